Context: an optimization exercise on an open-source flow, tuned for small area. The choices shown serve that exercise and are no tape-out recipe. At most, simulation tests tie the RTL to the original design; equivalence was not proved. Runs are listed by start time; runs that overlapped did not see each other's results, and the first one shown may already differ from the original design. Some runs may be left out. An edit can pass the tests and still lose a function that they never use. No functional check of the RTL was part of run 11. Power and IR drop assume default switching activity.

$ cat design.v
`timescale 1ps / 1fs
module top_module(input logic [7:0] pixel_r,pixel_g,pixel_b, input logic clk,reset,data_in_en,output logic signed [12:0] Convo_final,output logic start_add_1);
parameter N=10;
logic [3:0] x, y;           
logic [9:0] a [1:11];       
logic [9:0] b [1:9];        
logic [9:0] s;
logic acc;
assign s = pixel_r + pixel_g + pixel_b;
assign acc = reset && data_in_en;
always_ff @(posedge clk)
begin
if (!reset)
begin
x<=0;
y<=0;
start_add_1<=1'b0;
end
else
begin
start_add_1 <= data_in_en && (y >= 2) && (x != 0) && (x != N-1);
if (data_in_en)
begin
if (x==N-1)
begin
x<=0;
y<= (y==N-1) ? 4'd0 : y+1;
end
else
x<=x+1;
end
end
end
always_ff @(posedge clk)
begin
if (acc)
begin
a[1] <= s;
for (int k=2;k<=11;k++) a[k] <= a[k-1];
if (x != 0)
begin
b[1] <= a[11];
for (int k=2;k<=9;k++) b[k] <= b[k-1];
end
end
end
assign Convo_final = {3'b0,a[1]} + {3'b0,a[10]} + {3'b0,b[1]} + {3'b0,b[9]} - {1'b0,a[11],2'b0};
endmodule
$ cat constraint.sdc
create_clock -name core_clock -period 10.0 [get_ports {clk}]
set_input_delay 2.0000 -clock core_clock [delete_from_list [all_inputs] [get_ports {clk}]]
set_output_delay 2.0000 -clock core_clock [all_outputs]
set_load 0.01 [all_outputs]
$ cat run.sh
#!/bin/bash
# synth_recipe.tcl (not shown) runs the flow's synth.tcl, then flattens the netlist and writes it again
# the make line also repeats each setting of config.mk as NAME=value (left out here)
make -C /OpenROAD-flow-scripts/flow DESIGN_CONFIG=/design/flow/config.mk WORK_HOME=/design/flow/orfs CLKGATE_MAP_FILE= SYNTH_SCRIPT=/design/flow/synth_recipe.tcl finish
$ cat config.mk
export PLATFORM = sky130hd
export DESIGN_NAME = top_module
export DESIGN_NICKNAME = top_module
export VERILOG_FILES = /design/flow/design.v
export SDC_FILE = /design/flow/constraint.sdc
export NUM_CORES = 4
export LEC_CHECK = 0
export CAP_MARGIN = 20
export CORE_MARGIN = 2
export CORE_UTILIZATION = 40
export SLEW_MARGIN = 20
==> results_dict.tcl, run 1 <==
set metrics [dict create \
    status "no timing/DRC/antenna violations" \
    yosysWarnings 3 \
    cts-buffers-inserted 22 \
    rsz0062_at_grt "false" \
    layout.nets 600 \
    fin_ws_ns 3.422 \
    setup_tns_ns 0 \
    clockBufferDepth 3 \
    core-area_sq_um 20170 \
    grt.total_usage_pct 10.81 \
    endpoint_kind "output pin" \
    crit_path_max_incr_delay_ns 0.57 \
    start_util_pct 40.52 \
    first_pass_iters 4 \
    fillCellCount 1699 \
    drtAntennaViolNets 0 \
    setup_violations 0 \
    ys_ff_latch 209 \
    crit_top_cell "fa_1" \
    p_leak_nw 3.457 \
    ys_top_cells_by_count "200 x edfxtp_1, 69 x inv_1, 36 x fa_1, 24 x ha_1, 14 x xnor2_1" \
    crit_chain "fa_1 > fa_1 > inv_1 > fa_1 > inv_1 > ha_1 > a21oi_1 > o2111ai_2 > a31oi_1 > o21ai_1 > xor2_1 > clkdlybuf4s50_1" \
    critPathBufInv 3 \
    cts.sinks 209 \
    die_w_microns 146.9 \
    max_freq_mhz 152.0 \
    grt_remaining_overflow 0 \
    place_hpwl_microns 7310 \
    synth_most_common_cell "edfxtp_1" \
    worst_slew_pin_slew_ns 0.8882 \
    ys_async_sr_fraction_pct 0 \
    worstSetupStartpointType "flop" \
    synthToLayoutAreaGrowth_pct 18.08 \
    slew_viol_final 0 \
    peakVddDrop_mv 0.09989 \
    num_rows 52 \
    synth_area_sq_um 8173 \
    reg2reg_slack_ns 7.68 \
    max-slew-margin-rel_pct 40.79 \
    synth.net_count 536 \
    synth-seq-area-share_pct 75.69 \
    hold_viol_final 0 \
    crit_family "adder cells" \
    grt_start_max_net_pins 92 \
    drt_iter0_drc 341 \
    drc 0 \
    synthFlopType "edfxtp_1" \
    diodes 0 \
    netlist_instances 449 \
    syn_area_per_cell_sq_um 18.20 \
    place.gp.congestion 0.8097 \
    synth_top_area_share_pct 73.48 \
    finClkSkew_ns 0.01108 \
    crit_arrival_ns 4.58 \
    die_y_microns 146.9 \
    setup.worst_path.class "reg -> out" \
    hold_path_class "reg -> reg" \
    synthTopCellsByArea "edfxtp_1 73%, fa_1 8.8%, ha_1 3.7%" \
    period_minus_slack_ns 6.578 \
    yosysTopAreaCell "edfxtp_1" \
    grt_pass1_vias 3793 \
    port_buffers 40 \
    wl_microns 11170 \
    report.power.total_w 0.002354 \
    post_drt_wl_per_cell_microns 13.99 \
    seqCellArea_sq_um 6186 \
    cts_resized 0 \
    cap_violations 0 \
    vias_per_cell 4.588 \
    crit_fanout 3 \
    clk_pin_slew_ns 0.06 \
    postCtsSetupBuffers 0 \
    vias 3661 \
    antenna_found_initial 0 \
    hold_buffers 0 \
    critPathSlowestCell "clkdlybuf4s50_1" \
    io_pins 41 \
    clock_latency_ns 0.50 \
    cts_tree "done" \
    crit_required_ns 8.00 \
    cts_root_buf "clkbuf_16" \
    power_density_nw_per_um2 243.9 \
    floorplan.die_area_sq_um 21590 \
    htreeDepth 1 \
    post-place-ws_ns 3.866 \
    grt_pass1_wl_microns 18640 \
    min_period_over_period_pct 65.78 \
    yosys.cell_types.count 35 \
    layout-drive-gt1-share_pct 7.197 \
    multi_input_area_sq_um 1728 \
    synth-edff-count 200 \
]
per-stage QoR:
stage	cell area (sq um)	hold WS, ns	cells	utilization (%)
final	9651	0.4092	798	47.85
after global routing	9651	0.4213	798	47.85
after CTS	9647	0.4112	798	47.83
after detailed placement	8929	0.4045	759	44.27
after global placement	8929	0.4003	759	44.27
after floorplan	8173	0.4003	449	-
kinds of logic (layout without fill, tap and decap cells):
family / count (synthesis) / in the layout / share of synthesized area [%]
simple gates: 50 / 50 / 3.154
mux: 1 / 1 / 0.1225
flops: 209 / 209 / 75.69
xor+xnor: 19 / 19 / 2.036
fa+ha+maj: 60 / 60 / 12.49
buf+inv: 71 / 150 / 3.307
compound gates: 39 / 39 / 3.200
layer usage:
metal,routed length (microns),global-route usage (%),vias up,part of all wire (%)
met1,5429,15.76,1817,49
met5,0,0,-,0
met2,4901,15.96,91,44
met4,227,3.894,0,2.0
li1,-,-,1733,-
met3,607,2.702,20,5.4
cells in the final DEF, fill, tap and decap left out, drive strengths merged:
| cell | n |
|---|---|
| a211oi | 4 |
| a21boi | 1 |
| a21o | 2 |
| a21oi | 8 |
| a221oi | 1 |
| a31oi | 2 |
| and2 | 4 |
| and4bb | 1 |
| buf | 2 |
| bufinv | 3 |
| clkbuf | 24 |
| clkdlybuf4s50 | 40 |
| clkinv | 10 |
| clkinvlp | 2 |
| dfxtp | 9 |
| edfxtp | 200 |
| fa | 36 |
| ha | 24 |
| inv | 69 |
| mux2i | 1 |
| nand2 | 9 |
| nand2b | 1 |
| nand3 | 8 |
| nand4 | 2 |
| nor2 | 12 |
| nor2b | 8 |
| nor3 | 2 |
| nor3b | 1 |
| o2111ai | 1 |
| o21a | 5 |
| o21ai | 11 |
| o21bai | 1 |
| o221ai | 2 |
| o31a | 1 |
| or4 | 2 |
| xnor2 | 14 |
| xor2 | 5 |
power by group:
group          total, W  internal [W]  switching (W)
Sequential      0.00102       0.00100      0.0000160
Clock          0.000796      0.000481       0.000315
Combinational  0.000540      0.000264       0.000276
flip-flops by register name, indices dropped and copies added, names as in the netlist:
name	cells
start_add_1	1
b	90
y	4
x	4
a	110
path summary, 6_finish.rpt:
check	startpoint	to	cells past startpoint
max	a[1][2]	Convo_final[10]	12
min	a[3][6]	a[4][6]	0
max reg2reg	x[1]	b[2][1]	3
min reg2reg	a[3][6]	a[4][6]	0
area by class of cell:
type                    count  share of cell area, %
repair buffers             42                  4.343
flip-flops and latches    209                  64.10
clock inverters            15                  1.660
inverters                  69                  2.710
multi-input cells         169                  17.90
clock buffers              24                  5.782
well taps                 270                  3.501
==> inputs of run 2 (changes only) <==
--- a/config.mk
+++ b/config.mk
@@ -8,4 +8,7 @@
 export CAP_MARGIN = 20
 export CORE_MARGIN = 2
 export CORE_UTILIZATION = 40
+export CTS_BUF_LIST = sky130_fd_sc_hd__clkbuf_8
+export CTS_CLUSTER_DIAMETER = 60
+export CTS_CLUSTER_SIZE = 18
 export SLEW_MARGIN = 20
==> results_dict.tcl, run 2 <==
set metrics [dict create \
    grt_start_max_net_pins 92 \
    grt_pass1_vias 3727 \
    core-area_sq_um 20170 \
    worstSetupStartpointType "flop" \
    crit_arrival_ns 4.61 \
    peakVddDrop_mv 0.07688 \
    port_buffers 40 \
    reg.largest.list "a x110, b x90" \
    ys_ff_latch 209 \
    hold_viol_final 0 \
    place.gp.congestion 0.8097 \
    fillCellCount 1726 \
    min_period_over_period_pct 66.08 \
    max-slew-margin-rel_pct 39.82 \
    hold_path_class "reg -> reg" \
    postCtsSetupBuffers 0 \
    yosysWarnings 3 \
    final_design_area_no_fill_sq_um 9239 \
    synthTopCellsByArea "edfxtp_1 73%, fa_1 8.8%, ha_1 3.7%" \
    layout.nets 595 \
    die_y_microns 146.9 \
    vias 3593 \
    endpoint_kind "output pin" \
    critPathBufInv 3 \
    setup_tns_ns 0 \
    status "no timing/DRC/antenna violations" \
    cts.sinks 209 \
    num_rows 52 \
    ys_top_cells_by_count "200 x edfxtp_1, 69 x inv_1, 36 x fa_1, 24 x ha_1, 14 x xnor2_1" \
    rsz0062_at_grt "false" \
    die_w_microns 146.9 \
    synth-edff-count 200 \
    p_leak_nw 3.274 \
    drt_iter0_drc 358 \
    critPathSlowestCell "clkdlybuf4s50_1" \
    ys_async_sr_fraction_pct 0 \
    synth.net_count 536 \
    cts_tree "done" \
    synth_area_sq_um 8173 \
    synth_top_area_share_pct 73.48 \
    yosys.cell_types.count 35 \
    synth-seq-area-share_pct 75.69 \
    setup.worst_path.class "reg -> out" \
    largest_reg_flops 110 \
    diodes 0 \
    grt_remaining_overflow 0 \
    drtAntennaViolNets 0 \
    first_pass_iters 4 \
    floorplan.die_area_sq_um 21590 \
    htreeDepth 1 \
    cts-buffers-inserted 17 \
    hold_buffers 0 \
    worst_slew_pin_slew_ns 0.9028 \
    slew_viol_final 0 \
    final_cell_mix "200 x edfxtp_1, 71 x inv_1, 40 x clkdlybuf4s50_1" \
    place_area_sq_um 8929 \
    period_minus_slack_ns 6.608 \
    finClkSkew_ns 0.01825 \
    netlist_instances 449 \
    post_drt_wl_per_cell_microns 13.91 \
    vias_per_cell 4.565 \
    clock_latency_ns 0.50 \
    synthFlopType "edfxtp_1" \
    largest_register "a" \
    cap_violations 0 \
    grt.total_usage_pct 10.52 \
    max_freq_mhz 151.3 \
    io_pins 41 \
    setup_violations 0 \
    synthToLayoutAreaGrowth_pct 13.04 \
    crit_top_cell "fa_1" \
    layout.cells.most_common "edfxtp_1" \
    start_util_pct 40.52 \
    crit_family "adder cells" \
    layout-drive-gt1-share_pct 5.803 \
    antenna_found_initial 0 \
    yosysTopAreaCell "edfxtp_1" \
    wl_microns 10950 \
    syn_area_per_cell_sq_um 18.20 \
    crit_fanout 3 \
    crit_path_max_incr_delay_ns 0.57 \
    crit_chain "fa_1 > fa_1 > inv_1 > fa_1 > inv_1 > ha_1 > a21oi_1 > o2111ai_2 > a31oi_1 > o21bai_1 > xnor2_1 > clkdlybuf4s50_1" \
    report.power.total_w 0.001995 \
    power_density_nw_per_um2 215.9 \
    clockBufferDepth 3 \
    grt_pass1_wl_microns 18330 \
    hold_ws_ns 0.4116 \
    cts_root_buf "clkbuf_8" \
    crit_required_ns 8.00 \
    place_hpwl_microns 7310 \
    clk_pin_slew_ns 0.10 \
    cts_resized 0 \
    synth_most_common_cell "edfxtp_1" \
    drc 0 \
]
[run 2: area by class of cell]
class                           instances  area (sq um)  share of cell area, %
Sequential cell                       209          6186                  66.96
Multi-Input combinational cell        169          1728                  18.70
Timing Repair Buffer                   42         419.2                  4.537
Tap cell                              270         337.8                  3.657
Inverter                               69         261.5                  2.830
Clock buffer                           17         234.0                  2.532
Clock inverter                         11         72.57                 0.7855
[run 2: stage by stage]
stage,worst slack [ns],utilization [%],std cells
after floorplan,2.989,-,449
after global placement,3.919,44.27,759
after detailed placement,3.866,44.27,759
after CTS,3.290,45.79,787
after global routing,3.141,45.81,787
final,3.392,45.81,787
[run 2: cell families after synthesis]
group	synth area share, %
AOI/OAI and AO/OA	3.200
adders and majority gates	12.49
DFF	75.69
xor gates and xnor gates	2.036
and+or+nand+nor	3.154
muxes	0.1225
buffers and inverters	3.307
[run 2: final timing paths]
path,from,end,slack (ns),depth (start not counted)
max reg2reg,x[1],b[8][6],7.66,3
min,a[3][6],a[4][6],0.41,0
min reg2reg,a[3][6],a[4][6],0.41,0
max,a[1][2],Convo_final[12],3.39,12
[run 2: report_power, final]
part / total, W / switching (W) / internal, W
sequential: 0.00102 / 0.0000162 / 0.00100
combinational: 0.000539 / 0.000275 / 0.000264
clock: 0.000440 / 0.000271 / 0.000169
[run 2: per-layer routing]
| metal | routed length, microns | share of wire (%) | global-route usage [%] | vias up |
|---|---|---|---|---|
| met5 | 0 | 0 | 0 | - |
| met4 | 208 | 1.9 | 3.173 | 0 |
| met3 | 493 | 4.5 | 2.391 | 21 |
| met2 | 4823 | 44 | 15.63 | 78 |
| met1 | 5424 | 50 | 15.64 | 1785 |
| li1 | - | - | - | 1709 |
[run 2: worst register-to-register path: cells and delay by family (launching register included)]
family	cells	cell delay (ns)
and+or+nand+nor	1	0.14
AOI/OAI and AO/OA	1	0.53
buffers and inverters	1	0.78
DFF	1	0.44
==> inputs of run 3 (changes only) <==
--- a/config.mk
+++ b/config.mk
@@ -8,7 +8,7 @@
 export CAP_MARGIN = 20
 export CORE_MARGIN = 2
 export CORE_UTILIZATION = 40
-export CTS_BUF_LIST = sky130_fd_sc_hd__clkbuf_8
-export CTS_CLUSTER_DIAMETER = 60
-export CTS_CLUSTER_SIZE = 18
+export CTS_BUF_LIST = sky130_fd_sc_hd__clkbuf_4
+export CTS_CLUSTER_DIAMETER = 50
+export CTS_CLUSTER_SIZE = 10
 export SLEW_MARGIN = 20
==> results_dict.tcl, run 3 <==
set metrics [dict create \
    hold_path_class "reg -> reg" \
    r2r-start "x[1]" \
    dp.cells 759 \
    synthToLayoutAreaGrowth_pct 13.15 \
    port_buffers 40 \
    status "no timing/DRC/antenna violations" \
    cts-buffers-inserted 26 \
    hold_buffers 0 \
    hold_depth 0 \
    worst_slew_pin_slew_ns 0.9111 \
    hold_viol_final 0 \
    io_pins 41 \
    ys_ff_latch 209 \
    cap_violations 0 \
    wl_microns 11180 \
    worstSetupStartpointType "flop" \
    start_util_pct 40.52 \
    die_w_microns 146.9 \
    grt.total_usage_pct 10.72 \
    grt_pass1_vias 3792 \
    grt_start_max_net_pins 92 \
    p_leak_nw 3.294 \
    grt_pass1_wl_microns 18600 \
    max_freq_mhz 148.8 \
    fin_util_pct 45.85 \
    floorplan.die_area_sq_um 21590 \
    clk_pin_slew_ns 0.10 \
    synth.net_count 536 \
    die_y_microns 146.9 \
    worstRegToRegCells 3 \
    setup_tns_ns 0 \
    crit_required_ns 8.00 \
    cts_root_buf "clkbuf_4" \
    crit_fanout 3 \
    htreeDepth 1 \
    clock_latency_ns 0.62 \
    setup_violations 0 \
    crit_arrival_ns 4.72 \
    place_hpwl_microns 7310 \
    layout-drive-gt1-share_pct 8.523 \
    crit_path_max_incr_delay_ns 0.57 \
    netlist_instances 449 \
    synthFlopType "edfxtp_1" \
    cts_tree "done" \
    vias_per_cell 4.611 \
    vias 3684 \
    first_pass_iters 4 \
    period_minus_slack_ns 6.719 \
    power_density_nw_per_um2 217.0 \
    drc 0 \
    startpoint "a[1][2]" \
    num_rows 52 \
    yosysTopAreaCell "edfxtp_1" \
    cts.sinks 209 \
    place.gp.congestion 0.8097 \
    syn_area_per_cell_sq_um 18.20 \
    yosys.cell_types.count 35 \
    fin_cells 799 \
    largest_register "a" \
    antenna_found_initial 1 \
    synth_area_sq_um 8173 \
    synth-seq-area-share_pct 75.69 \
    synth_most_common_cell "edfxtp_1" \
    post_drt_wl_per_cell_microns 13.99 \
    yosysWarnings 3 \
    setup.worst_path.class "reg -> out" \
    endpoint_kind "output pin" \
    reg.largest.list "a x110, b x90" \
    layout.cells.most_common "edfxtp_1" \
    drtAntennaViolNets 0 \
    max-slew-margin-rel_pct 39.26 \
    synth-edff-count 200 \
    min_period_over_period_pct 67.19 \
    cts_resized 0 \
    postCtsSetupBuffers 0 \
    crit_top_cell "fa_1" \
    hold_start "b[3][4]" \
    largest_reg_flops 110 \
    ys_async_sr_fraction_pct 0 \
    synthTopCellsByArea "edfxtp_1 73%, fa_1 8.8%, ha_1 3.7%" \
    ys_top_cells_by_count "200 x edfxtp_1, 69 x inv_1, 36 x fa_1, 24 x ha_1, 14 x xnor2_1" \
    grt_remaining_overflow 0 \
    clockBufferDepth 3 \
    crit_chain "fa_1 > fa_1 > inv_1 > fa_1 > inv_1 > ha_1 > a21oi_1 > o2111ai_2 > a31oi_1 > o21ai_1 > xor2_1 > clkdlybuf4s50_1" \
    critPathSlowestCell "clkdlybuf4s50_1" \
    drt_iter0_drc 340 \
    final_cell_mix "200 x edfxtp_1, 68 x inv_1, 40 x clkdlybuf4s50_1" \
    slew_viol_final 0 \
    rsz0062_at_grt "false" \
    finClkSkew_ns 0.01807 \
    core-area_sq_um 20170 \
    layout.nets 604 \
    peakVddDrop_mv 0.08880 \
    synth_top_area_share_pct 73.48 \
]
-- run 3: cell types whose count changed in the layout (fill, tap and decap cells not counted), moves of 2 or more --
cell and delta:
clkbuf_4 +34, clkbuf_8 -17, inv_1 -3, inv_6 -2
-- run 3: final timing paths --
kind	end	slack, ns
worst min-delay path	b[4][4]	0.41
worst min register to register	b[4][4]	0.41
worst max register to register	b[3][4]	7.64
worst max-delay path	Convo_final[10]	3.28
-- run 3: worst max-delay path, delay by kind of cell (launching register included) --
| kind | cells | cell delay (ns) |
|---|---|---|
| flops | 1 | 0.44 |
| buf+inv | 3 | 0.68 |
| xor+xnor | 1 | 0.19 |
| compound gates | 4 | 0.92 |
| fa+ha+maj | 4 | 1.87 |
-- run 3: where the power goes --
group | total (W) | internal, W | switching, W
sequential | 0.00102 | 0.00100 | 0.0000160
clock | 0.000449 | 0.000185 | 0.000264
combinational | 0.000541 | 0.000264 | 0.000277
total | 0.00201 | 0.00145 | 0.000557
-- run 3: logic make-up (layout without fill, tap and decap cells) --
logic type	count (synthesis)	count (layout)	share of synthesized area [%]
AO/OA/AOI/OAI	39	39	3.200
adder cells (fa/ha/maj)	60	60	12.49
buffers and inverters	71	150	3.307
multiplexers	1	1	0.1225
XOR/XNOR	19	19	2.036
AND/OR/NAND/NOR	50	50	3.154
other	0	1	0
flip-flops	209	209	75.69
-- run 3: stage by stage --
| step | hold WS, ns | setup slack, ns | total power, W | cell area, sq um |
|---|---|---|---|---|
| floorplan | 0.4003 | 2.989 | 0.001357 | 8173 |
| global placement | 0.4003 | 3.919 | 0.001570 | 8929 |
| detailed placement | 0.4045 | 3.866 | 0.001582 | 8929 |
| CTS | 0.4126 | 3.135 | 0.002042 | 9241 |
| global route | 0.4196 | 2.995 | 0.002140 | 9248 |
| finish | 0.4118 | 3.281 | 0.002007 | 9248 |
-- run 3: area by class of cell --
cell class                      instances  area, sq um
Inverter                               69        261.5
Multi-Input combinational cell        169         1728
Clock inverter                          5        57.56
Antenna cell                            1        2.502
Clock buffer                           34        255.2
Fill cell                            1746        10920
Tap cell                              270        337.8
Timing Repair Buffer                   42        419.2
Sequential cell                       209         6186
-- run 3: routing by layer --
metal | vias to the layer above | wire length, microns | share of wire [%] | GRT usage (%)
li1 | 1743 | - | - | -
met4 | 0 | 201 | 1.8 | 3.750
met5 | - | 0 | 0 | 0
met2 | 88 | 4961 | 44 | 15.70
met1 | 1836 | 5440 | 49 | 15.69
met3 | 17 | 575 | 5.1 | 2.795
==> inputs of run 4 (changes only) <==
==> design.v (replaced) <==
`timescale 1ps / 1fs
module fa(input logic a, b, c, output logic s, co);
assign s = a ^ b ^ c;
assign co = (a & b) | (a & c) | (b & c);
endmodule
module ha(input logic a, b, output logic s, co);
assign s = a ^ b;
assign co = a & b;
endmodule
`timescale 1ps / 1fs
module top_module(input logic [7:0] pixel_r,pixel_g,pixel_b, input logic clk,reset,data_in_en,output logic signed [12:0] Convo_final,output logic start_add_1);
parameter N=10;
logic [3:0] x, y;           
logic [9:0] a1,a2,a3,a4,a5,a6,a7,a8,a9,a10,a11;
logic [9:0] b1,b2,b3,b4,b5,b6,b7,b8,b9;
logic [9:0] s;
always_ff @(posedge clk)
begin
if (!reset)
begin
x<=0;
y<=0;
start_add_1<=1'b0;
end
else
begin
start_add_1 <= data_in_en && (y >= 2) && (x != 0) && (x != N-1);
if (data_in_en)
begin
if (x==N-1)
begin
x<=0;
y<= (y==N-1) ? 4'd0 : y+1;
end
else
x<=x+1;
end
end
end
always_ff @(posedge clk)
begin
if (reset && data_in_en)
begin
{a11,a10,a9,a8,a7,a6,a5,a4,a3,a2,a1} <= {a10,a9,a8,a7,a6,a5,a4,a3,a2,a1,s};
if (x != 0)
{b9,b8,b7,b6,b5,b4,b3,b2,b1} <= {b8,b7,b6,b5,b4,b3,b2,b1,a11};
end
end
logic sa1;
logic sa2;
logic sa3;
logic sa4;
logic sa5;
logic sa6;
logic sa7;
logic sa8;
logic sa9;
logic sa10;
logic sa11;
logic sa12;
logic sa13;
logic sa14;
logic sa15;
logic sa16;
logic sa17;
logic sa18;
logic sa19;
logic sa20;
logic sa21;
logic sa22;
logic sa23;
logic sa24;
logic sa25;
logic sa26;
logic sa27;
logic sa28;
logic sa29;
logic sa30;
logic sa31;
logic sa32;
logic sa33;
logic sa34;
ha u_sa1 (pixel_r[0], pixel_g[0], sa1, sa2);
fa u_sa3 (pixel_r[1], pixel_g[1], pixel_b[1], sa3, sa4);
fa u_sa5 (pixel_r[2], pixel_g[2], pixel_b[2], sa5, sa6);
fa u_sa7 (pixel_r[3], pixel_g[3], pixel_b[3], sa7, sa8);
fa u_sa9 (pixel_r[4], pixel_g[4], pixel_b[4], sa9, sa10);
fa u_sa11 (pixel_r[5], pixel_g[5], pixel_b[5], sa11, sa12);
fa u_sa13 (pixel_r[6], pixel_g[6], pixel_b[6], sa13, sa14);
fa u_sa15 (pixel_r[7], pixel_g[7], pixel_b[7], sa15, sa16);
ha u_sa17 (sa1, pixel_b[0], sa17, sa18);
fa u_sa19 (sa2, sa3, sa18, sa19, sa20);
fa u_sa21 (sa4, sa5, sa20, sa21, sa22);
fa u_sa23 (sa6, sa7, sa22, sa23, sa24);
fa u_sa25 (sa8, sa9, sa24, sa25, sa26);
fa u_sa27 (sa10, sa11, sa26, sa27, sa28);
fa u_sa29 (sa12, sa13, sa28, sa29, sa30);
fa u_sa31 (sa14, sa15, sa30, sa31, sa32);
ha u_sa33 (sa16, sa32, sa33, sa34);
assign s = {sa34, sa33, sa31, sa29, sa27, sa25, sa23, sa21, sa19, sa17};
logic la1;
logic la2;
logic la3;
logic la4;
logic la5;
logic la6;
logic la7;
logic la8;
logic la9;
logic la10;
logic la11;
logic la12;
logic la13;
logic la14;
logic la15;
logic la16;
logic la17;
logic la18;
logic la19;
logic la20;
logic la21;
logic la22;
logic la23;
logic la24;
logic la25;
logic la26;
logic la27;
logic la28;
logic la29;
logic la30;
logic la31;
logic la32;
logic la33;
logic la34;
logic la35;
logic la36;
logic la37;
logic la38;
logic la39;
logic la40;
logic la41;
logic la42;
logic la43;
logic la44;
logic la45;
logic la46;
logic la47;
logic la48;
logic la49;
logic la50;
logic la51;
logic la52;
logic la53;
logic la54;
logic la55;
logic la56;
logic la57;
logic la58;
logic la59;
logic la60;
logic la61;
logic la62;
logic la63;
logic la64;
logic la65;
logic la66;
logic la67;
logic la68;
logic la69;
logic la70;
logic la71;
logic la72;
logic la73;
logic la74;
logic la75;
logic la76;
logic la77;
logic la78;
logic la79;
logic la80;
logic la81;
logic la82;
logic la83;
logic la84;
assign la1 = ~(~a11[0] ^ a1[2]);
assign la2 = ~a11[0] | a1[2];
fa u_la3 (~a11[1], a1[3], a10[3], la3, la4);
fa u_la5 (~a11[2], a1[4], a10[4], la5, la6);
fa u_la7 (~a11[3], a1[5], a10[5], la7, la8);
fa u_la9 (~a11[4], a1[6], a10[6], la9, la10);
fa u_la11 (~a11[5], a1[7], a10[7], la11, la12);
fa u_la13 (~a11[6], a1[8], a10[8], la13, la14);
fa u_la15 (~a11[7], a1[9], a10[9], la15, la16);
ha u_la17 (a1[0], a10[0], la17, la18);
fa u_la19 (a1[1], a10[1], b1[1], la19, la20);
fa u_la21 (la1, a10[2], b1[2], la21, la22);
fa u_la23 (la2, la3, b1[3], la23, la24);
fa u_la25 (la4, la5, b1[4], la25, la26);
fa u_la27 (la6, la7, b1[5], la27, la28);
fa u_la29 (la8, la9, b1[6], la29, la30);
fa u_la31 (la10, la11, b1[7], la31, la32);
fa u_la33 (la12, la13, b1[8], la33, la34);
fa u_la35 (la14, la15, b1[9], la35, la36);
ha u_la37 (la17, b1[0], la37, la38);
fa u_la39 (la18, la19, b9[1], la39, la40);
fa u_la41 (la20, la21, b9[2], la41, la42);
fa u_la43 (la22, la23, b9[3], la43, la44);
fa u_la45 (la24, la25, b9[4], la45, la46);
fa u_la47 (la26, la27, b9[5], la47, la48);
fa u_la49 (la28, la29, b9[6], la49, la50);
fa u_la51 (la30, la31, b9[7], la51, la52);
fa u_la53 (la32, la33, b9[8], la53, la54);
fa u_la55 (la34, la35, b9[9], la55, la56);
fa u_la57 (la36, la16, ~a11[8], la57, la58);
ha u_la59 (la37, b9[0], la59, la60);
fa u_la61 (la38, la39, la60, la61, la62);
fa u_la63 (la40, la41, la62, la63, la64);
fa u_la65 (la42, la43, la64, la65, la66);
fa u_la67 (la44, la45, la66, la67, la68);
fa u_la69 (la46, la47, la68, la69, la70);
fa u_la71 (la48, la49, la70, la71, la72);
fa u_la73 (la50, la51, la72, la73, la74);
fa u_la75 (la52, la53, la74, la75, la76);
fa u_la77 (la54, la55, la76, la77, la78);
fa u_la79 (la56, la57, la78, la79, la80);
fa u_la81 (la58, ~a11[9], la80, la81, la82);
assign la83 = ~la82;
assign Convo_final = {la83, la81, la79, la77, la75, la73, la71, la69, la67, la65, la63, la61, la59};
endmodule
--- a/config.mk
+++ b/config.mk
@@ -8,7 +8,8 @@
 export CAP_MARGIN = 20
 export CORE_MARGIN = 2
 export CORE_UTILIZATION = 40
-export CTS_BUF_LIST = sky130_fd_sc_hd__clkbuf_4
-export CTS_CLUSTER_DIAMETER = 50
-export CTS_CLUSTER_SIZE = 10
+export CTS_BUF_LIST = sky130_fd_sc_hd__clkbuf_8
+export CTS_CLUSTER_DIAMETER = 60
+export CTS_CLUSTER_SIZE = 18
 export SLEW_MARGIN = 20
+export SYNTH_HIERARCHICAL = 1
==> results_dict.tcl, run 4 <==
set metrics [dict create \
    floorplan.die_area_sq_um 20330 \
    p_sw_share_pct 24.96 \
    fin_util_pct 45.91 \
    grt_pass1_wl_microns 15540 \
    layout-drive-gt1-share_pct 8.462 \
    reg2reg_slack_ns 7.91 \
    hold_viol_final 0 \
    p_int_w 0.001357 \
    place_hpwl_microns 6141 \
    synthTopCellsByArea "edfxtp_1 78%, fa_1 13%, dfxtp_1 2.3%" \
    yosys.cell_types.count 28 \
    cap_violations 0 \
    postCtsSetupBuffers 0 \
    port_buffers 40 \
    io_pins 41 \
    crit_path_max_incr_delay_ns 0.59 \
    endpoint_kind "output pin" \
    synthToLayoutAreaGrowth_pct 12.17 \
    crit_fanout 2 \
    hold_path_class "reg -> reg" \
    vias 2907 \
    cts_tree "done" \
    pwr-share-comb_pct 19.1 \
    critPathSlowestCell "fa_1" \
    ys_top_cells_by_count "200 x edfxtp_1, 51 x fa_1, 16 x inv_1, 13 x buf_4, 9 x dfxtp_1" \
    synthFlopType "edfxtp_1" \
    crit_required_ns 8.00 \
    ys_ff_latch 209 \
    core-area_sq_um 18770 \
    synth-edff-count 200 \
    slew_viol_final 0 \
    setup_tns_ns 0 \
    grt_start_max_net_pins 88 \
    post_drt_wl_per_cell_microns 15.73 \
    hold_buffers 0 \
    final_design_area_no_fill_sq_um 8616 \
    finClkSkew_ns 0.02208 \
    synth_most_common_cell "edfxtp_1" \
    synth.net_count 418 \
    crit_top_cell "fa_1" \
    cts_resized 0 \
    place_area_sq_um 8307 \
    worstSetupStartpointType "flop" \
    ys_async_sr_fraction_pct 0 \
    rsz0062_at_grt "false" \
    grt.total_usage_pct 10.01 \
    seqPwrFrac_pct 56.3 \
    crit_arrival_ns 6.94 \
    grt_remaining_overflow 0 \
    setup.worst_path.class "reg -> out" \
    clk_pin_slew_ns 0.11 \
    clockBufferDepth 3 \
    start_util_pct 40.93 \
    netlist_instances 333 \
    grt_pass1_vias 3000 \
    post-place-ws_ns 1.504 \
    worst_slew_pin_slew_ns 1.052 \
    synth_area_sq_um 7681 \
    drt_iter0_drc 255 \
    peakVddDrop_mv 0.06951 \
    drc 0 \
    synth-seq-area-share_pct 80.53 \
    fin_ws_ns 1.059 \
    num_rows 50 \
    wl_microns 9818 \
    crit_chain "fa_1 > fa_1 > fa_1 > fa_1 > fa_1 > fa_1 > fa_1 > fa_1 > fa_1 > fa_1 > fa_1 > fa_1 > fa_1 > clkdlybuf4s50_1" \
    max_freq_mhz 111.8 \
    yosysTopAreaCell "edfxtp_1" \
    min_period_over_period_pct 89.41 \
    yosysWarnings 7 \
    antenna_found_initial 0 \
    cts-buffers-inserted 17 \
    die_y_microns 142.6 \
    setup_violations 0 \
    diodes 0 \
    vias_per_cell 4.659 \
    drtAntennaViolNets 0 \
    status "no timing/DRC/antenna violations" \
    max-slew-margin-rel_pct 29.84 \
    p_leak_nw 2.808 \
    place.gp.congestion 0.7249 \
    hold_ws_ns 0.4126 \
    htreeDepth 1 \
    first_pass_iters 4 \
    die_w_microns 142.6 \
    syn_area_per_cell_sq_um 23.07 \
    layout.cells.most_common "edfxtp_1" \
    cts_root_buf "clkbuf_8" \
    final_cell_mix "200 x edfxtp_1, 51 x fa_1, 40 x clkdlybuf4s50_1" \
    synth_top_area_share_pct 78.19 \
    layout.nets 466 \
    clock_power_share_pct 24.6 \
    cts.sinks 209 \
    period_minus_slack_ns 8.941 \
    p_sw_w 0.0004514 \
    power_density_nw_per_um2 209.9 \
    clock_latency_ns 0.51 \
]
[run 4: cell count changes in the layout (fill, tap and decap cells not counted), moves of 12 or more]
cell,previous run,this run
xnor2_1,14,2
clkbuf_4,34,0
inv_1,68,19
ha_1,24,7
fa_1,36,51
clkbuf_8,0,17
[run 4: path summary, 6_finish.rpt]
check / cells after the start / to / start
max: 14 / Convo_final[11] / a1[1]
min: 0 / a7[2] / a6[2]
max reg2reg: 4 / b6[8] / x[1]
min reg2reg: 0 / a7[2] / a6[2]
[run 4: kinds of logic (layout without fill, tap and decap cells)]
family                   after synthesis  in the layout  synth area share, %
AO/OA/AOI/OAI                         13             13                1.124
XOR/XNOR                               2              2               0.2281
adder cells (fa/ha/maj)               58             58                14.43
buffers and inverters                 31             88                2.166
flip-flops                           209            209                80.53
multiplexers                           1              1               0.1466
AND/OR/NAND/NOR                       19             19                1.368
[run 4: metal layers]
| layer | wire [microns] | GRT usage (%) | vias to the layer above |
|---|---|---|---|
| li1 | - | - | 1324 |
| met1 | 4861 | 14.93 | 1502 |
| met2 | 4232 | 14.35 | 59 |
| met3 | 472 | 2.524 | 22 |
| met4 | 252 | 3.648 | 0 |
| met5 | 0 | 0 | - |
[run 4: stage by stage]
stage,power [W],std cells
floorplan,0.001284,333
global placement,0.001391,596
detailed placement,0.001400,596
CTS,0.001848,624
global route,0.001912,624
finish,0.001809,624
[run 4: final cells by class]
cell class	count	area, sq um
sequential	209	6186
multi-input combinational	93	1341
tap	234	292.8
fill	1583	10150
timing repair buffer	43	422.9
inverter	17	63.81
clock buffer	17	234.0
clock inverter	11	75.07
[run 4: critical path, delay by kind of cell, from the launching register on]
family	cells	cell delay, ns
fa+ha+maj	13	5.46
buf+inv	1	0.53
flops	1	0.43
[run 4: modules after synthesis, one instance, submodules excluded]
module	cell area [sq um]	cells
top_module	6585	276
fa	20.02	1
ha	12.51	1
[run 4: power groups by stage]
| stage | clock (W) | sequential (W) | combinational, W |
|---|---|---|---|
| 2_1_floorplan | 0 | 0.00104 | 0.000248 |
| 3_3_place_gp | 0 | 0.00104 | 0.000355 |
| 3_5_place_dp | 0 | 0.00104 | 0.000362 |
| 4_1_cts | 0.000468 | 0.00102 | 0.000361 |
| 5_1_grt | 0.000499 | 0.00102 | 0.000392 |
| 6_report | 0.000446 | 0.00102 | 0.000345 |
==> inputs of run 5 (changes only) <==
==> flow/run.sh (new file) <==
#!/bin/bash
# Layout: the standard flow (standard.sh, unchanged synthesis) with two changes:
#  - ports are buffered with sky130_fd_sc_hd__buf_1 instead of the default port buffer;
#  - clock tree built from clkbuf_8 leaves over larger sink clusters, without dummy loads.
# The make output goes to standard.log in the work folder; ORFS's own per-step logs are
# under orfs/logs/.
set -euo pipefail
CTS="-sink_clustering_enable -repair_clock_nets -sink_clustering_size 18 -sink_clustering_max_diameter 60 -buf_list sky130_fd_sc_hd__clkbuf_8 -dont_use_dummy_load"
bash standard.sh "BUFFER_PORTS_ARGS=-buffer_cell sky130_fd_sc_hd__buf_1" "CTS_ARGS=$CTS" finish > standard.log 2>&1
==> standard.sh (new file) <==
#!/bin/bash
# synth_recipe.tcl (not shown) runs the flow's synth.tcl, then flattens the netlist and writes it again
# the make line also repeats each setting of config.mk as NAME=value (left out here)
make -C /OpenROAD-flow-scripts/flow DESIGN_CONFIG=/design/flow/config.mk WORK_HOME=/design/flow/orfs CLKGATE_MAP_FILE= SYNTH_SCRIPT=/design/flow/synth_recipe.tcl "${@:-finish}"
removed: run.sh
==> results_dict.tcl, run 5 <==
set metrics [dict create \
    status "no timing/DRC/antenna violations" \
    die_y_microns 142.6 \
    synthTopCellsByArea "edfxtp_1 78%, fa_1 13%, dfxtp_1 2.3%" \
    grt.total_usage_pct 9.542 \
    clk_pin_slew_ns 0.11 \
    io_pins 41 \
    grt_start_max_net_pins 92 \
    num_rows 50 \
    cts_tree "done" \
    setup_violations 0 \
    clock_latency_ns 0.50 \
    synthToLayoutAreaGrowth_pct 7.884 \
    slew_viol_final 0 \
    first_pass_iters 5 \
    finClkSkew_ns 0.04872 \
    drtAntennaViolNets 0 \
    place_area_sq_um 8049 \
    max_freq_mhz 116.9 \
    grt_pass1_vias 2908 \
    ys_top_cells_by_count "200 x edfxtp_1, 51 x fa_1, 16 x inv_1, 13 x buf_4, 9 x dfxtp_1" \
    synth-xor-area-share_pct 0.2281 \
    layout-drive-gt1-share_pct 6.614 \
    layout.cells.most_common "edfxtp_1" \
    cts-buffers-inserted 17 \
    power_density_nw_per_um2 202.1 \
    fin_util_pct 44.15 \
    synth_fa_ha_area_share_pct 14.43 \
    synth-simple-area-share_pct 1.368 \
    clockBufferDepth 3 \
    synth_mux_area_share_pct 0.1466 \
    grt_pass1_wl_microns 14800 \
    setup.worst_path.class "reg -> out" \
    vias_per_cell 4.660 \
    post_drt_wl_per_cell_microns 15.34 \
    drc 0 \
    diodes 0 \
    crit_required_ns 8.00 \
    max-slew-margin-rel_pct 29.67 \
    fillCellCount 1610 \
    synth_area_sq_um 7681 \
    synth_top_area_share_pct 78.19 \
    reg2reg_slack_ns 8.30 \
    cts.sinks 209 \
    grt_remaining_overflow 0 \
    p_leak_nw 2.655 \
    synth.net_count 418 \
    hold_buffers 0 \
    yosysWarnings 7 \
    ys_async_sr_fraction_pct 0 \
    synth-edff-count 200 \
    start_util_pct 40.93 \
    syn_area_per_cell_sq_um 23.07 \
    netlist_instances 333 \
    ys_ff_latch 209 \
    crit_arrival_ns 6.55 \
    worstSetupStartpointType "flop" \
    period_minus_slack_ns 8.554 \
    layout.nets 465 \
    die_w_microns 142.6 \
    synth_compound_area_share_pct 1.124 \
    final_cell_mix "200 x edfxtp_1, 51 x fa_1, 40 x buf_1" \
    wl_microns 9386 \
    yosys.cell_types.count 28 \
    yosysTopAreaCell "edfxtp_1" \
    synthFlopType "edfxtp_1" \
    hold_viol_final 0 \
    crit_fanout 2 \
    place.gp.congestion 0.7178 \
    place_hpwl_microns 5829 \
    peakVddDrop_mv 0.08457 \
    synth-seq-area-share_pct 80.53 \
    floorplan.die_area_sq_um 20330 \
    core-area_sq_um 18770 \
    report.power.total_w 0.001675 \
    endpoint_kind "output pin" \
    min_period_over_period_pct 85.54 \
    final_design_area_no_fill_sq_um 8287 \
    cts_resized 0 \
    rsz0062_at_grt "false" \
    cts_root_buf "clkbuf_8" \
    vias 2852 \
    hold_path_class "reg -> reg" \
    drt_iter0_drc 191 \
    worst_slew_pin_slew_ns 1.055 \
    cap_violations 0 \
    htreeDepth 1 \
    setup_tns_ns 0 \
    synth_top_family_by_area "adder cells" \
    port_buffers 40 \
    postCtsSetupBuffers 0 \
    synth_most_common_cell "edfxtp_1" \
    antenna_found_initial 0 \
]
-- run 5: kinds of logic (layout without fill, tap and decap cells) --
| kind of cell | count (synthesis) | after routing |
|---|---|---|
| AOI/OAI and AO/OA | 13 | 13 |
| adders and majority gates | 58 | 58 |
| xor gates and xnor gates | 2 | 2 |
| and+or+nand+nor | 19 | 19 |
| DFF | 209 | 209 |
| muxes | 1 | 1 |
| buffers and inverters | 31 | 76 |
-- run 5: metal layers --
layer  GRT usage [%]  up-vias  wire, microns
met3           2.557       16            388
met1           14.78     1479           4914
met4           3.335        0            268
met2           13.03       53           3814
li1                -     1304              -
met5               0        -              0
-- run 5: area by class of cell --
class / instances / area (sq um) / share of cell area [%]
flip-flops and latches: 209 / 6186 / 74.65
well taps: 234 / 292.8 / 3.533
clock buffers: 17 / 234.0 / 2.823
repair buffers: 42 / 168.9 / 2.038
inverters: 17 / 63.81 / 0.7700
multi-input cells: 93 / 1341 / 16.19
-- run 5: report_power, final --
group          leakage (nW)  switching, W  internal [W]
registers              1.92     0.0000162       0.00100
logic                 0.609      0.000157      0.000107
clock network         0.122      0.000240      0.000153
total                  2.66      0.000413       0.00126
-- run 5: worst paths after layout --
| kind | start | to | cells after the start |
|---|---|---|---|
| max | a1[1] | Convo_final[11] | 14 |
| min | b4[3] | b5[3] | 0 |
| max reg2reg | x[1] | b4[6] | 3 |
| min reg2reg | b4[3] | b5[3] | 0 |
-- run 5: Yosys stat by module (local to each module, per instance) --
| module | times used | cell area [sq um] | cells | flip-flops and latches |
|---|---|---|---|---|
| top_module | 1 | 6585 | 276 | 209 |
| ha | 6 | 12.51 | 1 | 0 |
| fa | 51 | 20.02 | 1 | 0 |
-- run 5: critical path, cell delays in order, from the launching register on --
cell	delay [ns]
edfxtp_1	0.44
fa_1	0.58
fa_1	0.46
fa_1	0.42
fa_1	0.40
fa_1	0.39
fa_1	0.39
fa_1	0.39
fa_1	0.41
fa_1	0.39
fa_1	0.39
fa_1	0.39
fa_1	0.38
fa_1	0.49
buf_1	0.15
-- run 5: metrics by stage --
step | worst slack (ns) | hold slack, ns | instances
after floorplan | 0.6037 | 0.4003 | 333
after global placement | 1.951 | 0.4004 | 595
after detailed placement | 1.864 | 0.4045 | 595
after CTS | 1.319 | 0.3933 | 612
after global routing | 1.193 | 0.4063 | 612
final | 1.446 | 0.3924 | 612
==> inputs of run 6 (changes only) <==
--- a/flow/run.sh
+++ b/flow/run.sh
@@ -5,5 +5,5 @@
 # The make output goes to standard.log in the work folder; ORFS's own per-step logs are
 # under orfs/logs/.
 set -euo pipefail
-CTS="-sink_clustering_enable -repair_clock_nets -sink_clustering_size 18 -sink_clustering_max_diameter 60 -buf_list sky130_fd_sc_hd__clkbuf_8 -dont_use_dummy_load"
+CTS="-sink_clustering_enable -repair_clock_nets -sink_clustering_size 10 -sink_clustering_max_diameter 60 -buf_list sky130_fd_sc_hd__clkbuf_4 -dont_use_dummy_load"
 bash standard.sh "BUFFER_PORTS_ARGS=-buffer_cell sky130_fd_sc_hd__buf_1" "CTS_ARGS=$CTS" finish > standard.log 2>&1
--- a/config.mk
+++ b/config.mk
@@ -7,9 +7,7 @@
 export LEC_CHECK = 0
 export CAP_MARGIN = 20
 export CORE_MARGIN = 2
-export CORE_UTILIZATION = 40
-export CTS_BUF_LIST = sky130_fd_sc_hd__clkbuf_8
-export CTS_CLUSTER_DIAMETER = 60
-export CTS_CLUSTER_SIZE = 18
+export CORE_UTILIZATION = 60
+export PLACE_DENSITY = 0.75
 export SLEW_MARGIN = 20
 export SYNTH_HIERARCHICAL = 1
==> results_dict.tcl, run 6 <==
set metrics [dict create \
    cts_root_buf "clkbuf_4" \
    fin_ws_ns 1.147 \
    fillCellCount 819 \
    grt_pass1_wl_microns 15120 \
    synth-seq-area-share_pct 80.53 \
    synth-edff-count 200 \
    clockBufferDepth 3 \
    netlist_instances 333 \
    setup.worst_path.class "reg -> out" \
    synth_mux_area_share_pct 0.1466 \
    post_drt_wl_per_cell_microns 17.42 \
    cts_tree "done" \
    synth-simple-area-share_pct 1.368 \
    synth-xor-area-share_pct 0.2281 \
    syn_area_per_cell_sq_um 23.07 \
    max-slew-margin-rel_pct 35.76 \
    synth_area_sq_um 7681 \
    critPathBufInv 1 \
    rsz0062_at_grt "false" \
    core-area_sq_um 12570 \
    cap_violations 0 \
    period_minus_slack_ns 8.853 \
    dp.cells 533 \
    ys_ff_latch 209 \
    htreeDepth 1 \
    num_rows 41 \
    antenna_found_initial 1 \
    slew_viol_final 0 \
    port_buffers 40 \
    place_hpwl_microns 6139 \
    yosys.cell_types.count 28 \
    crit_top_cell "fa_1" \
    crit_chain "fa_1 > fa_1 > fa_1 > fa_1 > fa_1 > fa_1 > fa_1 > fa_1 > fa_1 > fa_1 > fa_1 > fa_1 > fa_1 > buf_1" \
    yosysWarnings 7 \
    layout.cells.most_common "edfxtp_1" \
    first_pass_iters 4 \
    drt_iter0_drc 254 \
    grt_pass1_vias 2944 \
    start_util_pct 61.11 \
    drc 0 \
    synth.net_count 418 \
    synth_top_family_by_area "adder cells" \
    crit_path_max_incr_delay_ns 0.59 \
    synthTopCellsByArea "edfxtp_1 78%, fa_1 13%, dfxtp_1 2.3%" \
    crit_required_ns 8.00 \
    min_period_over_period_pct 88.53 \
    io_pins 41 \
    ys_async_sr_fraction_pct 0 \
    grt.total_usage_pct 15.07 \
    clock_latency_ns 0.61 \
    setup_violations 0 \
    hold_path_class "reg -> reg" \
    postCtsSetupBuffers 0 \
    die_w_microns 117.1 \
    fin_cells 559 \
    report.power.total_w 0.001643 \
    hold_ws_ns 0.4164 \
    synthToLayoutAreaGrowth_pct 6.271 \
    final_cell_mix "200 x edfxtp_1, 51 x fa_1, 40 x buf_1" \
    synth_top_area_share_pct 78.19 \
    crit_family "adder cells" \
    hold_buffers 0 \
    hold_viol_final 0 \
    synthFlopType "edfxtp_1" \
    cts.sinks 209 \
    die_y_microns 117.1 \
    worstSetupStartpointType "flop" \
    p_leak_nw 2.645 \
    floorplan.die_area_sq_um 13720 \
    layout-drive-gt1-share_pct 8.312 \
    endpoint_kind "output pin" \
    place.gp.congestion 0.7241 \
    finClkSkew_ns 0.03634 \
    yosysTopAreaCell "edfxtp_1" \
    setup_tns_ns 0 \
    cts_resized 0 \
    synth_most_common_cell "edfxtp_1" \
    vias 2891 \
    crit_arrival_ns 6.85 \
    post-place-ws_ns 1.709 \
    drtAntennaViolNets 0 \
    power_density_nw_per_um2 201.3 \
    critPathSlowestCell "fa_1" \
    synth_compound_area_share_pct 1.124 \
    cts-buffers-inserted 24 \
    grt_start_max_net_pins 83 \
    layout.nets 472 \
    crit_fanout 2 \
    synth_fa_ha_area_share_pct 14.43 \
    wl_microns 9738 \
    grt_remaining_overflow 0 \
    peakVddDrop_mv 0.08612 \
    status "no timing/DRC/antenna violations" \
    clk_pin_slew_ns 0.12 \
    max_freq_mhz 113.0 \
    worst_slew_pin_slew_ns 0.9636 \
    ys_top_cells_by_count "200 x edfxtp_1, 51 x fa_1, 16 x inv_1, 13 x buf_4, 9 x dfxtp_1" \
    vias_per_cell 5.172 \
]
run 6: cell counts after synthesis:
Identical to the previous run, type by type.
run 6: cell families after synthesis:
family,after synthesis
and+or+nand+nor,19
AOI/OAI and AO/OA,13
xor gates and xnor gates,2
adders and majority gates,58
muxes,1
buffers and inverters,31
DFF,209
run 6: cell type report:
class / instances / area, sq um / area share (%)
Inverter: 17 / 63.81 / 0.7817
Clock buffer: 24 / 180.2 / 2.207
Tap cell: 172 / 215.2 / 2.636
Timing Repair Buffer: 42 / 165.2 / 2.023
Multi-Input combinational cell: 93 / 1348 / 16.51
Sequential cell: 209 / 6186 / 75.78
Antenna cell: 2 / 5.005 / 0.06131
run 6: worst paths after layout:
kind                             from         endpoint  slack, ns  cells past startpoint
worst min register to register  b2[2]            b3[2]       0.42                      0
worst min-delay path            b2[2]            b3[2]       0.42                      0
worst max-delay path            a1[1]  Convo_final[11]       1.15                     14
worst max register to register   x[1]            b5[8]       7.57                      3
run 6: per-layer routing:
layer	routed length [microns]	GRT usage, %	up-vias
met5	0	0	-
met4	252	6.118	0
met3	431	3.913	24
met2	4272	21.26	64
met1	4781	23.01	1468
li1	-	-	1335
run 6: through the flow:
| stage | instance area, sq um | utilization, % |
|---|---|---|
| floorplan | 7681 | - |
| global placement | 7971 | 63.42 |
| detailed placement | 7971 | 63.42 |
| CTS | 8152 | 64.86 |
| global route | 8163 | 64.95 |
| finish | 8163 | 64.95 |
run 6: report_power, final:
part / switching (W) / internal (W) / total (W)
clock: 0.000245 / 0.000111 / 0.000356
combinational: 0.000159 / 0.000110 / 0.000269
sequential: 0.0000167 / 0.00100 / 0.00102
total: 0.000421 / 0.00122 / 0.00164
run 6: worst register-to-register path, stage by stage (launching register included):
cell and delay (ns):
dfxtp_1 0.46, nor4_1 0.12, nor3_4 0.55, buf_4 0.83
run 6: modules after synthesis (local to each module, per instance):
module / flops+latches / cells / cell area, sq um / copies in the design
ha: 0 / 1 / 12.51 / 6
top_module: 209 / 276 / 6585 / 1
fa: 0 / 1 / 20.02 / 51
==> inputs of run 7 (changes only) <==
--- a/config.mk
+++ b/config.mk
@@ -7,7 +7,6 @@
 export LEC_CHECK = 0
 export CAP_MARGIN = 20
 export CORE_MARGIN = 2
-export CORE_UTILIZATION = 60
-export PLACE_DENSITY = 0.75
+export CORE_UTILIZATION = 40
 export SLEW_MARGIN = 20
 export SYNTH_HIERARCHICAL = 1
==> results_dict.tcl, run 7 <==
set metrics [dict create \
    synth_most_common_cell "edfxtp_1" \
    cts_resized 0 \
    crit_arrival_ns 6.64 \
    seqCellArea_sq_um 6186 \
    cts.sinks 209 \
    drt_iter0_drc 176 \
    hold_buffers 0 \
    synth-xor-area-share_pct 0.2281 \
    crit_top_cell "fa_1" \
    synth_top_area_share_pct 78.19 \
    vias 2880 \
    wl_microns 9493 \
    grt_busiest_layer "met1" \
    grt_start_max_net_pins 92 \
    synth.net_count 418 \
    p_int_w 0.001220 \
    period_minus_slack_ns 8.640 \
    port_buffers 40 \
    layout-drive-gt1-share_pct 8.312 \
    slew_viol_final 0 \
    pwr-share-comb_pct 16.2 \
    fillCellCount 1620 \
    max-slew-margin-rel_pct 29.90 \
    worstSetupStartpointType "flop" \
    clock_power_share_pct 21.6 \
    clk_pin_slew_ns 0.10 \
    endpoint_kind "output pin" \
    postCtsSetupBuffers 0 \
    hold_path_class "reg -> reg" \
    synthFlopType "edfxtp_1" \
    syn_area_per_cell_sq_um 23.07 \
    ys_ff_latch 209 \
    grt_pass1_vias 2990 \
    die_y_microns 142.6 \
    worst_slew_pin_slew_ns 1.051 \
    synth_top_family_by_area "adder cells" \
    crit_fanout 2 \
    max_freq_mhz 115.7 \
    cts_tree "done" \
    cap_violations 0 \
    final_design_area_no_fill_sq_um 8233 \
    grt_remaining_overflow 0 \
    yosysWarnings 7 \
    start_util_pct 40.93 \
    grtUsageMet2_pct 13.06 \
    grt_pass1_wl_microns 15140 \
    vias_per_cell 4.653 \
    core-area_sq_um 18770 \
    seqPwrFrac_pct 62.2 \
    hold_viol_final 0 \
    multi_input_area_sq_um 1341 \
    ys_async_sr_fraction_pct 0 \
    crit_path_max_incr_delay_ns 0.58 \
    synthTopCellsByArea "edfxtp_1 78%, fa_1 13%, dfxtp_1 2.3%" \
    floorplan.die_area_sq_um 20330 \
    setup.worst_path.class "reg -> out" \
    grt.total_usage_pct 9.646 \
    clock_latency_ns 0.61 \
    netlist_instances 333 \
    finClkSkew_ns 0.03965 \
    cts-buffers-inserted 24 \
    peakVddDrop_mv 0.08495 \
    place_area_sq_um 8049 \
    crit_required_ns 8.00 \
    synth-seq-area-share_pct 80.53 \
    status "no timing/DRC/antenna violations" \
    critPathSlowestCell "fa_1" \
    min_period_over_period_pct 86.40 \
    first_pass_iters 4 \
    synth_compound_area_share_pct 1.124 \
    drtAntennaViolNets 0 \
    final_cell_mix "200 x edfxtp_1, 51 x fa_1, 40 x buf_1" \
    diodes 0 \
    synth-simple-area-share_pct 1.368 \
    yosys.cell_types.count 28 \
    critPathBufInv 1 \
    cts_root_buf "clkbuf_4" \
    yosysTopAreaCell "edfxtp_1" \
    p_sw_w 0.0004155 \
    layout.nets 472 \
    p_sw_share_pct 25.41 \
    antenna_found_initial 0 \
    met3_usage_pct 2.826 \
    clockBufferDepth 3 \
    drc 0 \
    synth_fa_ha_area_share_pct 14.43 \
    ys_top_cells_by_count "200 x edfxtp_1, 51 x fa_1, 16 x inv_1, 13 x buf_4, 9 x dfxtp_1" \
    rsz0062_at_grt "false" \
    io_pins 41 \
    p_leak_nw 2.643 \
    synthToLayoutAreaGrowth_pct 7.184 \
    num_rows 50 \
    power_density_nw_per_um2 198.6 \
    setup_violations 0 \
    synth_mux_area_share_pct 0.1466 \
    crit_chain "fa_1 > fa_1 > fa_1 > fa_1 > fa_1 > fa_1 > fa_1 > fa_1 > fa_1 > fa_1 > fa_1 > fa_1 > fa_1 > buf_1" \
    synth_area_sq_um 7681 \
    die_w_microns 142.6 \
    post_drt_wl_per_cell_microns 15.34 \
    setup_tns_ns 0 \
    grtUsageMet1_pct 15.04 \
    htreeDepth 1 \
    layout.cells.most_common "edfxtp_1" \
    crit_family "adder cells" \
    synth-edff-count 200 \
    place.gp.congestion 0.7178 \
    place_hpwl_microns 5829 \
]
==> run 7: cell counts after synthesis <==
Identical to the previous run, type by type.
==> run 7: path summary, 6_finish.rpt <==
kind	cells after the start	to	from	slack (ns)
hold reg to reg	0	a5[0]	a4[0]	0.42
setup / recovery	14	Convo_final[11]	a1[1]	1.36
setup reg to reg	3	b9[7]	x[1]	8.22
hold / removal	0	a5[0]	a4[0]	0.42
==> run 7: through the flow <==
stage | hold slack (ns) | power, W | instances | util [%] | setup slack (ns)
after floorplan | 0.4003 | 0.001284 | 333 | - | 0.6037
after global placement | 0.4004 | 0.001313 | 595 | 42.89 | 1.951
after detailed placement | 0.4045 | 0.001318 | 595 | 42.89 | 1.864
after CTS | 0.4217 | 0.001674 | 619 | 43.85 | 1.221
after global routing | 0.4217 | 0.001737 | 619 | 43.87 | 1.087
final | 0.4154 | 0.001635 | 619 | 43.87 | 1.360
==> run 7: kinds of logic after synthesis <==
kind of cell	after synthesis
flip-flops	209
adder cells (fa/ha/maj)	58
buffers and inverters	31
AND/OR/NAND/NOR	19
AO/OA/AOI/OAI	13
XOR/XNOR	2
multiplexers	1
==> run 7: Yosys stat by module (local to each module, per instance) <==
module / copies in the design / cells
ha: 6 / 1
fa: 51 / 1
top_module: 1 / 276
==> run 7: per-layer routing <==
metal | vias to the layer above | wire length, microns
met4 | 0 | 232
met5 | - | 0
met1 | 1463 | 4923
met2 | 63 | 3903
li1 | 1335 | -
met3 | 19 | 433
==> run 7: final cells by class <==
class / instances / area share [%]
sequential: 209 / 75.14
multi-input combinational: 93 / 16.29
tap: 234 / 3.556
clock buffer: 24 / 2.188
timing repair buffer: 42 / 2.052
inverter: 17 / 0.7751
==> run 7: power by group through the flow <==
stage	clock network, W	registers [W]	logic [W]
finish	0.000353	0.00102	0.000265
global route	0.000411	0.00102	0.000304
CTS	0.000376	0.00102	0.000280
detailed placement	0	0.00104	0.000280
global placement	0	0.00104	0.000277
floorplan	0	0.00104	0.000248
==> inputs of run 8 (changes only) <==
--- a/design.v
+++ b/design.v
@@ -78,9 +78,7 @@
 logic sa30;
 logic sa31;
 logic sa32;
-logic sa33;
-logic sa34;
-ha u_sa1 (pixel_r[0], pixel_g[0], sa1, sa2);
+fa u_sa1 (pixel_r[0], pixel_g[0], pixel_b[0], sa1, sa2);
 fa u_sa3 (pixel_r[1], pixel_g[1], pixel_b[1], sa3, sa4);
 fa u_sa5 (pixel_r[2], pixel_g[2], pixel_b[2], sa5, sa6);
 fa u_sa7 (pixel_r[3], pixel_g[3], pixel_b[3], sa7, sa8);
@@ -88,16 +86,15 @@
 fa u_sa11 (pixel_r[5], pixel_g[5], pixel_b[5], sa11, sa12);
 fa u_sa13 (pixel_r[6], pixel_g[6], pixel_b[6], sa13, sa14);
 fa u_sa15 (pixel_r[7], pixel_g[7], pixel_b[7], sa15, sa16);
-ha u_sa17 (sa1, pixel_b[0], sa17, sa18);
-fa u_sa19 (sa2, sa3, sa18, sa19, sa20);
-fa u_sa21 (sa4, sa5, sa20, sa21, sa22);
-fa u_sa23 (sa6, sa7, sa22, sa23, sa24);
-fa u_sa25 (sa8, sa9, sa24, sa25, sa26);
-fa u_sa27 (sa10, sa11, sa26, sa27, sa28);
-fa u_sa29 (sa12, sa13, sa28, sa29, sa30);
-fa u_sa31 (sa14, sa15, sa30, sa31, sa32);
-ha u_sa33 (sa16, sa32, sa33, sa34);
-assign s = {sa34, sa33, sa31, sa29, sa27, sa25, sa23, sa21, sa19, sa17};
+ha u_sa17 (sa2, sa3, sa17, sa18);
+fa u_sa19 (sa4, sa5, sa18, sa19, sa20);
+fa u_sa21 (sa6, sa7, sa20, sa21, sa22);
+fa u_sa23 (sa8, sa9, sa22, sa23, sa24);
+fa u_sa25 (sa10, sa11, sa24, sa25, sa26);
+fa u_sa27 (sa12, sa13, sa26, sa27, sa28);
+fa u_sa29 (sa14, sa15, sa28, sa29, sa30);
+ha u_sa31 (sa16, sa30, sa31, sa32);
+assign s = {sa32, sa31, sa29, sa27, sa25, sa23, sa21, sa19, sa17, sa1};
 logic la1;
 logic la2;
 logic la3;
@@ -179,42 +176,39 @@
 logic la79;
 logic la80;
 logic la81;
-logic la82;
-logic la83;
-logic la84;
-assign la1 = ~(~a11[0] ^ a1[2]);
-assign la2 = ~a11[0] | a1[2];
-fa u_la3 (~a11[1], a1[3], a10[3], la3, la4);
-fa u_la5 (~a11[2], a1[4], a10[4], la5, la6);
-fa u_la7 (~a11[3], a1[5], a10[5], la7, la8);
-fa u_la9 (~a11[4], a1[6], a10[6], la9, la10);
-fa u_la11 (~a11[5], a1[7], a10[7], la11, la12);
-fa u_la13 (~a11[6], a1[8], a10[8], la13, la14);
-fa u_la15 (~a11[7], a1[9], a10[9], la15, la16);
-ha u_la17 (a1[0], a10[0], la17, la18);
-fa u_la19 (a1[1], a10[1], b1[1], la19, la20);
-fa u_la21 (la1, a10[2], b1[2], la21, la22);
-fa u_la23 (la2, la3, b1[3], la23, la24);
-fa u_la25 (la4, la5, b1[4], la25, la26);
-fa u_la27 (la6, la7, b1[5], la27, la28);
-fa u_la29 (la8, la9, b1[6], la29, la30);
-fa u_la31 (la10, la11, b1[7], la31, la32);
-fa u_la33 (la12, la13, b1[8], la33, la34);
-fa u_la35 (la14, la15, b1[9], la35, la36);
-ha u_la37 (la17, b1[0], la37, la38);
-fa u_la39 (la18, la19, b9[1], la39, la40);
-fa u_la41 (la20, la21, b9[2], la41, la42);
-fa u_la43 (la22, la23, b9[3], la43, la44);
-fa u_la45 (la24, la25, b9[4], la45, la46);
-fa u_la47 (la26, la27, b9[5], la47, la48);
-fa u_la49 (la28, la29, b9[6], la49, la50);
-fa u_la51 (la30, la31, b9[7], la51, la52);
-fa u_la53 (la32, la33, b9[8], la53, la54);
-fa u_la55 (la34, la35, b9[9], la55, la56);
-fa u_la57 (la36, la16, ~a11[8], la57, la58);
-ha u_la59 (la37, b9[0], la59, la60);
-fa u_la61 (la38, la39, la60, la61, la62);
-fa u_la63 (la40, la41, la62, la63, la64);
+fa u_la1 (a1[0], a10[0], b1[0], la1, la2);
+fa u_la3 (a1[1], a10[1], b1[1], la3, la4);
+assign la5 = ~(~a11[0] ^ a1[2]);
+assign la6 = ~a11[0] | a1[2];
+fa u_la7 (a10[2], b1[2], b9[2], la7, la8);
+fa u_la9 (~a11[1], a1[3], a10[3], la9, la10);
+fa u_la11 (~a11[2], a1[4], a10[4], la11, la12);
+fa u_la13 (~a11[3], a1[5], a10[5], la13, la14);
+fa u_la15 (~a11[4], a1[6], a10[6], la15, la16);
+fa u_la17 (~a11[5], a1[7], a10[7], la17, la18);
+fa u_la19 (~a11[6], a1[8], a10[8], la19, la20);
+fa u_la21 (~a11[7], a1[9], a10[9], la21, la22);
+fa u_la23 (la2, la3, b9[1], la23, la24);
+fa u_la25 (la4, la5, la7, la25, la26);
+fa u_la27 (la6, la8, la9, la27, la28);
+fa u_la29 (la10, la11, b1[4], la29, la30);
+fa u_la31 (la12, la13, b1[5], la31, la32);
+fa u_la33 (la14, la15, b1[6], la33, la34);
+fa u_la35 (la16, la17, b1[7], la35, la36);
+fa u_la37 (la18, la19, b1[8], la37, la38);
+fa u_la39 (la20, la21, b1[9], la39, la40);
+fa u_la41 (la26, la27, b1[3], la41, la42);
+fa u_la43 (la28, la29, b9[4], la43, la44);
+fa u_la45 (la30, la31, b9[5], la45, la46);
+fa u_la47 (la32, la33, b9[6], la47, la48);
+fa u_la49 (la34, la35, b9[7], la49, la50);
+fa u_la51 (la36, la37, b9[8], la51, la52);
+fa u_la53 (la38, la39, b9[9], la53, la54);
+fa u_la55 (la40, la22, ~a11[8], la55, la56);
+ha u_la57 (la1, b9[0], la57, la58);
+ha u_la59 (la23, la58, la59, la60);
+fa u_la61 (la24, la25, la60, la61, la62);
+fa u_la63 (la41, b9[3], la62, la63, la64);
 fa u_la65 (la42, la43, la64, la65, la66);
 fa u_la67 (la44, la45, la66, la67, la68);
 fa u_la69 (la46, la47, la68, la69, la70);
@@ -222,8 +216,7 @@
 fa u_la73 (la50, la51, la72, la73, la74);
 fa u_la75 (la52, la53, la74, la75, la76);
 fa u_la77 (la54, la55, la76, la77, la78);
-fa u_la79 (la56, la57, la78, la79, la80);
-fa u_la81 (la58, ~a11[9], la80, la81, la82);
-assign la83 = ~la82;
-assign Convo_final = {la83, la81, la79, la77, la75, la73, la71, la69, la67, la65, la63, la61, la59};
+fa u_la79 (la56, ~a11[9], la78, la79, la80);
+assign la81 = ~la80;
+assign Convo_final = {la81, la79, la77, la75, la73, la71, la69, la67, la65, la63, la61, la59, la57};
 endmodule
==> results_dict.tcl, run 8 <==
set metrics [dict create \
    status "no timing/DRC/antenna violations" \
    synth-xor-area-share_pct 0.2288 \
    hold-path-endpoint "a8[3]" \
    cts_resized 0 \
    place.gp.congestion 0.7186 \
    postCtsSetupBuffers 0 \
    io_pins 41 \
    ys_async_sr_fraction_pct 0 \
    cts-buffers-inserted 25 \
    endpoint_kind "output pin" \
    synth.net_count 414 \
    yosysTopAreaCell "edfxtp_1" \
    synthFlopType "edfxtp_1" \
    layout.cells.most_common "edfxtp_1" \
    drt_iter0_drc 282 \
    final_cell_mix "200 x edfxtp_1, 51 x fa_1, 40 x buf_1" \
    first_pass_iters 4 \
    p_leak_nw 2.647 \
    clock_latency_ns 0.61 \
    peakVddDrop_mv 0.07719 \
    yosys.cell_types.count 28 \
    yosysWarnings 7 \
    slew_viol_final 0 \
    grt_pass1_wl_microns 15930 \
    r2r-start "x[3]" \
    vias 2932 \
    min_period_over_period_pct 84.19 \
    hold_viol_final 0 \
    num_rows 50 \
    layout.nets 471 \
    die_y_microns 142.4 \
    cts_tree "done" \
    floorplan.die_area_sq_um 20260 \
    period_minus_slack_ns 8.419 \
    vias_per_cell 4.721 \
    fillCellCount 1605 \
    worstRegToRegCells 4 \
    synth_most_common_cell "edfxtp_1" \
    crit_fanout 2 \
    setup_tns_ns 0 \
    crit_required_ns 8.00 \
    ys_top_cells_by_count "200 x edfxtp_1, 51 x fa_1, 16 x inv_1, 13 x buf_4, 9 x dfxtp_1" \
    hold_ws_ns 0.3964 \
    cts_root_buf "clkbuf_4" \
    grt.total_usage_pct 10.19 \
    layout-drive-gt1-share_pct 9.067 \
    synth_fa_ha_area_share_pct 14.15 \
    cap_violations 0 \
    place_hpwl_microns 6047 \
    hold_buffers 0 \
    hold_path_class "reg -> reg" \
    reg2reg_slack_ns 7.84 \
    worst_slew_pin_slew_ns 0.8672 \
    core-area_sq_um 18770 \
    worstSetupStartpointType "flop" \
    grt_pass1_vias 3127 \
    synthTopCellsByArea "edfxtp_1 78%, fa_1 13%, dfxtp_1 2.4%" \
    htreeDepth 1 \
    clockBufferDepth 3 \
    synth-seq-area-share_pct 80.80 \
    netlist_instances 331 \
    ys_ff_latch 209 \
    max_freq_mhz 118.8 \
    drtAntennaViolNets 0 \
    synth_area_sq_um 7656 \
    syn_area_per_cell_sq_um 23.13 \
    grt_remaining_overflow 0 \
    max-slew-margin-rel_pct 42.18 \
    cts.sinks 209 \
    die_w_microns 142.4 \
    hold_depth 0 \
    power_density_nw_per_um2 199.5 \
    synth-edff-count 200 \
    reg2reg_to "b6[9]" \
    setup.worst_path.class "reg -> out" \
    crit_arrival_ns 6.42 \
    hold_start "a7[3]" \
    antenna_found_initial 1 \
    wl_microns 9874 \
    synth_mux_area_share_pct 0.1471 \
    post_drt_wl_per_cell_microns 15.90 \
    grt_start_max_net_pins 89 \
    clk_pin_slew_ns 0.10 \
    finClkSkew_ns 0.03518 \
    rsz0062_at_grt "false" \
    synth_top_family_by_area "adder cells" \
    synth-simple-area-share_pct 1.373 \
    start_util_pct 40.79 \
    synth_top_area_share_pct 78.44 \
    synth_compound_area_share_pct 1.128 \
    port_buffers 40 \
    drc 0 \
    synthToLayoutAreaGrowth_pct 7.746 \
    setup_violations 0 \
]
## run 8: power breakdown
part | internal [W] | switching (W)
combinational | 0.000108 | 0.000158
clock | 0.000115 | 0.000248
sequential | 0.00100 | 0.0000163
total | 0.00122 | 0.000423
## run 8: cell type report
type	count	area [sq um]	share of cell area (%)
well taps	234	292.8	3.549
multi-input cells	91	1316	15.96
repair buffers	44	200.2	2.427
inverters	17	63.81	0.7735
clock buffers	25	187.7	2.275
flip-flops and latches	209	6186	74.99
diodes	1	2.502	0.03034
## run 8: worst max-delay path by stage
stage               start              end  slack [ns]
detailed placement  a1[1]  Convo_final[11]        2.19
global route        a1[1]  Convo_final[11]        1.33
global placement    a1[1]  Convo_final[11]        2.19
CTS                 a1[1]  Convo_final[11]        1.49
floorplan           reset      start_add_1        0.60
finish              a1[1]  Convo_final[11]        1.58
## run 8: Yosys stat by module (local to each module, per instance)
module,cell area [sq um],cells inside
top_module,6585,276
ha,12.51,1
fa,20.02,1
## run 8: through the flow
| stage | util (%) | area, sq um | setup WS [ns] | instances | power (W) |
|---|---|---|---|---|---|
| floorplan | - | 7656 | 0.6037 | 331 | 0.001279 |
| global placement | 42.79 | 8031 | 2.191 | 594 | 0.001307 |
| detailed placement | 42.79 | 8031 | 2.186 | 594 | 0.001313 |
| CTS | 43.79 | 8219 | 1.486 | 619 | 0.001681 |
| global route | 43.95 | 8249 | 1.331 | 621 | 0.001744 |
| finish | 43.95 | 8249 | 1.581 | 621 | 0.001646 |
## run 8: worst max-delay path: stages (launching register included)
cell and delay [ns]:
edfxtp_1 0.43, fa_1 0.58, fa_1 0.42, ha_1 0.22
fa_1 0.39, fa_1 0.39, fa_1 0.39, fa_1 0.39
fa_1 0.42, fa_1 0.39, fa_1 0.39, fa_1 0.39
fa_1 0.39, fa_1 0.49, buf_1 0.15
## run 8: cell families (layout without fill, tap and decap cells)
kind of cell,count (synthesis),in the layout
DFF,209,209
xor gates and xnor gates,2,2
and+or+nand+nor,19,19
muxes,1,1
buffers and inverters,31,86
adders and majority gates,56,56
other,0,1
AOI/OAI and AO/OA,13,13
## run 8: routing by layer
layer | GRT usage, % | part of all wire (%) | up-vias
met2 | 14.31 | 42 | 66
li1 | - | - | 1329
met4 | 3.700 | 2.9 | 0
met3 | 2.759 | 5.3 | 26
met5 | 0 | 0 | -
met1 | 15.37 | 50 | 1511
==> inputs of run 9 (changes only) <==
--- a/config.mk
+++ b/config.mk
@@ -5,8 +5,8 @@
 export SDC_FILE = /design/flow/constraint.sdc
 export NUM_CORES = 4
 export LEC_CHECK = 0
-export CAP_MARGIN = 20
+export CAP_MARGIN = 0
 export CORE_MARGIN = 2
 export CORE_UTILIZATION = 40
-export SLEW_MARGIN = 20
+export SLEW_MARGIN = 0
 export SYNTH_HIERARCHICAL = 1
==> results_dict.tcl, run 9 <==
set metrics [dict create \
    cap_violations 0 \
    netlist_instances 331 \
    cts_root_buf "clkbuf_4" \
    synth_area_sq_um 7656 \
    hold_viol_final 0 \
    worstRegToRegCells 4 \
    cts.sinks 209 \
    vias 2924 \
    worst_slew_pin_slew_ns 1.049 \
    synthToLayoutAreaGrowth_pct 7.387 \
    worstSetupStartpointType "flop" \
    grt_pass1_wl_microns 15930 \
    ys_top_cells_by_count "200 x edfxtp_1, 51 x fa_1, 16 x inv_1, 13 x buf_4, 9 x dfxtp_1" \
    grt_pass1_vias 3127 \
    final_cell_mix "200 x edfxtp_1, 51 x fa_1, 40 x buf_1" \
    crit_arrival_ns 6.41 \
    final_design_area_no_fill_sq_um 8222 \
    cts_tree "done" \
    seqCellArea_sq_um 6186 \
    synthFlopType "edfxtp_1" \
    drc 0 \
    layout.cells.most_common "edfxtp_1" \
    synth-edff-count 200 \
    synthTopCellsByArea "edfxtp_1 78%, fa_1 13%, dfxtp_1 2.4%" \
    htreeDepth 1 \
    die_w_microns 142.4 \
    hold_start "a7[3]" \
    num_rows 50 \
    setup_violations 0 \
    max_freq_mhz 118.9 \
    post_drt_wl_per_cell_microns 15.81 \
    slew_viol_final 0 \
    synth.net_count 414 \
    yosysWarnings 7 \
    port_buffers 40 \
    fillCellCount 1607 \
    ys_async_sr_fraction_pct 0 \
    setup.worst_path.class "reg -> out" \
    period_minus_slack_ns 8.411 \
    grt.total_usage_pct 10.19 \
    synth-seq-area-share_pct 80.80 \
    synth_most_common_cell "edfxtp_1" \
    ys_ff_latch 209 \
    synth-xor-area-share_pct 0.2288 \
    synth-simple-area-share_pct 1.373 \
    hold_path_class "reg -> reg" \
    antenna_found_initial 1 \
    rsz0062_at_grt "false" \
    hold-path-endpoint "a8[3]" \
    drt_iter0_drc 262 \
    drtAntennaViolNets 0 \
    synth_top_family_by_area "adder cells" \
    place.gp.congestion 0.7186 \
    vias_per_cell 4.716 \
    layout-drive-gt1-share_pct 8.831 \
    power_density_nw_per_um2 199.9 \
    clock_latency_ns 0.61 \
    synth_top_area_share_pct 78.44 \
    crit_required_ns 8.00 \
    hold_depth 0 \
    clockBufferDepth 3 \
    setup_tns_ns 0 \
    hold_buffers 0 \
    status "no timing/DRC/antenna violations" \
    cts-buffers-inserted 25 \
    finClkSkew_ns 0.03502 \
    p_leak_nw 2.635 \
    yosysTopAreaCell "edfxtp_1" \
    synth_compound_area_share_pct 1.128 \
    die_y_microns 142.4 \
    yosys.cell_types.count 28 \
    cts_resized 0 \
    synth_mux_area_share_pct 0.1471 \
    peakVddDrop_mv 0.07713 \
    crit_fanout 2 \
    floorplan.die_area_sq_um 20260 \
    reg2reg_slack_ns 7.85 \
    core-area_sq_um 18770 \
    grt_remaining_overflow 0 \
    multi_input_area_sq_um 1316 \
    synth_fa_ha_area_share_pct 14.15 \
    reg2reg_to "b8[8]" \
    syn_area_per_cell_sq_um 23.13 \
    place_area_sq_um 8031 \
    clk_pin_slew_ns 0.10 \
    wl_microns 9804 \
    place_hpwl_microns 6047 \
    postCtsSetupBuffers 0 \
    max-slew-margin-rel_pct 30.05 \
    endpoint_kind "output pin" \
    first_pass_iters 4 \
    grt_start_max_net_pins 89 \
    io_pins 41 \
    start_util_pct 40.79 \
    layout.nets 470 \
    min_period_over_period_pct 84.11 \
    r2r-start "x[3]" \
]
## run 9: per-layer routing
metal	wire length, microns	track usage (%)	up-vias
met4	286	3.700	0
li1	-	-	1327
met5	0	0	-
met1	4848	15.37	1500
met2	4144	14.31	70
met3	525	2.759	27
## run 9: cell type report
type,instances,share of cell area [%]
Sequential cell,209,75.24
Multi-Input combinational cell,91,16.01
Tap cell,234,3.561
Clock buffer,25,2.283
Timing Repair Buffer,43,2.100
Inverter,17,0.7761
Antenna cell,1,0.03044
## run 9: per-stage QoR
| step | utilization [%] | power (W) | hold WS (ns) | cells | setup WS (ns) |
|---|---|---|---|---|---|
| detailed placement | 42.79 | 0.001313 | 0.4045 | 594 | 2.186 |
| finish | 43.81 | 0.001643 | 0.3975 | 620 | 1.589 |
| global placement | 42.79 | 0.001307 | 0.4003 | 594 | 2.191 |
| floorplan | - | 0.001279 | 0.4003 | 331 | 0.6037 |
| global route | 43.81 | 0.001743 | 0.4161 | 620 | 1.331 |
| CTS | 43.79 | 0.001681 | 0.4001 | 619 | 1.486 |
## run 9: cells by family (layout without fill, tap and decap cells)
family                     after synthesis  count (layout)
muxes                                    1               1
other                                    0               1
and+or+nand+nor                         19              19
DFF                                    209             209
AOI/OAI and AO/OA                       13              13
buffers and inverters                   31              85
adders and majority gates               56              56
xor gates and xnor gates                 2               2
## run 9: worst max path at each step
stage | end | slack, ns | start
4_1_cts | Convo_final[11] | 1.49 | a1[1]
2_1_floorplan | start_add_1 | 0.60 | reset
3_3_place_gp | Convo_final[11] | 2.19 | a1[1]
3_5_place_dp | Convo_final[11] | 2.19 | a1[1]
5_1_grt | Convo_final[11] | 1.33 | a1[1]
6_report | Convo_final[11] | 1.59 | a1[1]
## run 9: critical path, cell delays in order (launching register included)
cell,delay [ns]
edfxtp_1,0.43
fa_1,0.58
fa_1,0.42
ha_1,0.22
fa_1,0.39
fa_1,0.39
fa_1,0.39
fa_1,0.39
fa_1,0.41
fa_1,0.39
fa_1,0.39
fa_1,0.39
fa_1,0.39
fa_1,0.49
buf_1,0.15
## run 9: per-module statistics from Yosys, one instance, submodules excluded
module,copies in the design,cells inside,cell area [sq um],flip-flops and latches
ha,4,1,12.51,0
fa,51,1,20.02,0
top_module,1,276,6585,209
## run 9: power by group
group | switching [W] | total (W) | internal (W)
combinational | 0.000157 | 0.000264 | 0.000106
clock | 0.000248 | 0.000363 | 0.000115
sequential | 0.0000162 | 0.00102 | 0.00100
total | 0.000421 | 0.00164 | 0.00122
==> inputs of run 10 (changes only) <==
--- a/config.mk
+++ b/config.mk
@@ -5,8 +5,8 @@
 export SDC_FILE = /design/flow/constraint.sdc
 export NUM_CORES = 4
 export LEC_CHECK = 0
-export CAP_MARGIN = 0
+export CAP_MARGIN = 5
 export CORE_MARGIN = 2
 export CORE_UTILIZATION = 40
-export SLEW_MARGIN = 0
+export SLEW_MARGIN = 5
 export SYNTH_HIERARCHICAL = 1
==> results_dict.tcl, run 10 <==
set metrics [dict create \
    synth.net_count 414 \
    peakVddDrop_mv 0.07713 \
    critPathSlowestCell "fa_1" \
    clockBufferDepth 3 \
    layout.cells.most_common "edfxtp_1" \
    layout.nets 470 \
    hold_viol_final 0 \
    cts_root_buf "clkbuf_4" \
    max_freq_mhz 118.9 \
    crit_top_cell "fa_1" \
    yosys.cell_types.count 28 \
    pwr-share-comb_pct 16.0 \
    p_sw_w 0.0004210 \
    synthTopCellsByArea "edfxtp_1 78%, fa_1 13%, dfxtp_1 2.4%" \
    hold_depth 0 \
    hold_path_class "reg -> reg" \
    setup_tns_ns 0 \
    clock_power_share_pct 22.1 \
    reg2reg_slack_ns 7.85 \
    drt_iter0_drc 262 \
    fillCellCount 1607 \
    antenna_found_initial 1 \
    synthToLayoutAreaGrowth_pct 7.387 \
    htreeDepth 1 \
    clock_latency_ns 0.61 \
    synth-seq-area-share_pct 80.80 \
    worst_slew_pin_slew_ns 1.049 \
    wl_microns 9804 \
    grt_pass1_vias 3127 \
    seqPwrFrac_pct 61.9 \
    grt.total_usage_pct 10.19 \
    cts.sinks 209 \
    crit_path_max_incr_delay_ns 0.58 \
    yosysWarnings 7 \
    status "no timing/DRC/antenna violations" \
    place.gp.congestion 0.7186 \
    cts_resized 0 \
    grt_start_max_net_pins 89 \
    cts-buffers-inserted 25 \
    synthFlopType "edfxtp_1" \
    report.power.total_w 0.001643 \
    hold_start "a7[3]" \
    drtAntennaViolNets 0 \
    p_leak_nw 2.635 \
    p_int_w 0.001222 \
    ys_top_cells_by_count "200 x edfxtp_1, 51 x fa_1, 16 x inv_1, 13 x buf_4, 9 x dfxtp_1" \
    worstRegToRegCells 4 \
    cts_tree "done" \
    hold_buffers 0 \
    crit_chain "fa_1 > fa_1 > ha_1 > fa_1 > fa_1 > fa_1 > fa_1 > fa_1 > fa_1 > fa_1 > fa_1 > fa_1 > fa_1 > buf_1" \
    port_buffers 40 \
    period_minus_slack_ns 8.411 \
    reg2reg_to "b8[8]" \
    drc 0 \
    max-slew-margin-rel_pct 30.05 \
    endpoint_kind "output pin" \
    cap_violations 0 \
    place_hpwl_microns 6047 \
    setup_violations 0 \
    floorplan.die_area_sq_um 20260 \
    worstSetupStartpointType "flop" \
    io_pins 41 \
    vias_per_cell 4.716 \
    synth_top_area_share_pct 78.44 \
    synth_area_sq_um 7656 \
    synth_most_common_cell "edfxtp_1" \
    r2r-start "x[3]" \
    post_drt_wl_per_cell_microns 15.81 \
    crit_arrival_ns 6.41 \
    grt_remaining_overflow 0 \
    grt_pass1_wl_microns 15930 \
    first_pass_iters 4 \
    die_y_microns 142.4 \
    synth-edff-count 200 \
    vias 2924 \
    ys_async_sr_fraction_pct 0 \
    clk_pin_slew_ns 0.10 \
    num_rows 50 \
    yosysTopAreaCell "edfxtp_1" \
    fin_ws_ns 1.589 \
    setup.worst_path.class "reg -> out" \
    start_util_pct 40.79 \
    core-area_sq_um 18770 \
    finClkSkew_ns 0.03502 \
    slew_viol_final 0 \
    min_period_over_period_pct 84.11 \
    post-place-ws_ns 2.186 \
    crit_fanout 2 \
    hold-path-endpoint "a8[3]" \
    netlist_instances 331 \
    final_cell_mix "200 x edfxtp_1, 51 x fa_1, 40 x buf_1" \
    die_w_microns 142.4 \
    crit_required_ns 8.00 \
    layout-drive-gt1-share_pct 8.831 \
    postCtsSetupBuffers 0 \
    p_sw_share_pct 25.62 \
    ys_ff_latch 209 \
    rsz0062_at_grt "false" \
    power_density_nw_per_um2 199.9 \
    syn_area_per_cell_sq_um 23.13 \
]
run 10: cell type report:
| class | instances | area [sq um] | area share (%) |
|---|---|---|---|
| well taps | 234 | 292.8 | 3.561 |
| inverters | 17 | 63.81 | 0.7761 |
| flip-flops and latches | 209 | 6186 | 75.24 |
| diodes | 1 | 2.502 | 0.03044 |
| multi-input cells | 91 | 1316 | 16.01 |
| repair buffers | 43 | 172.7 | 2.100 |
| clock buffers | 25 | 187.7 | 2.283 |
run 10: how the worst max path moves through the flow:
stage,startpoint,to,slack [ns],depth (start not counted)
after floorplan,reset,start_add_1,0.60,3
after global placement,a1[1],Convo_final[11],2.19,14
after detailed placement,a1[1],Convo_final[11],2.19,14
after CTS,a1[1],Convo_final[11],1.49,14
after global routing,a1[1],Convo_final[11],1.33,14
final,a1[1],Convo_final[11],1.59,14
run 10: metal layers:
metal	GRT usage (%)	vias to the layer above	share of wire, %
li1	-	1327	-
met1	15.37	1500	49
met2	14.31	70	42
met3	2.759	27	5.4
met4	3.700	0	2.9
met5	0	-	0
run 10: modules after synthesis, one instance, submodules excluded:
module      cells inside  cell area, sq um
ha                     1             12.51
fa                     1             20.02
top_module           276              6585
run 10: worst max-delay path: cells and delay by family (launching register included):
family / cells / cell delay [ns]
adder cells (fa/ha/maj): 13 / 5.24
buffers and inverters: 1 / 0.15
flip-flops: 1 / 0.43
run 10: kinds of logic after synthesis:
group,after synthesis,share of synthesized area (%)
xor+xnor,2,0.2288
buf+inv,31,2.173
fa+ha+maj,56,14.15
mux,1,0.1471
compound gates,13,1.128
simple gates,19,1.373
flops,209,80.80
run 10: per-stage QoR:
step / instances / area [sq um] / hold WS (ns) / utilization (%)
CTS: 619 / 8219 / 0.4001 / 43.79
floorplan: 331 / 7656 / 0.4003 / -
global route: 620 / 8222 / 0.4161 / 43.81
global placement: 594 / 8031 / 0.4003 / 42.79
detailed placement: 594 / 8031 / 0.4045 / 42.79
finish: 620 / 8222 / 0.3975 / 43.81
run 10: power groups by stage:
stage               Sequential (W)  Clock (W)  Combinational (W)
finish                     0.00102   0.000363           0.000264
global route               0.00102   0.000417           0.000304
CTS                        0.00102   0.000386           0.000276
detailed placement         0.00104          0           0.000276
global placement           0.00104          0           0.000271
floorplan                  0.00104          0           0.000243
==> inputs of run 11 (changes only) <==
--- a/design.v
+++ b/design.v
@@ -14,28 +14,17 @@
 logic [9:0] a1,a2,a3,a4,a5,a6,a7,a8,a9,a10,a11;
 logic [9:0] b1,b2,b3,b4,b5,b6,b7,b8,b9;
 logic [9:0] s;
+logic x9, y9;
+logic [3:0] tx, ty;
+assign x9 = x[3] && x[0];
+assign y9 = y[3] && y[0];
+assign tx = {x9 || (x[2] && x[1] && x[0]), x[1] && x[0], x[0] && !x[3], 1'b1};
+assign ty = {y9 || (y[2] && y[1] && y[0]), y[1] && y[0], y[0] && !y[3], 1'b1};
 always_ff @(posedge clk)
 begin
-if (!reset)
-begin
-x<=0;
-y<=0;
-start_add_1<=1'b0;
-end
-else
-begin
-start_add_1 <= data_in_en && (y >= 2) && (x != 0) && (x != N-1);
-if (data_in_en)
-begin
-if (x==N-1)
-begin
-x<=0;
-y<= (y==N-1) ? 4'd0 : y+1;
-end
-else
-x<=x+1;
-end
-end
+x <= reset ? x ^ (tx & {4{data_in_en}}) : 4'd0;
+y <= reset ? y ^ (ty & {4{data_in_en && x9}}) : 4'd0;
+start_add_1 <= reset && data_in_en && (y >= 2) && (x != 0) && !x9;
 end
 always_ff @(posedge clk)
 begin
==> results_dict.tcl, run 11 <==
set metrics [dict create \
    status "no timing/DRC/antenna violations" \
    setup.worst_path.class "reg -> out" \
    setup_violations 0 \
    cts_tree "done" \
    cts.sinks 209 \
    yosysTopAreaCell "edfxtp_1" \
    vias_per_cell 4.649 \
    synth-edff-count 200 \
    ys_top_cells_by_count "200 x edfxtp_1, 51 x fa_1, 14 x inv_1, 13 x buf_4, 9 x dfxtp_1" \
    ys_ff_latch 209 \
    period_minus_slack_ns 8.392 \
    synth_compound_area_share_pct 0.7706 \
    grt_start_max_net_pins 91 \
    synth_mux_area_share_pct 0.1312 \
    synth_most_common_cell "edfxtp_1" \
    drc 0 \
    netlist_instances 322 \
    drtAntennaViolNets 0 \
    ys_async_sr_fraction_pct 0 \
    io_pins 41 \
    fin_ws_ns 1.608 \
    num_rows 50 \
    vias 2836 \
    clockBufferDepth 3 \
    synthToLayoutAreaGrowth_pct 7.165 \
    slew_viol_final 0 \
    endpoint_kind "output pin" \
    place_area_sq_um 7985 \
    synthTopCellsByArea "edfxtp_1 79%, fa_1 13%, dfxtp_1 2.4%" \
    endpoint "Convo_final[11]" \
    synth-simple-area-share_pct 1.295 \
    grtUsageMet2_pct 13.37 \
    start_util_pct 40.80 \
    r2r-start "x[0]" \
    synth-seq-area-share_pct 81.06 \
    power_density_nw_per_um2 200.4 \
    max-slew-margin-rel_pct 22.70 \
    post-place-ws_ns 2.136 \
    hold_start "a4[4]" \
    worstSetupStartpointType "flop" \
    crit_required_ns 8.00 \
    finClkSkew_ns 0.1054 \
    grt_pass1_wl_microns 15530 \
    grt_busiest_layer "met1" \
    fin_util_pct 43.72 \
    yosys.cell_types.count 28 \
    first_pass_iters 4 \
    rsz0062_at_grt "false" \
    cts_resized 0 \
    synth_area_sq_um 7631 \
    final_cell_mix "200 x edfxtp_1, 51 x fa_1, 40 x buf_1" \
    synth.net_count 405 \
    synthFlopType "edfxtp_1" \
    core-area_sq_um 18710 \
    hold_ws_ns 0.3631 \
    port_buffers 40 \
    floorplan.die_area_sq_um 20200 \
    grtUsageMet1_pct 15.74 \
    grt_pass1_vias 2925 \
    antenna_found_initial 1 \
    layout-drive-gt1-share_pct 8.289 \
    grt.total_usage_pct 10.04 \
    place_hpwl_microns 5822 \
    max_freq_mhz 119.2 \
    die_w_microns 142.1 \
    layout.nets 459 \
    place.gp.congestion 0.7241 \
    post_drt_wl_per_cell_microns 15.70 \
    cts_root_buf "clkbuf_4" \
    layout.cells.most_common "edfxtp_1" \
    clock_latency_ns 0.63 \
    hold_path_class "reg -> reg" \
    cts-buffers-inserted 25 \
    startpoint "a1[1]" \
    final_design_area_no_fill_sq_um 8178 \
    synth_top_area_share_pct 78.70 \
    clk_pin_slew_ns 0.10 \
    yosysWarnings 7 \
    hold_viol_final 0 \
    min_period_over_period_pct 83.92 \
    syn_area_per_cell_sq_um 23.70 \
    hold_depth 0 \
    htreeDepth 1 \
    worstRegToRegCells 2 \
    peakVddDrop_mv 0.08871 \
    crit_arrival_ns 6.39 \
    synth-xor-area-share_pct 0.4591 \
    setup_tns_ns 0 \
    crit_fanout 2 \
    p_leak_nw 2.676 \
    synth_top_family_by_area "adder cells" \
    drt_iter0_drc 221 \
    grt_remaining_overflow 0 \
    postCtsSetupBuffers 0 \
    cap_violations 0 \
    met3_usage_pct 2.423 \
    hold_buffers 0 \
    synth_fa_ha_area_share_pct 14.20 \
    worst_slew_pin_slew_ns 1.159 \
    reg2reg_slack_ns 7.98 \
    wl_microns 9579 \
    reg2reg_to "b6[0]" \
    die_y_microns 142.1 \
]
-- run 11: kinds of logic (layout without fill, tap and decap cells) --
kind of cell / count (synthesis) / in the layout
simple gates: 16 / 16
fa+ha+maj: 56 / 56
compound gates: 7 / 7
other cells: 0 / 2
xor+xnor: 4 / 4
buf+inv: 29 / 81
mux: 1 / 1
flops: 209 / 209
-- run 11: layer usage --
| layer | vias up | share of wire (%) | wire (microns) |
|---|---|---|---|
| met5 | - | 0 | 0 |
| met4 | 0 | 2.6 | 248 |
| met3 | 23 | 4.5 | 429 |
| met2 | 63 | 40 | 3864 |
| met1 | 1465 | 53 | 5037 |
| li1 | 1285 | - | - |
-- run 11: Yosys stat by module, one instance, submodules excluded --
| module | copies in the design | cells | flip-flops and latches | cell area (sq um) |
|---|---|---|---|---|
| fa | 51 | 1 | 0 | 20.02 |
| ha | 4 | 1 | 0 | 12.51 |
| top_module | 1 | 267 | 209 | 6560 |
-- run 11: critical path, cell delays in order, from the launching register on --
cell	delay, ns
edfxtp_1	0.44
fa_1	0.58
fa_1	0.43
ha_1	0.23
fa_1	0.38
fa_1	0.40
fa_1	0.40
fa_1	0.39
fa_1	0.40
fa_1	0.39
fa_1	0.39
fa_1	0.39
fa_1	0.38
fa_1	0.48
buf_1	0.15
-- run 11: final cells by class --
type	instances	area [sq um]
Timing Repair Buffer	42	165.2
Fill cell	1612	10530
Clock buffer	25	187.7
Multi-Input combinational cell	84	1289
Inverter	14	52.55
Sequential cell	209	6186
Antenna cell	2	5.005
Tap cell	234	292.8
-- run 11: power breakdown --
group | internal [W] | switching (W)
clock network | 0.000115 | 0.000246
registers | 0.00100 | 0.0000167
logic | 0.000105 | 0.000155
-- run 11: stage by stage --
stage | total power [W] | std cells
after floorplan | 0.001276 | 322
after global placement | 0.001308 | 583
after detailed placement | 0.001314 | 583
after CTS | 0.001676 | 608
after global routing | 0.001748 | 610
final | 0.001639 | 610
-- run 11: worst min-delay path by stage --
stage / to / slack (ns)
global route: a5[4] / 0.35
global placement: b3[4] / 0.40
CTS: a5[4] / 0.36
floorplan: a10[0] / 0.40
finish: a5[4] / 0.36
detailed placement: a8[0] / 0.40
==> inputs of run 12 (changes only) <==
--- a/design.v
+++ b/design.v
@@ -16,7 +16,7 @@
 logic [9:0] s;
 logic x9, y9;
 logic [3:0] tx, ty;
-assign x9 = x[3] && x[0];
+assign x9 = x[3] && x[0];            
 assign y9 = y[3] && y[0];
 assign tx = {x9 || (x[2] && x[1] && x[0]), x[1] && x[0], x[0] && !x[3], 1'b1};
 assign ty = {y9 || (y[2] && y[1] && y[0]), y[1] && y[0], y[0] && !y[3], 1'b1};
==> results_dict.tcl, run 12 <==
set metrics [dict create \
    status "no timing/DRC/antenna violations" \
    io_pins 41 \
    start_util_pct 40.80 \
    r2r-start "x[0]" \
    finClkSkew_ns 0.1054 \
    worstSetupStartpointType "flop" \
    yosysTopAreaCell "edfxtp_1" \
    vias 2836 \
    fillCellCount 1612 \
    worstRegToRegCells 2 \
    crit_path_max_incr_delay_ns 0.58 \
    clock_latency_ns 0.63 \
    setup_violations 0 \
    synth-xor-area-share_pct 0.4591 \
    netlist_instances 322 \
    reg2reg_slack_ns 7.98 \
    critPathSlowestCell "fa_1" \
    port_buffers 40 \
    hold_start "a4[4]" \
    layout-drive-gt1-share_pct 8.289 \
    synth_most_common_cell "edfxtp_1" \
    yosysWarnings 7 \
    die_w_microns 142.1 \
    max-slew-margin-rel_pct 22.70 \
    fin_util_pct 43.72 \
    vias_per_cell 4.649 \
    drtAntennaViolNets 0 \
    period_minus_slack_ns 8.392 \
    min_period_over_period_pct 83.92 \
    crit_top_cell "fa_1" \
    synth.net_count 405 \
    routed-wl-met3_microns 429 \
    crit_chain "fa_1 > fa_1 > ha_1 > fa_1 > fa_1 > fa_1 > fa_1 > fa_1 > fa_1 > fa_1 > fa_1 > fa_1 > fa_1 > buf_1" \
    synth-seq-area-share_pct 81.06 \
    die_y_microns 142.1 \
    ys_top_cells_by_count "200 x edfxtp_1, 51 x fa_1, 14 x inv_1, 13 x buf_4, 9 x dfxtp_1" \
    grt.total_usage_pct 10.04 \
    synthToLayoutAreaGrowth_pct 7.165 \
    hold_path_class "reg -> reg" \
    setup.worst_path.class "reg -> out" \
    wl_microns 9579 \
    ys_ff_latch 209 \
    antenna_found_initial 1 \
    synth_mux_area_share_pct 0.1312 \
    synth_area_sq_um 7631 \
    critPathBufInv 1 \
    hold_depth 0 \
    endpoint_kind "output pin" \
    num_rows 50 \
    layout.cells.most_common "edfxtp_1" \
    grt_start_max_net_pins 91 \
    worst_slew_pin_slew_ns 1.159 \
    synth_top_area_share_pct 78.70 \
    hold_viol_final 0 \
    cts-buffers-inserted 25 \
    ys_async_sr_fraction_pct 0 \
    post_drt_wl_per_cell_microns 15.70 \
    floorplan.die_area_sq_um 20200 \
    hold_ws_ns 0.3631 \
    grt_pass1_vias 2925 \
    clk_pin_slew_ns 0.10 \
    grt_pass1_wl_microns 15530 \
    synth-simple-area-share_pct 1.295 \
    fin_cells 610 \
    synth-edff-count 200 \
    p_leak_nw 2.676 \
    setup_tns_ns 0 \
    slew_viol_final 0 \
    crit_fanout 2 \
    reg2reg_to "b6[0]" \
    wl_met2_microns 3864 \
    crit_family "adder cells" \
    synth_top_family_by_area "adder cells" \
    drc 0 \
    met1_length_microns 5037 \
    post-place-ws_ns 2.136 \
    fin_ws_ns 1.608 \
    crit_required_ns 8.00 \
    first_pass_iters 4 \
    htreeDepth 1 \
    crit_arrival_ns 6.39 \
    worst-path-stages 14 \
    layout.nets 459 \
    cts_tree "done" \
    final_cell_mix "200 x edfxtp_1, 51 x fa_1, 40 x buf_1" \
    cts.sinks 209 \
    maxUsedRoutingLayer "met4" \
    hold_buffers 0 \
    clockBufferDepth 3 \
    dp.cells 583 \
    synth_fa_ha_area_share_pct 14.20 \
    postCtsSetupBuffers 0 \
    power_density_nw_per_um2 200.4 \
    max_freq_mhz 119.2 \
    grt_remaining_overflow 0 \
    cts_resized 0 \
    place_hpwl_microns 5822 \
    drt_iter0_drc 221 \
    syn_area_per_cell_sq_um 23.70 \
    synth_compound_area_share_pct 0.7706 \
    place.gp.congestion 0.7241 \
    cap_violations 0 \
    hold-path-endpoint "a5[4]" \
    core-area_sq_um 18710 \
    yosys.cell_types.count 28 \
    synthTopCellsByArea "edfxtp_1 79%, fa_1 13%, dfxtp_1 2.4%" \
    synthFlopType "edfxtp_1" \
    cts_root_buf "clkbuf_4" \
    peakVddDrop_mv 0.08871 \
    rsz0062_at_grt "false" \
]
## run 12: cell counts after synthesis
Identical to the previous run, type by type.
## run 12: Yosys stat by module, one instance, submodules excluded
module,cell area (sq um),cells,times used,flops+latches
top_module,6560,267,1,209
fa,20.02,1,51,0
ha,12.51,1,4,0
## run 12: cell type report
cell class / instances / area [sq um] / share of cell area, %
inverters: 14 / 52.55 / 0.6426
multi-input cells: 84 / 1289 / 15.76
well taps: 234 / 292.8 / 3.580
flip-flops and latches: 209 / 6186 / 75.64
clock buffers: 25 / 187.7 / 2.295
diodes: 2 / 5.005 / 0.06120
repair buffers: 42 / 165.2 / 2.020
## run 12: kinds of logic (layout without fill, tap and decap cells)
family | Yosys count | after routing
compound gates | 7 | 7
xor+xnor | 4 | 4
fa+ha+maj | 56 | 56
buf+inv | 29 | 81
flops | 209 | 209
mux | 1 | 1
other cells | 0 | 2
simple gates | 16 | 16
## run 12: how the worst max path moves through the flow
stage,startpoint,end,slack (ns)
4_1_cts,a1[1],Convo_final[11],1.48
3_5_place_dp,a1[1],Convo_final[11],2.14
5_1_grt,a1[3],Convo_final[11],1.30
3_3_place_gp,a1[1],Convo_final[11],2.19
6_report,a1[1],Convo_final[11],1.61
2_1_floorplan,a1[1],Convo_final[11],2.42
## run 12: per-layer routing
layer / GRT usage [%] / up-vias
met2: 13.37 / 63
met3: 2.423 / 23
met4: 4.211 / 0
met5: 0 / -
li1: - / 1285
met1: 15.74 / 1465
## run 12: power by group
| group | switching, W | leakage [nW] | internal [W] |
|---|---|---|---|
| registers | 0.0000167 | 1.92 | 0.00100 |
| logic | 0.000155 | 0.636 | 0.000105 |
| clock network | 0.000246 | 0.115 | 0.000115 |
| total | 0.000418 | 2.68 | 0.00122 |
## run 12: stage by stage
stage               total power [W]  instance area, sq um
finish                     0.001639                  8178
global route               0.001748                  8178
CTS                        0.001676                  8173
detailed placement         0.001314                  7985
global placement           0.001308                  7985
floorplan                  0.001276                  7631
==> inputs of run 13 (changes only) <==
--- a/flow/run.sh
+++ b/flow/run.sh
@@ -5,5 +5,5 @@
 # The make output goes to standard.log in the work folder; ORFS's own per-step logs are
 # under orfs/logs/.
 set -euo pipefail
-CTS="-sink_clustering_enable -repair_clock_nets -sink_clustering_size 10 -sink_clustering_max_diameter 60 -buf_list sky130_fd_sc_hd__clkbuf_4 -dont_use_dummy_load"
+CTS="-sink_clustering_enable -repair_clock_nets -sink_clustering_size 12 -sink_clustering_max_diameter 60 -buf_list sky130_fd_sc_hd__clkbuf_4 -dont_use_dummy_load"
 bash standard.sh "BUFFER_PORTS_ARGS=-buffer_cell sky130_fd_sc_hd__buf_1" "CTS_ARGS=$CTS" finish > standard.log 2>&1
--- a/config.mk
+++ b/config.mk
@@ -8,5 +8,6 @@
 export CAP_MARGIN = 5
 export CORE_MARGIN = 2
 export CORE_UTILIZATION = 40
+export PLACE_DENSITY = 0.9
 export SLEW_MARGIN = 5
 export SYNTH_HIERARCHICAL = 1
==> results_dict.tcl, run 13 <==
set metrics [dict create \
    status "no timing/DRC/antenna violations" \
    synth_mux_area_share_pct 0.1312 \
    vias 2791 \
    cap_violations 0 \
    finClkSkew_ns 0.03246 \
    grt_remaining_overflow 0 \
    worst_slew_pin_slew_ns 1.086 \
    start_util_pct 40.80 \
    synth-edff-count 200 \
    crit_path_max_incr_delay_ns 0.58 \
    hold_depth 0 \
    min_period_over_period_pct 84.44 \
    worstSetupStartpointType "flop" \
    hold_viol_final 0 \
    cts_resized 0 \
    fin_util_pct 43.53 \
    port_buffers 40 \
    diodes 0 \
    cts.sinks 209 \
    drtAntennaViolNets 0 \
    hold_start "a9[5]" \
    setup_violations 0 \
    vias_per_cell 4.621 \
    max-slew-margin-rel_pct 27.62 \
    grt.total_usage_pct 9.987 \
    worstRegToRegCells 2 \
    io_pins 41 \
    worst-path-stages 14 \
    crit_chain "fa_1 > fa_1 > ha_1 > fa_1 > fa_1 > fa_1 > fa_1 > fa_1 > fa_1 > fa_1 > fa_1 > fa_1 > fa_1 > buf_1" \
    peakVddDrop_mv 0.08351 \
    power_density_nw_per_um2 199.2 \
    synth.net_count 405 \
    grt_start_max_net_pins 92 \
    ys_async_sr_fraction_pct 0 \
    drt_iter0_drc 263 \
    grt_pass1_wl_microns 15240 \
    reg2reg_to "b1[6]" \
    layout-drive-gt1-share_pct 7.297 \
    synth_compound_area_share_pct 0.7706 \
    critPathBufInv 1 \
    drc 0 \
    ys_top_cells_by_count "200 x edfxtp_1, 51 x fa_1, 14 x inv_1, 13 x buf_4, 9 x dfxtp_1" \
    synth_fa_ha_area_share_pct 14.20 \
    floorplan.die_area_sq_um 20200 \
    crit_family "adder cells" \
    synth-xor-area-share_pct 0.4591 \
    clockBufferDepth 3 \
    synth-seq-area-share_pct 81.06 \
    first_pass_iters 7 \
    die_y_microns 142.1 \
    fillCellCount 1537 \
    seqCellArea_sq_um 6186 \
    max_freq_mhz 118.4 \
    core-area_sq_um 18710 \
    crit_fanout 2 \
    hold-path-endpoint "a10[5]" \
    synthTopCellsByArea "edfxtp_1 79%, fa_1 13%, dfxtp_1 2.4%" \
    fin_ws_ns 1.556 \
    crit_top_cell "fa_1" \
    die_w_microns 142.1 \
    cts_root_buf "clkbuf_4" \
    p_leak_nw 2.657 \
    r2r-start "x[0]" \
    clk_pin_slew_ns 0.12 \
    synth_top_family_by_area "adder cells" \
    place.gp.congestion 0.8058 \
    rsz0062_at_grt "false" \
    slew_viol_final 0 \
    post-place-ws_ns 2.136 \
    htreeDepth 1 \
    period_minus_slack_ns 8.444 \
    hold_buffers 0 \
    cts-buffers-inserted 21 \
    synth_most_common_cell "edfxtp_1" \
    cts_tree "done" \
    reg2reg_slack_ns 8.06 \
    setup.worst_path.class "reg -> out" \
    synthToLayoutAreaGrowth_pct 6.706 \
    post_drt_wl_per_cell_microns 16.19 \
    crit_required_ns 8.00 \
    grt_pass1_vias 2943 \
    layout.nets 455 \
    critPathSlowestCell "fa_1" \
    place_hpwl_microns 6503 \
    netlist_instances 322 \
    num_rows 50 \
    layout.cells.most_common "edfxtp_1" \
    setup_tns_ns 0 \
    hold_ws_ns 0.4128 \
    synth_top_area_share_pct 78.70 \
    synthFlopType "edfxtp_1" \
    multi_input_area_sq_um 1289 \
    synth-simple-area-share_pct 1.295 \
    yosys.cell_types.count 28 \
    ys_ff_latch 209 \
    clock_latency_ns 0.59 \
    yosysTopAreaCell "edfxtp_1" \
    wl_microns 9777 \
    synth_area_sq_um 7631 \
    antenna_found_initial 0 \
    final_cell_mix "200 x edfxtp_1, 51 x fa_1, 40 x buf_1" \
    crit_arrival_ns 6.44 \
    syn_area_per_cell_sq_um 23.70 \
    endpoint_kind "output pin" \
    hold_path_class "reg -> reg" \
    yosysWarnings 7 \
    postCtsSetupBuffers 0 \
]
run 13: cells by family after synthesis:
family                     Yosys count
and+or+nand+nor                     16
muxes                                1
AOI/OAI and AO/OA                    7
xor gates and xnor gates             4
buffers and inverters               29
DFF                                209
adders and majority gates           56
run 13: cell type report:
class	instances	area share, %
Clock buffer	21	1.936
Inverter	14	0.6454
Multi-Input combinational cell	84	15.83
Sequential cell	209	75.97
Tap cell	234	3.596
Timing Repair Buffer	42	2.028
run 13: worst max path at each step:
stage,start,end
detailed placement,a1[3],Convo_final[11]
global placement,a1[1],Convo_final[11]
global route,a1[1],Convo_final[11]
CTS,a1[1],Convo_final[11]
finish,a1[1],Convo_final[11]
floorplan,a1[1],Convo_final[11]
run 13: where the power goes:
part | internal, W | switching, W
registers | 0.00100 | 0.0000177
logic | 0.000107 | 0.000165
clock network | 0.0000978 | 0.000233
total | 0.00121 | 0.000416
run 13: metrics by stage:
| step | std cells | total power, W | cell area (sq um) |
|---|---|---|---|
| floorplan | 322 | 0.001276 | 7631 |
| global placement | 583 | 0.001307 | 7985 |
| detailed placement | 583 | 0.001326 | 7985 |
| CTS | 604 | 0.001652 | 8143 |
| global route | 604 | 0.001713 | 8143 |
| finish | 604 | 0.001622 | 8143 |
run 13: worst reg2reg max path: cells and delay by family (launching register included):
family          cells  cell delay, ns
compound gates      1            0.20
buf+inv             1            0.80
flops               1            0.51
run 13: per-module statistics from Yosys (local to each module, per instance):
module	cells	area [sq um]	flip-flops and latches
fa	1	20.02	0
ha	1	12.51	0
top_module	267	6560	209
run 13: metal layers:
layer | global-route usage [%] | vias to the layer above | routed length [microns]
met5 | 0 | - | 0
met4 | 2.737 | 0 | 148
li1 | - | 1272 | -
met2 | 15.00 | 69 | 4405
met1 | 14.48 | 1431 | 4727
met3 | 2.826 | 19 | 494
==> inputs of run 14 (changes only) <==
--- a/flow/run.sh
+++ b/flow/run.sh
@@ -5,5 +5,5 @@
 # The make output goes to standard.log in the work folder; ORFS's own per-step logs are
 # under orfs/logs/.
 set -euo pipefail
-CTS="-sink_clustering_enable -repair_clock_nets -sink_clustering_size 12 -sink_clustering_max_diameter 60 -buf_list sky130_fd_sc_hd__clkbuf_4 -dont_use_dummy_load"
+CTS="-sink_clustering_enable -repair_clock_nets -sink_clustering_size 10 -sink_clustering_max_diameter 60 -buf_list sky130_fd_sc_hd__clkbuf_4 -dont_use_dummy_load"
 bash standard.sh "BUFFER_PORTS_ARGS=-buffer_cell sky130_fd_sc_hd__buf_1" "CTS_ARGS=$CTS" finish > standard.log 2>&1
==> results_dict.tcl, run 14 <==
set metrics [dict create \
    max-slew-margin-rel_pct 25.98 \
    cts_tree "done" \
    post-place-ws_ns 2.136 \
    post_drt_wl_per_cell_microns 16.26 \
    clock_latency_ns 0.59 \
    hold_ws_ns 0.3569 \
    wl_microns 9889 \
    synth_top_area_share_pct 78.70 \
    setup_tns_ns 0 \
    period_minus_slack_ns 8.441 \
    synth_most_common_cell "edfxtp_1" \
    yosysTopAreaCell "edfxtp_1" \
    place_hpwl_microns 6503 \
    ys_ff_latch 209 \
    vias 2835 \
    port_buffers 40 \
    drc 0 \
    clk_pin_slew_ns 0.12 \
    yosysWarnings 7 \
    layout.nets 459 \
    power_density_nw_per_um2 201.3 \
    synthToLayoutAreaGrowth_pct 7.100 \
    synthTopCellsByArea "edfxtp_1 79%, fa_1 13%, dfxtp_1 2.4%" \
    syn_area_per_cell_sq_um 23.70 \
    synth.net_count 405 \
    finClkSkew_ns 0.04939 \
    drtAntennaViolNets 0 \
    place.gp.congestion 0.8058 \
    status "no timing/DRC/antenna violations" \
    crit_fanout 2 \
    crit_chain "inv_1 > fa_1 > fa_1 > fa_1 > fa_1 > fa_1 > fa_1 > fa_1 > fa_1 > fa_1 > fa_1 > fa_1 > fa_1 > buf_1" \
    synth-seq-area-share_pct 81.06 \
    cts-buffers-inserted 25 \
    io_pins 41 \
    ys_top_cells_by_count "200 x edfxtp_1, 51 x fa_1, 14 x inv_1, 13 x buf_4, 9 x dfxtp_1" \
    antenna_found_initial 0 \
    grt_pass1_wl_microns 15390 \
    setup.worst_path.class "reg -> out" \
    critPathSlowestCell "fa_1" \
    slew_viol_final 0 \
    crit_arrival_ns 6.44 \
    crit_required_ns 8.00 \
    floorplan.die_area_sq_um 20200 \
    cts.sinks 209 \
    layout.cells.most_common "edfxtp_1" \
    synthFlopType "edfxtp_1" \
    first_pass_iters 4 \
    worstSetupStartpointType "flop" \
    synth-edff-count 200 \
    htreeDepth 1 \
    hold_buffers 0 \
    clockBufferDepth 3 \
    drt_iter0_drc 235 \
    ys_async_sr_fraction_pct 0 \
    cts_root_buf "clkbuf_4" \
    grt_remaining_overflow 0 \
    crit_family "adder cells" \
    postCtsSetupBuffers 0 \
    vias_per_cell 4.663 \
    grtUsageMet1_pct 14.27 \
    hold_viol_final 0 \
    core-area_sq_um 18710 \
    netlist_instances 322 \
    setup_violations 0 \
    num_rows 50 \
    grt_start_max_net_pins 92 \
    max_freq_mhz 118.5 \
    grtUsageMet2_pct 15.26 \
    die_w_microns 142.1 \
    grt_busiest_layer "met2" \
    crit_top_cell "fa_1" \
    start_util_pct 40.80 \
    peakVddDrop_mv 0.09155 \
    die_y_microns 142.1 \
    grt.total_usage_pct 10.08 \
    p_leak_nw 2.675 \
    rsz0062_at_grt "false" \
    crit_path_max_incr_delay_ns 0.56 \
    cts_resized 0 \
    critPathBufInv 2 \
    final_cell_mix "200 x edfxtp_1, 51 x fa_1, 40 x buf_1" \
    fin_ws_ns 1.559 \
    worst_slew_pin_slew_ns 1.110 \
    endpoint_kind "output pin" \
    cap_violations 0 \
    grt_pass1_vias 2975 \
    synth_area_sq_um 7631 \
    hold_path_class "reg -> reg" \
    yosys.cell_types.count 28 \
    min_period_over_period_pct 84.41 \
    met3_usage_pct 3.028 \
    layout-drive-gt1-share_pct 8.289 \
    diodes 0 \
]
[run 14: cell counts after synthesis]
Identical to the previous run, type by type.
[run 14: area by class of cell]
class                      count  area [sq um]
fill                        1528         10530
sequential                   209          6186
multi-input combinational     84          1289
tap                          234         292.8
clock buffer                  25         187.7
timing repair buffer          42         165.2
inverter                      14         52.55
[run 14: worst paths after layout]
check               from         endpoint  slack, ns  depth (start not counted)
setup / recovery  a11[1]  Convo_final[11]       1.56                         14
setup reg to reg    x[0]            b4[9]       8.03                          2
hold / removal     a2[2]            a3[2]       0.36                          0
hold reg to reg    a2[2]            a3[2]       0.36                          0
[run 14: per-module statistics from Yosys (local to each module, per instance)]
module / flops+latches / area [sq um] / cells inside
top_module: 209 / 6560 / 267
fa: 0 / 20.02 / 1
ha: 0 / 12.51 / 1
[run 14: power by group]
group | internal (W) | total (W) | switching [W]
Combinational | 0.000107 | 0.000271 | 0.000164
Clock | 0.000115 | 0.000354 | 0.000239
Sequential | 0.00100 | 0.00102 | 0.0000178
[run 14: logic make-up (layout without fill, tap and decap cells)]
logic type,after synthesis,in the layout,share of synthesized area (%)
compound gates,7,7,0.7707
xor+xnor,4,4,0.4592
mux,1,1,0.1312
flops,209,209,81.06
fa+ha+maj,56,56,14.20
simple gates,16,16,1.295
buf+inv,29,81,2.082
[run 14: per-layer routing]
layer | wire length (microns) | share of wire [%]
met1 | 4728 | 48
met2 | 4411 | 45
met3 | 529 | 5.3
met4 | 220 | 2.2
met5 | 0 | 0
[run 14: through the flow]
stage	cells	area, sq um	utilization, %	power (W)
2_1_floorplan	322	7631	-	0.001276
3_3_place_gp	583	7985	42.69	0.001307
3_5_place_dp	583	7985	42.69	0.001326
4_1_cts	608	8173	43.69	0.001674
5_1_grt	608	8173	43.69	0.001739
6_report	608	8173	43.69	0.001645
[run 14: worst register-to-register path, delay by kind of cell (launching register included)]
kind | cells | cell delay (ns)
buffers and inverters | 1 | 0.82
DFF | 1 | 0.52
AOI/OAI and AO/OA | 1 | 0.20

port drivers added, routing unchanged:
The results above use ideal ports. As a check the final layouts listed here were re-extracted and re-timed, cells and wires unchanged. Step 1 assumes that a clkbuf_16 drives the clock port and a buf_2 every other input. Step 2 moves the port delays by t, midway between the first and last clock arrival at a register: inputs arrive t later, outputs are due t later. That takes back most of the time a late clock gives input paths. Three values: ideal, step 1, step 2; two values: the first two.
run | t, ns | setup WS [ns] | worst register clock-pin slew, ns
run 1 | 0.538 | 3.422 / 3.376 / 3.914 | 0.06 / 0.06
run 2 | 0.530 | 3.392 / 3.355 / 3.884 | 0.10 / 0.10
run 3 | 0.654 | 3.281 / 3.242 / 3.896 | 0.11 / 0.11
run 4 | 0.534 | 1.059 / 1.019 / 1.553 | 0.11 / 0.11
run 5 | 0.509 | 1.446 / 1.408 / 1.917 | 0.11 / 0.11
run 6 | 0.633 | 1.147 / 1.109 / 1.741 | 0.12 / 0.12
run 7 | 0.623 | 1.360 / 1.325 / 1.948 | 0.11 / 0.11
run 8 | 0.633 | 1.581 / 1.543 / 2.177 | 0.11 / 0.11
run 9 | 0.632 | 1.589 / 1.551 / 2.183 | 0.11 / 0.11
run 10 | 0.632 | 1.589 / 1.551 / 2.183 | 0.11 / 0.11
run 11 | 0.617 | 1.608 / 1.568 / 2.185 | 0.11 / 0.11
run 12 | 0.617 | 1.608 / 1.568 / 2.185 | 0.11 / 0.11
run 13 | 0.601 | 1.556 / 1.525 / 2.125 | 0.13 / 0.13
run 14 | 0.603 | 1.559 / 1.528 / 2.131 | 0.12 / 0.12
After both steps every run listed still meets setup and hold.
